From an optimization exercise on the open Yosys and OpenROAD flow, aimed at small area and a short achievable clock period; shortcuts taken in it are not production practice. Where RTL was checked, it was by simulation tests only, not by an equivalence proof against the original. Order is by start time. A run may have started before the one above it ended, and the first run may already hold edits. The series may have gaps, and a smaller design here may also do less where the tests do not look. Only the layout flow was run in run 7; the RTL was not checked for function there. Power is estimated from default activity; no workload was simulated.

$ cat design/flow/design.v
module mul8_top (
    input  logic        clk,
    input  logic [ 7:0] i_A,
    input  logic [ 7:0] i_B,
    output logic [15:0] o_result
);
    logic [ 7:0] a_q;
    logic [ 7:0] b_q;
    logic [15:0] product;
    r4mbe_dadda_multiplier_8bit mult_i (
        .i_A     (a_q),
        .i_B     (b_q),
        .o_result(product)
    );
    always_ff @(posedge clk) begin
        a_q      <= i_A;
        b_q      <= i_B;
        o_result <= product;
    end
endmodule

module HA (
    input  logic a,
    input  logic b,
    output logic s,
    output logic cout
);
    assign s = a ^ b;
    assign cout = a & b;
endmodule
module FA (
    input  logic a,
    input  logic b,
    input  logic cin,
    output logic s,
    output logic cout
);
    assign s = a ^ b ^ cin;
    assign cout = (a & b) | (a & cin) | (b & cin);
endmodule
module booth_encoder #(
    parameter int DATAW = 7
) (
    input logic [DATAW-1:0] i_multiplicand,
    input logic [2:0] i_window,
    output logic [DATAW:0] o_encoded,
    output logic o_sign
);
    always_comb begin
        case (i_window)
            3'b000:  o_encoded = '0;
            3'b001:  o_encoded = {1'b0, i_multiplicand[DATAW-1:0]};
            3'b010:  o_encoded = {1'b0, i_multiplicand[DATAW-1:0]};
            3'b011:  o_encoded = {i_multiplicand[DATAW-1:0], 1'b0};
            3'b100:  o_encoded = ~{i_multiplicand[DATAW-1:0], 1'b0};
            3'b101:  o_encoded = ~{1'b0, i_multiplicand[DATAW-1:0]};
            3'b110:  o_encoded = ~{1'b0, i_multiplicand[DATAW-1:0]};
            default: o_encoded = '1;
        endcase
    end
    assign o_sign = i_window[2];
endmodule
module dadda_tree(
    input  logic [8:0] i_rows_0,
    input  logic [8:0] i_rows_1,
    input  logic [8:0] i_rows_2,
    input  logic [8:0] i_rows_3,
    input  logic [8:0] i_rows_4,
    input  logic i_signs_0,
    input  logic i_signs_1,
    input  logic i_signs_2,
    input  logic i_signs_3,
    input  logic i_signs_4,
    output logic [16:0] o_sums,
    output logic [16:0] o_carries
);
    logic [1:0] layer_03_col_00;
    logic [0:0] layer_03_col_01;
    logic [2:0] layer_03_col_02;
    logic [1:0] layer_03_col_03;
    logic [3:0] layer_03_col_04;
    logic [2:0] layer_03_col_05;
    logic [4:0] layer_03_col_06;
    logic [3:0] layer_03_col_07;
    logic [4:0] layer_03_col_08;
    logic [4:0] layer_03_col_09;
    logic [4:0] layer_03_col_10;
    logic [4:0] layer_03_col_11;
    logic [3:0] layer_03_col_12;
    logic [2:0] layer_03_col_13;
    logic [2:0] layer_03_col_14;
    logic [1:0] layer_03_col_15;
    logic [1:0] layer_02_col_00;
    logic [0:0] layer_02_col_01;
    logic [2:0] layer_02_col_02;
    logic [1:0] layer_02_col_03;
    logic [3:0] layer_02_col_04;
    logic [2:0] layer_02_col_05;
    logic [3:0] layer_02_col_06;
    logic [3:0] layer_02_col_07;
    logic [3:0] layer_02_col_08;
    logic [3:0] layer_02_col_09;
    logic [3:0] layer_02_col_10;
    logic [3:0] layer_02_col_11;
    logic [3:0] layer_02_col_12;
    logic [3:0] layer_02_col_13;
    logic [2:0] layer_02_col_14;
    logic [1:0] layer_02_col_15;
    logic [1:0] layer_01_col_00;
    logic [0:0] layer_01_col_01;
    logic [2:0] layer_01_col_02;
    logic [1:0] layer_01_col_03;
    logic [2:0] layer_01_col_04;
    logic [2:0] layer_01_col_05;
    logic [2:0] layer_01_col_06;
    logic [2:0] layer_01_col_07;
    logic [2:0] layer_01_col_08;
    logic [2:0] layer_01_col_09;
    logic [2:0] layer_01_col_10;
    logic [2:0] layer_01_col_11;
    logic [2:0] layer_01_col_12;
    logic [2:0] layer_01_col_13;
    logic [2:0] layer_01_col_14;
    logic [2:0] layer_01_col_15;
    logic [1:0] layer_00_col_00;
    logic [0:0] layer_00_col_01;
    logic [1:0] layer_00_col_02;
    logic [1:0] layer_00_col_03;
    logic [1:0] layer_00_col_04;
    logic [1:0] layer_00_col_05;
    logic [1:0] layer_00_col_06;
    logic [1:0] layer_00_col_07;
    logic [1:0] layer_00_col_08;
    logic [1:0] layer_00_col_09;
    logic [1:0] layer_00_col_10;
    logic [1:0] layer_00_col_11;
    logic [1:0] layer_00_col_12;
    logic [1:0] layer_00_col_13;
    logic [1:0] layer_00_col_14;
    logic [1:0] layer_00_col_15;
    logic [0:0] layer_00_col_16;
    assign layer_03_col_00 = {i_rows_0[0], i_signs_0};
    assign layer_03_col_01 = {i_rows_0[1]};
    assign layer_03_col_02 = {i_rows_0[2], i_rows_1[0], i_signs_1};
    assign layer_03_col_03 = {i_rows_0[3], i_rows_1[1]};
    assign layer_03_col_04 = {i_rows_0[4], i_rows_1[2], i_rows_2[0], i_signs_2};
    assign layer_03_col_05 = {i_rows_0[5], i_rows_1[3], i_rows_2[1]};
    assign layer_03_col_06 = {i_rows_0[6], i_rows_1[4], i_rows_2[2], i_rows_3[0], i_signs_3};
    assign layer_03_col_07 = {i_rows_0[7], i_rows_1[5], i_rows_2[3], i_rows_3[1]};
    assign layer_03_col_08 = {i_rows_0[8], i_rows_1[6], i_rows_2[4], i_rows_3[2], i_rows_4[0]};
    assign layer_03_col_09 = {i_signs_0, i_rows_1[7], i_rows_2[5], i_rows_3[3], i_rows_4[1]};
    assign layer_03_col_10 = {i_signs_0, i_rows_1[8], i_rows_2[6], i_rows_3[4], i_rows_4[2]};
    assign layer_03_col_11 = {~i_signs_0, ~i_signs_1, i_rows_2[7], i_rows_3[5], i_rows_4[3]};
    assign layer_03_col_12 = {1'b1, i_rows_2[8], i_rows_3[6], i_rows_4[4]};
    assign layer_03_col_13 = {~i_signs_2, i_rows_3[7], i_rows_4[5]};
    assign layer_03_col_14 = {1'b1, i_rows_3[8], i_rows_4[6]};
    assign layer_03_col_15 = {~i_signs_3, i_rows_4[7]};
    HA HA_2_0_i (.a(layer_03_col_06[0]), .b(layer_03_col_06[1]), .s(layer_02_col_06[0]), .cout(layer_02_col_07[0]));
    HA HA_2_1_i (.a(layer_03_col_07[0]), .b(layer_03_col_07[1]), .s(layer_02_col_07[1]), .cout(layer_02_col_08[0]));
    HA HA_2_2_i (.a(layer_03_col_12[0]), .b(layer_03_col_12[1]), .s(layer_02_col_12[0]), .cout(layer_02_col_13[0]));
    FA FA_2_0_i (.a(layer_03_col_08[0]), .b(layer_03_col_08[1]), .cin(layer_03_col_08[2]), .s(layer_02_col_08[1]), .cout(layer_02_col_09[0]));
    FA FA_2_1_i (.a(layer_03_col_09[0]), .b(layer_03_col_09[1]), .cin(layer_03_col_09[2]), .s(layer_02_col_09[1]), .cout(layer_02_col_10[0]));
    FA FA_2_2_i (.a(layer_03_col_10[0]), .b(layer_03_col_10[1]), .cin(layer_03_col_10[2]), .s(layer_02_col_10[1]), .cout(layer_02_col_11[0]));
    FA FA_2_3_i (.a(layer_03_col_11[0]), .b(layer_03_col_11[1]), .cin(layer_03_col_11[2]), .s(layer_02_col_11[1]), .cout(layer_02_col_12[1]));
    assign layer_02_col_00[0] = layer_03_col_00[0];
    assign layer_02_col_00[1] = layer_03_col_00[1];
    assign layer_02_col_01[0] = layer_03_col_01[0];
    assign layer_02_col_02[0] = layer_03_col_02[0];
    assign layer_02_col_02[1] = layer_03_col_02[1];
    assign layer_02_col_02[2] = layer_03_col_02[2];
    assign layer_02_col_03[0] = layer_03_col_03[0];
    assign layer_02_col_03[1] = layer_03_col_03[1];
    assign layer_02_col_04[0] = layer_03_col_04[0];
    assign layer_02_col_04[1] = layer_03_col_04[1];
    assign layer_02_col_04[2] = layer_03_col_04[2];
    assign layer_02_col_04[3] = layer_03_col_04[3];
    assign layer_02_col_05[0] = layer_03_col_05[0];
    assign layer_02_col_05[1] = layer_03_col_05[1];
    assign layer_02_col_05[2] = layer_03_col_05[2];
    assign layer_02_col_06[1] = layer_03_col_06[2];
    assign layer_02_col_06[2] = layer_03_col_06[3];
    assign layer_02_col_06[3] = layer_03_col_06[4];
    assign layer_02_col_07[2] = layer_03_col_07[2];
    assign layer_02_col_07[3] = layer_03_col_07[3];
    assign layer_02_col_08[2] = layer_03_col_08[3];
    assign layer_02_col_08[3] = layer_03_col_08[4];
    assign layer_02_col_09[2] = layer_03_col_09[3];
    assign layer_02_col_09[3] = layer_03_col_09[4];
    assign layer_02_col_10[2] = layer_03_col_10[3];
    assign layer_02_col_10[3] = layer_03_col_10[4];
    assign layer_02_col_11[2] = layer_03_col_11[3];
    assign layer_02_col_11[3] = layer_03_col_11[4];
    assign layer_02_col_12[2] = layer_03_col_12[2];
    assign layer_02_col_12[3] = layer_03_col_12[3];
    assign layer_02_col_13[1] = layer_03_col_13[0];
    assign layer_02_col_13[2] = layer_03_col_13[1];
    assign layer_02_col_13[3] = layer_03_col_13[2];
    assign layer_02_col_14[0] = layer_03_col_14[0];
    assign layer_02_col_14[1] = layer_03_col_14[1];
    assign layer_02_col_14[2] = layer_03_col_14[2];
    assign layer_02_col_15[0] = layer_03_col_15[0];
    assign layer_02_col_15[1] = layer_03_col_15[1];
    HA HA_1_0_i (.a(layer_02_col_04[0]), .b(layer_02_col_04[1]), .s(layer_01_col_04[0]), .cout(layer_01_col_05[0]));
    HA HA_1_1_i (.a(layer_02_col_05[0]), .b(layer_02_col_05[1]), .s(layer_01_col_05[1]), .cout(layer_01_col_06[0]));
    HA HA_1_2_i (.a(layer_02_col_14[0]), .b(layer_02_col_14[1]), .s(layer_01_col_14[0]), .cout(layer_01_col_15[0]));
    FA FA_1_0_i (.a(layer_02_col_06[0]), .b(layer_02_col_06[1]), .cin(layer_02_col_06[2]), .s(layer_01_col_06[1]), .cout(layer_01_col_07[0]));
    FA FA_1_1_i (.a(layer_02_col_07[0]), .b(layer_02_col_07[1]), .cin(layer_02_col_07[2]), .s(layer_01_col_07[1]), .cout(layer_01_col_08[0]));
    FA FA_1_2_i (.a(layer_02_col_08[0]), .b(layer_02_col_08[1]), .cin(layer_02_col_08[2]), .s(layer_01_col_08[1]), .cout(layer_01_col_09[0]));
    FA FA_1_3_i (.a(layer_02_col_09[0]), .b(layer_02_col_09[1]), .cin(layer_02_col_09[2]), .s(layer_01_col_09[1]), .cout(layer_01_col_10[0]));
    FA FA_1_4_i (.a(layer_02_col_10[0]), .b(layer_02_col_10[1]), .cin(layer_02_col_10[2]), .s(layer_01_col_10[1]), .cout(layer_01_col_11[0]));
    FA FA_1_5_i (.a(layer_02_col_11[0]), .b(layer_02_col_11[1]), .cin(layer_02_col_11[2]), .s(layer_01_col_11[1]), .cout(layer_01_col_12[0]));
    FA FA_1_6_i (.a(layer_02_col_12[0]), .b(layer_02_col_12[1]), .cin(layer_02_col_12[2]), .s(layer_01_col_12[1]), .cout(layer_01_col_13[0]));
    FA FA_1_7_i (.a(layer_02_col_13[0]), .b(layer_02_col_13[1]), .cin(layer_02_col_13[2]), .s(layer_01_col_13[1]), .cout(layer_01_col_14[1]));
    assign layer_01_col_00[0] = layer_02_col_00[0];
    assign layer_01_col_00[1] = layer_02_col_00[1];
    assign layer_01_col_01[0] = layer_02_col_01[0];
    assign layer_01_col_02[0] = layer_02_col_02[0];
    assign layer_01_col_02[1] = layer_02_col_02[1];
    assign layer_01_col_02[2] = layer_02_col_02[2];
    assign layer_01_col_03[0] = layer_02_col_03[0];
    assign layer_01_col_03[1] = layer_02_col_03[1];
    assign layer_01_col_04[1] = layer_02_col_04[2];
    assign layer_01_col_04[2] = layer_02_col_04[3];
    assign layer_01_col_05[2] = layer_02_col_05[2];
    assign layer_01_col_06[2] = layer_02_col_06[3];
    assign layer_01_col_07[2] = layer_02_col_07[3];
    assign layer_01_col_08[2] = layer_02_col_08[3];
    assign layer_01_col_09[2] = layer_02_col_09[3];
    assign layer_01_col_10[2] = layer_02_col_10[3];
    assign layer_01_col_11[2] = layer_02_col_11[3];
    assign layer_01_col_12[2] = layer_02_col_12[3];
    assign layer_01_col_13[2] = layer_02_col_13[3];
    assign layer_01_col_14[2] = layer_02_col_14[2];
    assign layer_01_col_15[1] = layer_02_col_15[0];
    assign layer_01_col_15[2] = layer_02_col_15[1];
    HA HA_0_0_i (.a(layer_01_col_02[0]), .b(layer_01_col_02[1]), .s(layer_00_col_02[0]), .cout(layer_00_col_03[0]));
    HA HA_0_1_i (.a(layer_01_col_03[0]), .b(layer_01_col_03[1]), .s(layer_00_col_03[1]), .cout(layer_00_col_04[0]));
    FA FA_0_0_i (.a(layer_01_col_04[0]), .b(layer_01_col_04[1]), .cin(layer_01_col_04[2]), .s(layer_00_col_04[1]), .cout(layer_00_col_05[0]));
    FA FA_0_1_i (.a(layer_01_col_05[0]), .b(layer_01_col_05[1]), .cin(layer_01_col_05[2]), .s(layer_00_col_05[1]), .cout(layer_00_col_06[0]));
    FA FA_0_2_i (.a(layer_01_col_06[0]), .b(layer_01_col_06[1]), .cin(layer_01_col_06[2]), .s(layer_00_col_06[1]), .cout(layer_00_col_07[0]));
    FA FA_0_3_i (.a(layer_01_col_07[0]), .b(layer_01_col_07[1]), .cin(layer_01_col_07[2]), .s(layer_00_col_07[1]), .cout(layer_00_col_08[0]));
    FA FA_0_4_i (.a(layer_01_col_08[0]), .b(layer_01_col_08[1]), .cin(layer_01_col_08[2]), .s(layer_00_col_08[1]), .cout(layer_00_col_09[0]));
    FA FA_0_5_i (.a(layer_01_col_09[0]), .b(layer_01_col_09[1]), .cin(layer_01_col_09[2]), .s(layer_00_col_09[1]), .cout(layer_00_col_10[0]));
    FA FA_0_6_i (.a(layer_01_col_10[0]), .b(layer_01_col_10[1]), .cin(layer_01_col_10[2]), .s(layer_00_col_10[1]), .cout(layer_00_col_11[0]));
    FA FA_0_7_i (.a(layer_01_col_11[0]), .b(layer_01_col_11[1]), .cin(layer_01_col_11[2]), .s(layer_00_col_11[1]), .cout(layer_00_col_12[0]));
    FA FA_0_8_i (.a(layer_01_col_12[0]), .b(layer_01_col_12[1]), .cin(layer_01_col_12[2]), .s(layer_00_col_12[1]), .cout(layer_00_col_13[0]));
    FA FA_0_9_i (.a(layer_01_col_13[0]), .b(layer_01_col_13[1]), .cin(layer_01_col_13[2]), .s(layer_00_col_13[1]), .cout(layer_00_col_14[0]));
    FA FA_0_10_i (.a(layer_01_col_14[0]), .b(layer_01_col_14[1]), .cin(layer_01_col_14[2]), .s(layer_00_col_14[1]), .cout(layer_00_col_15[0]));
    FA FA_0_11_i (.a(layer_01_col_15[0]), .b(layer_01_col_15[1]), .cin(layer_01_col_15[2]), .s(layer_00_col_15[1]), .cout(layer_00_col_16[0]));
    assign layer_00_col_00[0] = layer_01_col_00[0];
    assign layer_00_col_00[1] = layer_01_col_00[1];
    assign layer_00_col_01[0] = layer_01_col_01[0];
    assign layer_00_col_02[1] = layer_01_col_02[2];
    assign o_carries[0] = layer_00_col_00[0];
    assign o_sums[0] = layer_00_col_00[1];
    assign o_carries[1] = layer_00_col_01[0];
    assign o_sums[1] = 0;
    assign o_carries[2] = layer_00_col_02[0];
    assign o_sums[2] = layer_00_col_02[1];
    assign o_carries[3] = layer_00_col_03[0];
    assign o_sums[3] = layer_00_col_03[1];
    assign o_carries[4] = layer_00_col_04[0];
    assign o_sums[4] = layer_00_col_04[1];
    assign o_carries[5] = layer_00_col_05[0];
    assign o_sums[5] = layer_00_col_05[1];
    assign o_carries[6] = layer_00_col_06[0];
    assign o_sums[6] = layer_00_col_06[1];
    assign o_carries[7] = layer_00_col_07[0];
    assign o_sums[7] = layer_00_col_07[1];
    assign o_carries[8] = layer_00_col_08[0];
    assign o_sums[8] = layer_00_col_08[1];
    assign o_carries[9] = layer_00_col_09[0];
    assign o_sums[9] = layer_00_col_09[1];
    assign o_carries[10] = layer_00_col_10[0];
    assign o_sums[10] = layer_00_col_10[1];
    assign o_carries[11] = layer_00_col_11[0];
    assign o_sums[11] = layer_00_col_11[1];
    assign o_carries[12] = layer_00_col_12[0];
    assign o_sums[12] = layer_00_col_12[1];
    assign o_carries[13] = layer_00_col_13[0];
    assign o_sums[13] = layer_00_col_13[1];
    assign o_carries[14] = layer_00_col_14[0];
    assign o_sums[14] = layer_00_col_14[1];
    assign o_carries[15] = layer_00_col_15[0];
    assign o_sums[15] = layer_00_col_15[1];
    assign o_carries[16] = layer_00_col_16[0];
    assign o_sums[16] = 0;
endmodule
module r4mbe_dadda_multiplier_8bit (
    input  logic [ 7:0] i_A,
    input  logic [ 7:0] i_B,
    output logic [15:0] o_result
);
    logic [ 8:0] rows_0     ;
    logic        rows_sign_0;
    logic [ 8:0] rows_1     ;
    logic        rows_sign_1;
    logic [ 8:0] rows_2     ;
    logic        rows_sign_2;
    logic [ 8:0] rows_3     ;
    logic        rows_sign_3;
    logic [ 8:0] rows_4     ;
    logic        rows_sign_4;
    logic [10:0] padded_B;
    logic [16:0] dadda_out1;
    logic [16:0] dadda_out2;
    logic [17:0] full_result;
    assign padded_B = {1'b0, 1'b0, i_B, 1'b0};
    booth_encoder #(
        .DATAW(8)
    ) encoder_0 (
        .i_multiplicand(i_A),
        .i_window      (padded_B[2:0]),
        .o_encoded     (rows_0),
        .o_sign        (rows_sign_0)
    );
    booth_encoder #(
        .DATAW(8)
    ) encoder_1 (
        .i_multiplicand(i_A),
        .i_window      (padded_B[4:2]),
        .o_encoded     (rows_1),
        .o_sign        (rows_sign_1)
    );
    booth_encoder #(
        .DATAW(8)
    ) encoder_2 (
        .i_multiplicand(i_A),
        .i_window      (padded_B[6:4]),
        .o_encoded     (rows_2),
        .o_sign        (rows_sign_2)
    );
    booth_encoder #(
        .DATAW(8)
    ) encoder_3 (
        .i_multiplicand(i_A),
        .i_window      (padded_B[8:6]),
        .o_encoded     (rows_3),
        .o_sign        (rows_sign_3)
    );
    booth_encoder #(
        .DATAW(8)
    ) encoder_4 (
        .i_multiplicand(i_A),
        .i_window      (padded_B[10:8]),
        .o_encoded     (rows_4),
        .o_sign        (rows_sign_4)
    );
    dadda_tree dadda_tree_i (
        .i_rows_0(rows_0),
        .i_rows_1(rows_1),
        .i_rows_2(rows_2),
        .i_rows_3(rows_3),
        .i_rows_4(rows_4),
        .i_signs_0(rows_sign_0),
        .i_signs_1(rows_sign_1),
        .i_signs_2(rows_sign_2),
        .i_signs_3(rows_sign_3),
        .i_signs_4(rows_sign_4),
        .o_sums(dadda_out1),
        .o_carries(dadda_out2)
    );
    assign full_result = dadda_out1 + dadda_out2;
    assign o_result = full_result[15:0];
endmodule
$ cat design/flow/run.sh
#!/bin/bash
# synth_recipe.tcl (not shown) runs the flow's synth.tcl, then flattens the netlist and writes it again
# the make line also repeats each setting of config.mk as NAME=value (left out here)
make -C /OpenROAD-flow-scripts/flow DESIGN_CONFIG=/design/flow/config.mk WORK_HOME=/design/flow/orfs CLKGATE_MAP_FILE= SYNTH_SCRIPT=/design/flow/synth_recipe.tcl finish
$ cat design/flow/config.mk
export PLATFORM = sky130hd
export DESIGN_NAME = mul8_top
export DESIGN_NICKNAME = mul8_top
export VERILOG_FILES = /design/flow/design.v
export SDC_FILE = /design/flow/constraint.sdc
export NUM_CORES = 4
export LEC_CHECK = 0
export CAP_MARGIN = 20
export CORE_MARGIN = 2
export CORE_UTILIZATION = 40
export SLEW_MARGIN = 20
$ cat design/flow/constraint.sdc
create_clock -name core_clock -period 5.0 [get_ports {clk}]
set_input_delay 1.0000 -clock core_clock [delete_from_list [all_inputs] [get_ports {clk}]]
set_output_delay 1.0000 -clock core_clock [all_outputs]
set_load 0.01 [all_outputs]
==> impl_metrics.py, run 1 <==
metrics = {
    "sta": {
        "slew_viol_final": 0,
        "worst_slew_pin_slew_ns": 0.8061,
        "rsz0062_at_grt": "false",
        "slew_headroom_pct": 46.06,
        "final.setup.tns_ns": 0,
        "hold_viol_final": 0,
        "fin_skew_ns": 0.005271,
        "clock.fmax_ghz": 0.2154,
        "post-route-period-util_pct": 92.85,
        "setup_viol": 0,
        "finalCriticalPeriod_ns": 4.643,
    },
    "hold_path": {
        "hp-class": "flip-flop to flip-flop",
        "worstHoldPathCells": 3,
        "min_to": "o_result[0]",
        "worstHoldStart": "a_q[0]",
    },
    "finish": {
        "fin_area_um2": 3585,
        "drive_gt1_share_pct": 7.125,
        "mostFrequentLayoutCell": "nand2_1",
        "mostFrequentLayoutCells": "nand2_1, a21oi_1, inv_1",
        "final_nets": 469,
        "fillers": 762,
        "antenna_cells": 0,
        "area_growth_pct": 14.92,
        "instances_no_fill": 509,
    },
    "synthesis": {
        "syn_inst": 391,
        "syn_area_um2": 3119,
        "yosys_warnings": 2,
        "yosysUniqueCellTypes": 43,
        "ys_ff_latch": 32,
        "syn_nets": 454,
        "seq_area_frac_synth_pct": 20.54,
        "synth_flop_cell": "dfxtp_1",
        "async_flop_share_pct": 0,
        "synth.avg_cell_area_um2": 7.978,
        "synth_edf_count": 0,
    },
    "drt": {
        "routedWlPerCell_um": 14.08,
        "routed_wl_mm": 7.169,
        "final_antenna_net_count": 0,
        "drc_errors": 0,
        "dr.pass1.iters": 4,
        "vias_per_cell": 5.350,
        "drtIter0Drc": 147,
        "num_vias": 2723,
    },
    "global_route": {
        "grt_max_degree": 20,
        "grt_pass1_wl_mm": 11.96,
        "antenna_found_initial": 0,
        "grt_pass1_vias": 2616,
        "gr-total-overflow": 0,
        "grtUsageTotal_pct": 17.80,
    },
    "clock_network": {
        "cts_inserted_buffers": 5,
        "cts_tree": "yes",
        "cts_buffer_depth": 2,
        "htree_levels": 2,
        "clkSlewWorstSetupHoldPaths_ns": 0.07,
        "root_buffer": "clkbuf_8",
        "clock_sinks": 32,
        "insertion_delay_ns": 0.29,
    },
    "floorplan": {
        "io_pins": 33,
        "start_util_pct": 40.79,
        "rows": 32,
        "die_h_um": 92.31,
        "dieWidth_um": 92.31,
        "coreArea_um2": 7647,
        "dieArea_um2": 8520,
    },
    "setup_path": {
        "r2r_slack_ns": 0.36,
        "cp-end-kind": "flip-flop",
        "reg2reg_depth": 15,
        "rr_endpoint": "o_result[14]",
        "cp_max_fo": 12,
        "start_kind": "flip-flop",
        "critPathArrivalTime_ns": 4.82,
        "slowest_delay_ns": 0.59,
        "worstSetupPathType": "flip-flop to flip-flop",
        "rr_startpoint": "b_q[5]",
        "path_cells": "xor2_1, and2_1, a221oi_1, fa_1, inv_1, fa_1, fa_1, inv_1, ha_1, a21oi_1, o22ai_1, o21a_1, nor3_1, o22a_1, o21ai_0",
        "path_common_cell": "fa_1",
        "crit_path_top_delay_cell": "dfxtp_1",
        "required_ns": 5.18,
    },
    "place": {
        "dp_cells": 501,
        "port_buffers": 32,
        "hpwl_mm": 5.452,
        "gp_congestion": 0.8766,
        "place_area_um2": 3493,
    },
    "power": {
        "power.net_switching_uw": 735.9,
        "p_total_uw": 1713,
        "clkPwrFrac_pct": 12.5,
        "swShare_pct": 42.97,
        "p_int_uw": 976.7,
        "power_leakage_uw": 0.001572,
        "combPwrFrac_pct": 66.2,
        "ir_drop_uv": 203.7,
        "power_density_nw_per_um2": 477.8,
        "p_seq_share_pct": 21.3,
    },
    "job": {
        "drv_cap": 0,
    },
    "run_status": {
        "outcome": "timing/DRC/antenna clean",
    },
}
cells in the mapped netlist (2+ instances only):
master | count | area [um^2]
buf_1 | 2 | 7.510
o21a_1 | 4 | 30.03
fa_1 | 21 | 420.4
xor2_1 | 8 | 70.07
a211oi_1 | 2 | 15.01
o21ai_0 | 18 | 90.09
a21oi_1 | 38 | 190.2
buf_2 | 2 | 10.01
clkbuf_1 | 28 | 105.1
a31oi_1 | 5 | 31.28
ha_1 | 25 | 312.8
nand2b_1 | 2 | 12.51
dfxtp_1 | 32 | 640.6
nand3_1 | 4 | 20.02
a221oi_2 | 2 | 30.03
mux2i_1 | 7 | 70.07
a22o_2 | 5 | 50.05
buf_6 | 3 | 33.78
a21o_1 | 3 | 22.52
nand4_1 | 2 | 12.51
and2_1 | 8 | 50.05
nand2_1 | 42 | 157.7
inv_1 | 35 | 131.4
and2_0 | 2 | 12.51
a221oi_1 | 14 | 122.6
nor2_1 | 32 | 120.1
xnor2_1 | 12 | 105.1
nor3_1 | 3 | 15.01
o22ai_1 | 8 | 50.05
a22oi_1 | 9 | 67.56
area by class of cell:
class                   count  area, um^2  share of cell area (%)
clock buffers               8       90.09                   2.513
inverters                  35       131.4                   3.665
well taps                 102       127.6                   3.560
flip-flops and latches     32       641.9                   17.91
repair buffers             43       402.9                   11.24
multi-input cells         289        2191                   61.12
critical path: cells and delay by family (launching register included):
family | cells | cell delay (ns)
adder cells (fa/ha/maj) | 4 | 1.82
AO/OA/AOI/OAI | 6 | 1.17
AND/OR/NAND/NOR | 2 | 0.64
flip-flops | 1 | 0.59
XOR/XNOR | 1 | 0.16
buffers and inverters | 2 | 0.13
state kept, by name, indices dropped and copies added, names as in the netlist:
| name | cells |
|---|---|
| o_result | 16 |
| a_q | 8 |
| b_q | 8 |
how the worst max path moves through the flow:
| stage | start | end | cells after the start |
|---|---|---|---|
| 6_report | b_q[5] | o_result[14] | 15 |
| 5_1_grt | b_q[5] | o_result[14] | 15 |
| 4_1_cts | b_q[6] | o_result[14] | 15 |
| 3_5_place_dp | b_q[6] | o_result[14] | 15 |
| 3_3_place_gp | b_q[6] | o_result[14] | 15 |
| 2_1_floorplan | b_q[3] | o_result[14] | 20 |
metrics by stage:
step | util (%) | hold slack [ns] | setup WS (ns)
after CTS | 46.86 | 0.8576 | 0.2622
after global routing | 46.88 | 0.9229 | 0.07299
final | 46.88 | 0.8519 | 0.3574
after global placement | 45.68 | 0.8430 | 0.5077
after detailed placement | 45.68 | 0.8406 | 0.2486
after floorplan | - | 0.5643 | 0.6620
per-layer routing:
layer | share of wire (%) | wire (um) | vias to the layer above | track usage (%)
li1 | - | - | 1370 | -
met1 | 44 | 3140 | 1278 | 21.28
met3 | 3.7 | 263 | 12 | 2.848
met4 | 2.4 | 169 | 0 | 5.846
met5 | 0 | 0 | - | 0
met2 | 50 | 3595 | 63 | 32.36
power groups by stage:
stage	clock network [uW]	logic, uW	registers [uW]
after detailed placement	0	1140	370
after global placement	0	1120	370
after global routing	233	1300	372
after CTS	223	1140	364
final	214	1130	364
after floorplan	0	821	391
what timing repair did:
action,CTS,global route
resized for setup,0,1
hold buffers,0,0
setup buffers,0,0
setup endpoints to repair,0,1
logic make-up (layout without fill, tap and decap cells):
| logic type | count (synthesis) | after routing | share of synthesized area (%) |
|---|---|---|---|
| AOI/OAI and AO/OA | 116 | 116 | 24.71 |
| muxes | 7 | 7 | 2.246 |
| DFF | 32 | 32 | 20.54 |
| and+or+nand+nor | 100 | 100 | 14.16 |
| xor gates and xnor gates | 20 | 20 | 5.616 |
| adders and majority gates | 46 | 46 | 23.51 |
| buffers and inverters | 70 | 86 | 9.226 |
==> inputs of run 2 (changes only) <==
==> design/flow/design.v (replaced) <==
module mul8_top (
    input  logic        clk,
    input  logic [ 7:0] i_A,
    input  logic [ 7:0] i_B,
    output logic [15:0] o_result
);
    logic [ 7:0] a_q;
    logic [ 7:0] b_q;
    logic [15:0] product;
    r4mbe_dadda_multiplier_8bit mult_i (
        .i_A     (a_q),
        .i_B     (b_q),
        .o_result(product)
    );
    always_ff @(posedge clk) begin
        a_q      <= i_A;
        b_q      <= i_B;
        o_result <= product;
    end
endmodule

module r4mbe_dadda_multiplier_8bit (
    input  logic [ 7:0] i_A,
    input  logic [ 7:0] i_B,
    output logic [15:0] o_result
);
    wire pp_0_0 = i_A[0] & i_B[0];
    wire pp_0_1 = i_A[0] & i_B[1];
    wire pp_0_2 = i_A[0] & i_B[2];
    wire pp_0_3 = i_A[0] & i_B[3];
    wire pp_0_4 = i_A[0] & i_B[4];
    wire pp_0_5 = i_A[0] & i_B[5];
    wire pp_0_6 = i_A[0] & i_B[6];
    wire pp_0_7 = i_A[0] & i_B[7];
    wire pp_1_0 = i_A[1] & i_B[0];
    wire pp_1_1 = i_A[1] & i_B[1];
    wire pp_1_2 = i_A[1] & i_B[2];
    wire pp_1_3 = i_A[1] & i_B[3];
    wire pp_1_4 = i_A[1] & i_B[4];
    wire pp_1_5 = i_A[1] & i_B[5];
    wire pp_1_6 = i_A[1] & i_B[6];
    wire pp_1_7 = i_A[1] & i_B[7];
    wire pp_2_0 = i_A[2] & i_B[0];
    wire pp_2_1 = i_A[2] & i_B[1];
    wire pp_2_2 = i_A[2] & i_B[2];
    wire pp_2_3 = i_A[2] & i_B[3];
    wire pp_2_4 = i_A[2] & i_B[4];
    wire pp_2_5 = i_A[2] & i_B[5];
    wire pp_2_6 = i_A[2] & i_B[6];
    wire pp_2_7 = i_A[2] & i_B[7];
    wire pp_3_0 = i_A[3] & i_B[0];
    wire pp_3_1 = i_A[3] & i_B[1];
    wire pp_3_2 = i_A[3] & i_B[2];
    wire pp_3_3 = i_A[3] & i_B[3];
    wire pp_3_4 = i_A[3] & i_B[4];
    wire pp_3_5 = i_A[3] & i_B[5];
    wire pp_3_6 = i_A[3] & i_B[6];
    wire pp_3_7 = i_A[3] & i_B[7];
    wire pp_4_0 = i_A[4] & i_B[0];
    wire pp_4_1 = i_A[4] & i_B[1];
    wire pp_4_2 = i_A[4] & i_B[2];
    wire pp_4_3 = i_A[4] & i_B[3];
    wire pp_4_4 = i_A[4] & i_B[4];
    wire pp_4_5 = i_A[4] & i_B[5];
    wire pp_4_6 = i_A[4] & i_B[6];
    wire pp_4_7 = i_A[4] & i_B[7];
    wire pp_5_0 = i_A[5] & i_B[0];
    wire pp_5_1 = i_A[5] & i_B[1];
    wire pp_5_2 = i_A[5] & i_B[2];
    wire pp_5_3 = i_A[5] & i_B[3];
    wire pp_5_4 = i_A[5] & i_B[4];
    wire pp_5_5 = i_A[5] & i_B[5];
    wire pp_5_6 = i_A[5] & i_B[6];
    wire pp_5_7 = i_A[5] & i_B[7];
    wire pp_6_0 = i_A[6] & i_B[0];
    wire pp_6_1 = i_A[6] & i_B[1];
    wire pp_6_2 = i_A[6] & i_B[2];
    wire pp_6_3 = i_A[6] & i_B[3];
    wire pp_6_4 = i_A[6] & i_B[4];
    wire pp_6_5 = i_A[6] & i_B[5];
    wire pp_6_6 = i_A[6] & i_B[6];
    wire pp_6_7 = i_A[6] & i_B[7];
    wire pp_7_0 = i_A[7] & i_B[0];
    wire pp_7_1 = i_A[7] & i_B[1];
    wire pp_7_2 = i_A[7] & i_B[2];
    wire pp_7_3 = i_A[7] & i_B[3];
    wire pp_7_4 = i_A[7] & i_B[4];
    wire pp_7_5 = i_A[7] & i_B[5];
    wire pp_7_6 = i_A[7] & i_B[6];
    wire pp_7_7 = i_A[7] & i_B[7];
    wire s0 = pp_0_6 ^ pp_1_5;
    wire c1 = pp_0_6 & pp_1_5;
    wire s2 = pp_0_7 ^ pp_1_6 ^ pp_2_5;
    wire c3 = (pp_0_7 & pp_1_6) | (pp_0_7 & pp_2_5) | (pp_1_6 & pp_2_5);
    wire s4 = pp_3_4 ^ pp_4_3;
    wire c5 = pp_3_4 & pp_4_3;
    wire s6 = pp_1_7 ^ pp_2_6 ^ pp_3_5;
    wire c7 = (pp_1_7 & pp_2_6) | (pp_1_7 & pp_3_5) | (pp_2_6 & pp_3_5);
    wire s8 = pp_4_4 ^ pp_5_3;
    wire c9 = pp_4_4 & pp_5_3;
    wire s10 = pp_2_7 ^ pp_3_6 ^ pp_4_5;
    wire c11 = (pp_2_7 & pp_3_6) | (pp_2_7 & pp_4_5) | (pp_3_6 & pp_4_5);
    wire s12 = pp_0_4 ^ pp_1_3;
    wire c13 = pp_0_4 & pp_1_3;
    wire s14 = pp_0_5 ^ pp_1_4 ^ pp_2_3;
    wire c15 = (pp_0_5 & pp_1_4) | (pp_0_5 & pp_2_3) | (pp_1_4 & pp_2_3);
    wire s16 = pp_3_2 ^ pp_4_1;
    wire c17 = pp_3_2 & pp_4_1;
    wire s18 = pp_2_4 ^ pp_3_3 ^ pp_4_2;
    wire c19 = (pp_2_4 & pp_3_3) | (pp_2_4 & pp_4_2) | (pp_3_3 & pp_4_2);
    wire s20 = pp_5_1 ^ pp_6_0 ^ s0;
    wire c21 = (pp_5_1 & pp_6_0) | (pp_5_1 & s0) | (pp_6_0 & s0);
    wire s22 = pp_5_2 ^ pp_6_1 ^ pp_7_0;
    wire c23 = (pp_5_2 & pp_6_1) | (pp_5_2 & pp_7_0) | (pp_6_1 & pp_7_0);
    wire s24 = c1 ^ s4 ^ s2;
    wire c25 = (c1 & s4) | (c1 & s2) | (s4 & s2);
    wire s26 = pp_6_2 ^ pp_7_1 ^ c5;
    wire c27 = (pp_6_2 & pp_7_1) | (pp_6_2 & c5) | (pp_7_1 & c5);
    wire s28 = s8 ^ c3 ^ s6;
    wire c29 = (s8 & c3) | (s8 & s6) | (c3 & s6);
    wire s30 = pp_5_4 ^ pp_6_3 ^ pp_7_2;
    wire c31 = (pp_5_4 & pp_6_3) | (pp_5_4 & pp_7_2) | (pp_6_3 & pp_7_2);
    wire s32 = c9 ^ c7 ^ s10;
    wire c33 = (c9 & c7) | (c9 & s10) | (c7 & s10);
    wire s34 = pp_3_7 ^ pp_4_6 ^ pp_5_5;
    wire c35 = (pp_3_7 & pp_4_6) | (pp_3_7 & pp_5_5) | (pp_4_6 & pp_5_5);
    wire s36 = pp_6_4 ^ pp_7_3 ^ c11;
    wire c37 = (pp_6_4 & pp_7_3) | (pp_6_4 & c11) | (pp_7_3 & c11);
    wire s38 = pp_4_7 ^ pp_5_6 ^ pp_6_5;
    wire c39 = (pp_4_7 & pp_5_6) | (pp_4_7 & pp_6_5) | (pp_5_6 & pp_6_5);
    wire s40 = pp_0_3 ^ pp_1_2;
    wire c41 = pp_0_3 & pp_1_2;
    wire s42 = pp_2_2 ^ pp_3_1 ^ pp_4_0;
    wire c43 = (pp_2_2 & pp_3_1) | (pp_2_2 & pp_4_0) | (pp_3_1 & pp_4_0);
    wire s44 = pp_5_0 ^ c13 ^ s16;
    wire c45 = (pp_5_0 & c13) | (pp_5_0 & s16) | (c13 & s16);
    wire s46 = c17 ^ c15 ^ s18;
    wire c47 = (c17 & c15) | (c17 & s18) | (c15 & s18);
    wire s48 = c19 ^ s22 ^ c21;
    wire c49 = (c19 & s22) | (c19 & c21) | (s22 & c21);
    wire s50 = c23 ^ s26 ^ c25;
    wire c51 = (c23 & s26) | (c23 & c25) | (s26 & c25);
    wire s52 = s30 ^ c27 ^ c29;
    wire c53 = (s30 & c27) | (s30 & c29) | (c27 & c29);
    wire s54 = c31 ^ s34 ^ s36;
    wire c55 = (c31 & s34) | (c31 & s36) | (s34 & s36);
    wire s56 = pp_7_4 ^ c35 ^ s38;
    wire c57 = (pp_7_4 & c35) | (pp_7_4 & s38) | (c35 & s38);
    wire s58 = pp_5_7 ^ pp_6_6 ^ pp_7_5;
    wire c59 = (pp_5_7 & pp_6_6) | (pp_5_7 & pp_7_5) | (pp_6_6 & pp_7_5);
    wire s60 = pp_0_2 ^ pp_1_1;
    wire c61 = pp_0_2 & pp_1_1;
    wire s62 = pp_2_1 ^ pp_3_0 ^ s40;
    wire c63 = (pp_2_1 & pp_3_0) | (pp_2_1 & s40) | (pp_3_0 & s40);
    wire s64 = c41 ^ s12 ^ s42;
    wire c65 = (c41 & s12) | (c41 & s42) | (s12 & s42);
    wire s66 = c43 ^ s14 ^ s44;
    wire c67 = (c43 & s14) | (c43 & s44) | (s14 & s44);
    wire s68 = c45 ^ s20 ^ s46;
    wire c69 = (c45 & s20) | (c45 & s46) | (s20 & s46);
    wire s70 = c47 ^ s24 ^ s48;
    wire c71 = (c47 & s24) | (c47 & s48) | (s24 & s48);
    wire s72 = c49 ^ s28 ^ s50;
    wire c73 = (c49 & s28) | (c49 & s50) | (s28 & s50);
    wire s74 = s32 ^ c51 ^ s52;
    wire c75 = (s32 & c51) | (s32 & s52) | (c51 & s52);
    wire s76 = c33 ^ c53 ^ s54;
    wire c77 = (c33 & c53) | (c33 & s54) | (c53 & s54);
    wire s78 = c37 ^ s56 ^ c55;
    wire c79 = (c37 & s56) | (c37 & c55) | (s56 & c55);
    wire s80 = c39 ^ s58 ^ c57;
    wire c81 = (c39 & s58) | (c39 & c57) | (s58 & c57);
    wire s82 = pp_6_7 ^ pp_7_6 ^ c59;
    wire c83 = (pp_6_7 & pp_7_6) | (pp_6_7 & c59) | (pp_7_6 & c59);
    wire g84 = pp_0_0 & 1'b0;
    wire p85 = pp_0_0 ^ 1'b0;
    wire g86 = pp_0_1 & pp_1_0;
    wire p87 = pp_0_1 ^ pp_1_0;
    wire g88 = pp_2_0 & s60;
    wire p89 = pp_2_0 ^ s60;
    wire g90 = c61 & s62;
    wire p91 = c61 ^ s62;
    wire g92 = c63 & s64;
    wire p93 = c63 ^ s64;
    wire g94 = c65 & s66;
    wire p95 = c65 ^ s66;
    wire g96 = c67 & s68;
    wire p97 = c67 ^ s68;
    wire g98 = c69 & s70;
    wire p99 = c69 ^ s70;
    wire g100 = c71 & s72;
    wire p101 = c71 ^ s72;
    wire g102 = c73 & s74;
    wire p103 = c73 ^ s74;
    wire g104 = c75 & s76;
    wire p105 = c75 ^ s76;
    wire g106 = s78 & c77;
    wire p107 = s78 ^ c77;
    wire g108 = s80 & c79;
    wire p109 = s80 ^ c79;
    wire g110 = s82 & c81;
    wire p111 = s82 ^ c81;
    wire g112 = pp_7_7 & c83;
    wire p113 = pp_7_7 ^ c83;
    wire g114 = 1'b0 & 1'b0;
    wire p115 = 1'b0 ^ 1'b0;
    wire g116 = g86 | (p87 & g84);
    wire g117 = g90 | (p91 & g88);
    wire p118 = p91 & p89;
    wire g119 = g94 | (p95 & g92);
    wire p120 = p95 & p93;
    wire g121 = g98 | (p99 & g96);
    wire p122 = p99 & p97;
    wire g123 = g102 | (p103 & g100);
    wire p124 = p103 & p101;
    wire g125 = g106 | (p107 & g104);
    wire p126 = p107 & p105;
    wire g127 = g110 | (p111 & g108);
    wire p128 = p111 & p109;
    wire g129 = g88 | (p89 & g116);
    wire g130 = g117 | (p118 & g116);
    wire g131 = g96 | (p97 & g119);
    wire p132 = p97 & p120;
    wire g133 = g121 | (p122 & g119);
    wire p134 = p122 & p120;
    wire g135 = g104 | (p105 & g123);
    wire p136 = p105 & p124;
    wire g137 = g125 | (p126 & g123);
    wire p138 = p126 & p124;
    wire g139 = g112 | (p113 & g127);
    wire p140 = p113 & p128;
    wire g141 = g92 | (p93 & g130);
    wire g142 = g119 | (p120 & g130);
    wire g143 = g131 | (p132 & g130);
    wire g144 = g133 | (p134 & g130);
    wire g145 = g108 | (p109 & g137);
    wire p146 = p109 & p138;
    wire g147 = g127 | (p128 & g137);
    wire p148 = p128 & p138;
    wire g149 = g139 | (p140 & g137);
    wire p150 = p140 & p138;
    wire g151 = g100 | (p101 & g144);
    wire g152 = g123 | (p124 & g144);
    wire g153 = g135 | (p136 & g144);
    wire g154 = g137 | (p138 & g144);
    wire g155 = g145 | (p146 & g144);
    wire g156 = g147 | (p148 & g144);
    wire g157 = g149 | (p150 & g144);
    wire o158 = p87 ^ g84;
    wire o159 = p89 ^ g116;
    wire o160 = p91 ^ g129;
    wire o161 = p93 ^ g130;
    wire o162 = p95 ^ g141;
    wire o163 = p97 ^ g142;
    wire o164 = p99 ^ g143;
    wire o165 = p101 ^ g144;
    wire o166 = p103 ^ g151;
    wire o167 = p105 ^ g152;
    wire o168 = p107 ^ g153;
    wire o169 = p109 ^ g154;
    wire o170 = p111 ^ g155;
    wire o171 = p113 ^ g156;
    wire o172 = p115 ^ g157;
    assign o_result = {o172, o171, o170, o169, o168, o167, o166, o165, o164, o163, o162, o161, o160, o159, o158, p85};
endmodule
==> run 2 against run 1 <==
  * Still clean on timing, DRC and antenna
  * Power is 26% lower
  * Sequential power shrank 5%
  * Synthesized cell count decreased by 40%
  * First-iteration DRC count down 64%
  * Die area fell by 18%
  * Sequential share of layout area increased by 3.1 points
  * Register-to-register slack improved by 0.65 ns
  * Clock power increased by 23%
  * Critical path depth fell by 2
  * Clock skew increased by 0.0056 ns
  * Highest routed layer unchanged
==> impl_metrics.py, run 2 <==
metrics = {
    "clock_network": {
        "ctsResizeCount": 0,
        "cts_tree": "yes",
        "cts_inserted_buffers": 5,
        "htree_levels": 2,
        "clock_sinks": 32,
        "root_buffer": "clkbuf_8",
        "clkSlewWorstSetupHoldPaths_ns": 0.08,
        "cts_buffer_depth": 2,
        "insertion_delay_ns": 0.30,
        "hold_buffers": 0,
        "postCtsSetupBuffers": 0,
    },
    "run_status": {
        "outcome": "timing/DRC/antenna clean",
    },
    "drt": {
        "routedLengthMet1_mm": 2.124,
        "final_antenna_net_count": 0,
        "met2_length_mm": 2.228,
        "routed_wl_mm": 4.551,
        "drc_errors": 0,
        "wl_met3_um": 132,
        "routedWlPerCell_um": 13.04,
        "drtIter0Drc": 53,
        "vias_per_cell": 4.759,
        "num_vias": 1661,
        "highest_layer": "met4",
        "dr.pass1.iters": 4,
    },
    "setup_path": {
        "path_common_cell": "fa_1",
        "worstSetupPathType": "flip-flop to flip-flop",
        "cp_max_fo": 8,
        "reg2reg_depth": 13,
        "critPathArrivalTime_ns": 4.18,
        "cp-end-kind": "flip-flop",
        "rr_endpoint": "o_result[14]",
        "r2r_slack_ns": 1.01,
        "slowest_delay_ns": 0.54,
        "rr_startpoint": "b_q[7]",
        "crit_path_top_delay_cell": "fa_1",
        "required_ns": 5.19,
        "start_kind": "flip-flop",
        "path_cells": "and2_1, fa_1, inv_1, fa_1, inv_1, fa_1, fa_1, ha_1, and3_4, a221oi_4, nor2b_2, nor4_1, nor3b_2",
    },
    "synthesis": {
        "yosys_warnings": 1,
        "syn_area_um2": 2527,
        "synth.avg_cell_area_um2": 10.80,
        "syn_nets": 310,
        "synthTopCellsByArea": "fa_1, dfxtp_1, and2_1, ha_1, inv_1",
        "yosys.area.top_type": "fa_1",
        "synth_common_cells": "and2_1, fa_1, dfxtp_1",
        "seq_area_frac_synth_pct": 25.35,
        "async_flop_share_pct": 0,
        "post-synth-top-count-cell": "and2_1",
        "synth_edf_count": 0,
        "yosys.area.top_type_share_pct": 30.10,
        "syn_inst": 234,
        "ys_ff_latch": 32,
        "synth_flop_cell": "dfxtp_1",
        "yosysUniqueCellTypes": 31,
    },
    "finish": {
        "area_growth_pct": 20.94,
        "mostFrequentLayoutCell": "and2_1",
        "regArea_um2": 640.6,
        "final_nets": 349,
        "largest_register_ffs": 16,
        "fillers": 571,
        "antenna_cells": 0,
        "regMostFlops": "o_result",
        "multi_input_area_um2": 1778,
        "fin_area_um2": 3057,
        "drive_gt1_share_pct": 5.839,
        "top_regs": "o_result (16), a_q (8), b_q (8)",
        "instances_no_fill": 349,
        "mostFrequentLayoutCells": "and2_1, fa_1, dfxtp_1, clkdlybuf4s50_1, inv_1",
    },
    "sta": {
        "slew_headroom_pct": 78.30,
        "worst_slew_pin_slew_ns": 0.3225,
        "final.setup.tns_ns": 0,
        "clock.fmax_ghz": 0.2505,
        "post-route-period-util_pct": 79.82,
        "slew_viol_final": 0,
        "hold_viol_final": 0,
        "setup_viol": 0,
        "fin_skew_ns": 0.01083,
        "rsz0062_at_grt": "false",
        "finalCriticalPeriod_ns": 3.991,
    },
    "floorplan": {
        "start_util_pct": 41.94,
        "io_pins": 33,
        "dieArea_um2": 6971,
        "coreArea_um2": 6026,
        "die_h_um": 83.49,
        "dieWidth_um": 83.49,
        "rows": 28,
    },
    "place": {
        "hpwl_mm": 3.645,
        "place_area_um2": 2942,
        "gp_congestion": 0.7743,
        "port_buffers": 32,
        "dp_cells": 341,
    },
    "hold_path": {
        "worstHoldPathCells": 1,
        "min_to": "o_result[0]",
        "worstHoldStart": "b_q[0]",
        "hp-class": "flip-flop to flip-flop",
    },
    "job": {
        "drv_cap": 0,
    },
    "global_route": {
        "grtUsageTotal_pct": 14.96,
        "grt_pass1_wl_mm": 8.190,
        "grt_max_degree": 13,
        "antenna_found_initial": 0,
        "gr-total-overflow": 0,
        "grt_pass1_vias": 1780,
    },
    "power": {
        "ir_drop_uv": 248.6,
        "p_total_uw": 1265,
        "power_leakage_uw": 0.001450,
        "power_density_nw_per_um2": 413.9,
    },
}
==> run 2: cell families after synthesis <==
| logic type | count (synthesis) | share of synthesized area [%] |
|---|---|---|
| AOI/OAI and AO/OA | 22 | 7.080 |
| xor gates and xnor gates | 8 | 2.772 |
| adders and majority gates | 59 | 40.49 |
| buffers and inverters | 29 | 4.307 |
| DFF | 32 | 25.35 |
| muxes | 1 | 0.4455 |
| and+or+nand+nor | 83 | 19.56 |
==> run 2: layout make-up <==
| type | count | share of cell area, % |
|---|---|---|
| Timing Repair Buffer | 32 | 10.48 |
| Sequential cell | 32 | 20.96 |
| Multi-Input combinational cell | 173 | 58.17 |
| Inverter | 29 | 3.561 |
| Clock inverter | 3 | 1.515 |
| Clock buffer | 5 | 2.251 |
| Tap cell | 75 | 3.070 |
==> run 2: through the flow <==
stage | hold WS [ns] | util, % | worst slack [ns]
floorplan | 0.5083 | - | 1.280
global placement | 0.5705 | 48.82 | 1.071
detailed placement | 0.5800 | 48.82 | 1.000
CTS | 0.5902 | 50.73 | 0.9724
global route | 0.6179 | 50.73 | 0.7625
finish | 0.5891 | 50.73 | 1.009
==> run 2: critical path: cells and delay by family, from the launching register on <==
kind,cells,cell delay [ns]
compound gates,1,0.33
fa+ha+maj,5,2.16
buf+inv,2,0.15
flops,1,0.38
simple gates,5,0.87
==> run 2: how the worst max path moves through the flow <==
| stage | startpoint | cells after the start | end |
|---|---|---|---|
| after global placement | a_q[0] | 13 | o_result[14] |
| after CTS | b_q[7] | 13 | o_result[14] |
| final | b_q[7] | 13 | o_result[14] |
| after global routing | a_q[0] | 13 | o_result[14] |
| after floorplan | b_q[7] | 13 | o_result[14] |
| after detailed placement | b_q[7] | 13 | o_result[14] |
==> run 2: routing by layer <==
| metal | track usage [%] | vias up |
|---|---|---|
| met4 | 4.839 | 0 |
| met2 | 25.88 | 25 |
| met5 | 0 | - |
| met1 | 18.62 | 811 |
| li1 | - | 819 |
| met3 | 3.264 | 6 |
==> run 2: power by group <==
group | internal, uW | switching (uW) | total, uW | leakage [uW]
Clock | 150 | 113 | 263 | 0.0000548
Combinational | 335 | 321 | 656 | 0.00113
Sequential | 321 | 25.3 | 346 | 0.000269
Total | 806 | 459 | 1270 | 0.00145
==> inputs of run 3 (changes only) <==
==> design/flow/flow/run.sh (new file) <==
#!/bin/bash
# The standard layout (standard.sh), with two changes:
#  - ports are buffered with the smallest buffer, sky130_fd_sc_hd__buf_1;
#  - the clock tree is built without dummy loads.
# The make output goes to flow.log in the work folder; each ORFS step keeps its own
# log under orfs/logs/.
set -euo pipefail
export BUFFER_PORTS_ARGS="-buffer_cell sky130_fd_sc_hd__buf_1"
export CTS_ARGS="-sink_clustering_enable -repair_clock_nets -dont_use_dummy_load"
bash standard.sh > flow.log 2>&1
==> design/flow/standard.sh (new file) <==
#!/bin/bash
# synth_recipe.tcl (not shown) runs the flow's synth.tcl, then flattens the netlist and writes it again
# the make line also repeats each setting of config.mk as NAME=value (left out here)
make -C /OpenROAD-flow-scripts/flow DESIGN_CONFIG=/design/flow/config.mk WORK_HOME=/design/flow/orfs CLKGATE_MAP_FILE= SYNTH_SCRIPT=/design/flow/synth_recipe.tcl "${@:-finish}"
removed: design/flow/run.sh
==> run 3 against run 2 <==
  * Combinational power decreased by 11%
  * Sequential share of layout area increased by 1.8 points
  * Fmax increased by 0.48%
  * Largest power group unchanged
  * Critical path type unchanged
  * Final area decreased by 8.1%
  * Critical endpoint unchanged
  * Power decreased by 12%
  * Largest cell class unchanged
==> impl_metrics.py, run 3 <==
metrics = {
    "clock_network": {
        "htree_levels": 2,
        "cts_inserted_buffers": 5,
        "insertion_delay_ns": 0.29,
        "cts_tree": "yes",
        "clock_sinks": 32,
        "hold_buffers": 0,
        "root_buffer": "clkbuf_8",
        "cts_buffer_depth": 2,
        "postCtsSetupBuffers": 0,
        "ctsResizeCount": 0,
        "clkSlewWorstSetupHoldPaths_ns": 0.08,
    },
    "global_route": {
        "gr-total-overflow": 0,
        "antenna_found_initial": 0,
        "grt_pass1_wl_mm": 8.445,
        "grtUsageTotal_pct": 15.21,
        "grt_pass1_vias": 1810,
        "grt_max_degree": 13,
    },
    "synthesis": {
        "synth_edf_count": 0,
        "post-synth-top-count-cell": "and2_1",
        "seq_area_frac_synth_pct": 25.35,
        "synth_common_cells": "and2_1, fa_1, dfxtp_1",
        "syn_area_um2": 2527,
        "ys_ff_latch": 32,
        "yosys_warnings": 1,
        "yosys.area.top_type_share_pct": 30.10,
        "async_flop_share_pct": 0,
        "yosys.area.top_type": "fa_1",
        "syn_inst": 234,
        "synth_flop_cell": "dfxtp_1",
        "synth.avg_cell_area_um2": 10.80,
        "yosysUniqueCellTypes": 31,
        "synthTopCellsByArea": "fa_1, dfxtp_1, and2_1, ha_1, inv_1",
        "syn_nets": 310,
    },
    "setup_path": {
        "required_ns": 5.17,
        "cp-end-kind": "flip-flop",
        "critPathArrivalTime_ns": 4.14,
        "worstSetupPathType": "flip-flop to flip-flop",
        "cp_max_fo": 8,
        "start_kind": "flip-flop",
    },
    "sta": {
        "worst_slew_pin_slew_ns": 0.3117,
        "setup_viol": 0,
        "clock.fmax_ghz": 0.2518,
        "slew_headroom_pct": 79.03,
        "setup_slack_ns": 1.028,
        "fin_skew_ns": 0.01205,
        "hold_viol_final": 0,
        "holdWs_ns": 0.5861,
        "finalCriticalPeriod_ns": 3.972,
        "final.setup.tns_ns": 0,
        "slew_viol_final": 0,
        "rsz0062_at_grt": "false",
        "post-route-period-util_pct": 79.44,
    },
    "floorplan": {
        "coreArea_um2": 6026,
        "rows": 28,
        "dieWidth_um": 83.49,
        "start_util_pct": 41.94,
        "die_h_um": 83.49,
        "dieArea_um2": 6971,
        "io_pins": 33,
    },
    "drt": {
        "drtIter0Drc": 73,
        "dr.pass1.iters": 4,
        "highest_layer": "met4",
        "wl_met3_um": 186,
        "vias_per_cell": 4.850,
        "final_antenna_net_count": 0,
        "routedLengthMet1_mm": 2.089,
        "routedWlPerCell_um": 13.05,
        "num_vias": 1678,
        "routed_wl_mm": 4.517,
        "met2_length_mm": 2.180,
        "drc_errors": 0,
    },
    "finish": {
        "top_regs": "o_result (16), a_q (8), b_q (8)",
        "regMostFlops": "o_result",
        "mostFrequentLayoutCells": "and2_1, fa_1, dfxtp_1, buf_1, inv_1",
        "final_nets": 349,
        "drive_gt1_share_pct": 4.797,
        "fillers": 610,
        "area_growth_pct": 11.19,
        "largest_register_ffs": 16,
        "mostFrequentLayoutCell": "and2_1",
        "instances_no_fill": 346,
        "fin_area_um2": 2810,
        "antenna_cells": 0,
    },
    "power": {
        "ir_drop_uv": 217.3,
        "power_density_nw_per_um2": 396.4,
        "power_leakage_uw": 0.001345,
    },
    "hold_path": {
        "hp-class": "flip-flop to flip-flop",
    },
    "place": {
        "gp_congestion": 0.8031,
        "place_area_um2": 2741,
        "dp_cells": 341,
        "port_buffers": 32,
        "pre_cts_slack_ns": 1.031,
        "hpwl_mm": 3.617,
    },
    "job": {
        "drv_cap": 0,
    },
    "run_status": {
        "outcome": "timing/DRC/antenna clean",
    },
}
-- run 3: metrics by stage --
step / utilization (%) / power, uW
2_1_floorplan: - / 810.4
3_3_place_gp: 45.49 / 937.0
3_5_place_dp: 45.49 / 942.1
4_1_cts: 46.64 / 1130
5_1_grt: 46.64 / 1230
6_report: 46.64 / 1114
-- run 3: worst max-delay path: stages (launching register included) --
cell and delay, ns:
dfxtp_1 0.38, and2_1 0.20, fa_1 0.53, inv_1 0.05, fa_1 0.36, inv_1 0.09
fa_1 0.42, fa_1 0.50, ha_1 0.34, and3_4 0.18, a221oi_4 0.32, nor2b_2 0.10
nor4_1 0.30, nor3b_2 0.07
-- run 3: final cells by class --
type	count	area [um^2]	area share [%]
Clock buffer	5	68.82	2.449
Inverter	29	108.9	3.874
Tap cell	75	93.84	3.339
Multi-Input combinational cell	173	1778	63.27
Sequential cell	32	640.6	22.80
Timing Repair Buffer	32	120.1	4.274
-- run 3: power breakdown --
| group | internal, uW | switching [uW] | total, uW |
|---|---|---|---|
| logic | 263 | 319 | 583 |
| registers | 321 | 23.9 | 345 |
| clock network | 89.8 | 96.7 | 186 |
-- run 3: final timing paths --
check | start | end | slack, ns | cells past startpoint
worst min register to register | b_q[0] | o_result[0] | 0.59 | 1
worst max-delay path | b_q[7] | o_result[14] | 1.03 | 13
worst max register to register | b_q[7] | o_result[14] | 1.03 | 13
worst min-delay path | b_q[0] | o_result[0] | 0.59 | 1
-- run 3: layer usage --
layer	vias to the layer above	track usage (%)
met3	7	2.572
li1	821	-
met2	27	25.37
met5	-	0
met1	823	19.56
met4	0	6.452
-- run 3: kinds of logic after synthesis --
| logic type | count (synthesis) | synth area share [%] |
|---|---|---|
| AOI/OAI and AO/OA | 22 | 7.080 |
| xor gates and xnor gates | 8 | 2.772 |
| adders and majority gates | 59 | 40.49 |
| buffers and inverters | 29 | 4.307 |
| DFF | 32 | 25.35 |
| muxes | 1 | 0.4455 |
| and+or+nand+nor | 83 | 19.56 |
==> inputs of run 4 (changes only) <==
--- a/design/flow/flow/run.sh
+++ b/design/flow/flow/run.sh
@@ -6,5 +6,5 @@
 # log under orfs/logs/.
 set -euo pipefail
 export BUFFER_PORTS_ARGS="-buffer_cell sky130_fd_sc_hd__buf_1"
-export CTS_ARGS="-sink_clustering_enable -repair_clock_nets -dont_use_dummy_load"
+export CTS_ARGS="-sink_clustering_enable -sink_clustering_size 32 -sink_clustering_max_diameter 400 -repair_clock_nets -dont_use_dummy_load -root_buf sky130_fd_sc_hd__clkbuf_8 -buf_list sky130_fd_sc_hd__clkbuf_8"
 bash standard.sh > flow.log 2>&1
==> run 4 against run 3 <==
  * Fmax unchanged
  * Largest cell class unchanged
  * Sequential share of layout area unchanged
  * Critical endpoint unchanged
  * Sequential cell count unchanged
==> impl_metrics.py, run 4 <==
metrics = {
    "setup_path": {
        "cp-end-kind": "flip-flop",
        "path_cells": "and2_1, fa_1, inv_1, fa_1, inv_1, fa_1, fa_1, ha_1, and3_4, a221oi_4, nor2b_2, nor4_1, nor3b_2",
        "critPathArrivalTime_ns": 4.14,
        "critPathBufInv": 2,
        "start_kind": "flip-flop",
        "required_ns": 5.17,
        "cp_max_fo": 8,
        "slowest_delay_ns": 0.53,
        "path_common_cell": "fa_1",
        "worstSetupPathType": "flip-flop to flip-flop",
        "crit_path_top_delay_cell": "fa_1",
        "crit_family": "adder cells",
    },
    "synthesis": {
        "syn_nets": 310,
        "syn_area_um2": 2527,
        "synthTopCellsByArea": "fa_1, dfxtp_1, and2_1, ha_1, inv_1",
        "yosys.area.top_type_share_pct": 30.10,
        "yosysUniqueCellTypes": 31,
        "synth.avg_cell_area_um2": 10.80,
        "async_flop_share_pct": 0,
        "ys_ff_latch": 32,
        "synth_common_cells": "and2_1, fa_1, dfxtp_1",
        "post-synth-top-count-cell": "and2_1",
        "yosys.area.top_type": "fa_1",
        "yosys_warnings": 1,
        "synth_edf_count": 0,
        "syn_inst": 234,
        "seq_area_frac_synth_pct": 25.35,
        "synth_flop_cell": "dfxtp_1",
    },
    "sta": {
        "rsz0062_at_grt": "false",
        "slew_headroom_pct": 79.03,
        "fin_skew_ns": 0.01205,
        "clock.fmax_ghz": 0.2518,
        "post-route-period-util_pct": 79.44,
        "slew_viol_final": 0,
        "setup_viol": 0,
        "final.setup.tns_ns": 0,
        "worst_slew_pin_slew_ns": 0.3117,
        "finalCriticalPeriod_ns": 3.972,
        "hold_viol_final": 0,
    },
    "clock_network": {
        "clkSlewWorstSetupHoldPaths_ns": 0.08,
        "ctsResizeCount": 0,
        "cts_inserted_buffers": 5,
        "insertion_delay_ns": 0.29,
        "clock_sinks": 32,
        "hold_buffers": 0,
        "cts_buffer_depth": 2,
        "root_buffer": "clkbuf_8",
        "postCtsSetupBuffers": 0,
        "htree_levels": 2,
        "cts_tree": "yes",
    },
    "drt": {
        "final_antenna_net_count": 0,
        "routedWlPerCell_um": 13.05,
        "num_vias": 1678,
        "dr.pass1.iters": 4,
        "drtIter0Drc": 73,
        "routed_wl_mm": 4.517,
        "vias_per_cell": 4.850,
        "drc_errors": 0,
    },
    "global_route": {
        "gr-total-overflow": 0,
        "grt-busiest-layer": "met2",
        "grt_pass1_wl_mm": 8.445,
        "grt_util_met1_pct": 19.56,
        "grt_max_degree": 13,
        "grt_use_met3_pct": 2.572,
        "grt_pass1_vias": 1810,
        "antenna_found_initial": 0,
        "grtUsageTotal_pct": 15.21,
        "grtUsageMet2_pct": 25.37,
    },
    "finish": {
        "area_growth_pct": 11.19,
        "regMostFlops": "o_result",
        "mostFrequentLayoutCells": "and2_1, fa_1, dfxtp_1, buf_1, inv_1",
        "top_regs": "o_result (16), a_q (8), b_q (8)",
        "final_nets": 349,
        "fin_area_um2": 2810,
        "antenna_cells": 0,
        "fin_util_pct": 46.64,
        "fillers": 610,
        "mostFrequentLayoutCell": "and2_1",
        "regArea_um2": 640.6,
        "largest_register_ffs": 16,
        "drive_gt1_share_pct": 4.797,
        "multi_input_area_um2": 1778,
    },
    "place": {
        "port_buffers": 32,
        "gp_congestion": 0.8031,
        "place_area_um2": 2741,
        "hpwl_mm": 3.617,
    },
    "power": {
        "power_density_nw_per_um2": 396.4,
        "power_leakage_uw": 0.001345,
        "ir_drop_uv": 217.3,
    },
    "floorplan": {
        "dieArea_um2": 6971,
        "io_pins": 33,
        "start_util_pct": 41.94,
        "dieWidth_um": 83.49,
        "rows": 28,
        "coreArea_um2": 6026,
        "die_h_um": 83.49,
    },
    "run_status": {
        "outcome": "timing/DRC/antenna clean",
    },
    "hold_path": {
        "hp-class": "flip-flop to flip-flop",
    },
    "job": {
        "drv_cap": 0,
    },
}
run 4: cell counts after synthesis:
No cell type changed its count.
run 4: area by class of cell:
| cell class | count | area share (%) |
|---|---|---|
| Multi-Input combinational cell | 173 | 63.27 |
| Timing Repair Buffer | 32 | 4.274 |
| Clock buffer | 5 | 2.449 |
| Tap cell | 75 | 3.339 |
| Sequential cell | 32 | 22.80 |
| Inverter | 29 | 3.874 |
run 4: power by group:
group	switching, uW	leakage (uW)	total [uW]	internal, uW
clock	96.7	0.0000359	186	89.8
sequential	23.9	0.000269	345	321
combinational	319	0.00104	583	263
run 4: metal layers:
layer / wire, um / up-vias / part of all wire (%)
li1: - / 821 / -
met1: 2089 / 823 / 46
met2: 2180 / 27 / 48
met3: 186 / 7 / 4.1
met4: 61 / 0 / 1.4
met5: 0 / - / 0
run 4: cells by family (layout without fill, tap and decap cells):
| family | after synthesis | count (layout) | synth area share (%) |
|---|---|---|---|
| adders and majority gates | 59 | 59 | 40.49 |
| AOI/OAI and AO/OA | 22 | 22 | 7.080 |
| buffers and inverters | 29 | 66 | 4.307 |
| DFF | 32 | 32 | 25.35 |
| and+or+nand+nor | 83 | 83 | 19.56 |
| xor gates and xnor gates | 8 | 8 | 2.772 |
| muxes | 1 | 1 | 0.4455 |
run 4: per-stage QoR:
| stage | setup WS, ns | total power (uW) | std cells | hold slack, ns |
|---|---|---|---|---|
| final | 1.028 | 1114 | 346 | 0.5861 |
| after global routing | 0.8084 | 1230 | 346 | 0.6414 |
| after CTS | 1.002 | 1130 | 346 | 0.5808 |
| after detailed placement | 1.031 | 942.1 | 341 | 0.5799 |
| after global placement | 1.064 | 937.0 | 341 | 0.5811 |
| after floorplan | 1.280 | 810.4 | 234 | 0.5083 |
run 4: worst paths after layout:
check / from / end / slack, ns / depth (start not counted)
max: b_q[7] / o_result[14] / 1.03 / 13
min: b_q[0] / o_result[0] / 0.59 / 1
max reg2reg: b_q[7] / o_result[14] / 1.03 / 13
min reg2reg: b_q[0] / o_result[0] / 0.59 / 1
==> inputs of run 5 (changes only) <==
==> design/flow/flow/run.sh (replaced) <==
#!/bin/bash
# The standard layout (standard.sh), with two changes:
#  - ports are buffered with the smallest buffer, sky130_fd_sc_hd__buf_1;
#  - the clock tree is built without dummy loads.
# The make output goes to flow.log in the work folder; each ORFS step keeps its own
# log under orfs/logs/.
set -euo pipefail
export BUFFER_PORTS_ARGS="-buffer_cell sky130_fd_sc_hd__buf_1"
export CTS_ARGS="-repair_clock_nets -dont_use_dummy_load -root_buf sky130_fd_sc_hd__clkbuf_16 -buf_list sky130_fd_sc_hd__clkbuf_16"
bash standard.sh > flow.log 2>&1
==> run 5 against run 4 <==
  * Critical path type unchanged
  * Worst hold slack got worse by 0.0053 ns
  * Critical endpoint unchanged
  * Sequential cell count did not move
  * Utilization rose by 0.93 points
  * Highest routed layer unchanged
==> impl_metrics.py, run 5 <==
metrics = {
    "synthesis": {
        "synth_edf_count": 0,
        "syn_nets": 310,
        "synth_top_family_by_area": "adder cells",
        "synthMuxAreaShare_pct": 0.4455,
        "syn_inst": 234,
        "syn_area_um2": 2527,
        "yosysUniqueCellTypes": 31,
        "post-synth-top-count-cell": "and2_1",
        "yosys_warnings": 1,
        "synth_common_cells": "and2_1, fa_1, dfxtp_1",
        "synth-xor-area-share_pct": 2.772,
        "ys_ff_latch": 32,
        "synth.avg_cell_area_um2": 10.80,
        "synthTopCellsByArea": "fa_1, dfxtp_1, and2_1, ha_1, inv_1",
        "synth_fa_ha_area_share_pct": 40.50,
        "synth_compound_area_share_pct": 7.079,
        "synth_flop_cell": "dfxtp_1",
        "yosys.area.top_type_share_pct": 30.10,
        "yosys.area.top_type": "fa_1",
        "async_flop_share_pct": 0,
        "synth-simple-area-share_pct": 19.55,
        "seq_area_frac_synth_pct": 25.35,
    },
    "drt": {
        "vias_per_cell": 4.838,
        "wl_met3_um": 192,
        "dr.pass1.iters": 4,
        "drc_errors": 0,
        "routedLengthMet1_mm": 2.094,
        "routedWlPerCell_um": 13.03,
        "highest_layer": "met4",
        "met2_length_mm": 2.153,
        "num_vias": 1674,
        "drtIter0Drc": 49,
        "final_antenna_net_count": 0,
        "routed_wl_mm": 4.510,
    },
    "sta": {
        "clock.fmax_ghz": 0.2521,
        "slew_viol_final": 0,
        "fin_skew_ns": 0.009948,
        "worst_slew_pin_slew_ns": 0.3122,
        "final.setup.tns_ns": 0,
        "setup_viol": 0,
        "slew_headroom_pct": 78.99,
        "hold_viol_final": 0,
        "post-route-period-util_pct": 79.34,
        "rsz0062_at_grt": "false",
        "finalCriticalPeriod_ns": 3.967,
    },
    "power": {
        "p_int_uw": 760.5,
        "swShare_pct": 37.13,
        "clkPwrFrac_pct": 23.3,
        "p_seq_share_pct": 28.5,
        "p_total_uw": 1210,
        "power.net_switching_uw": 449.2,
        "ir_drop_uv": 260.3,
        "combPwrFrac_pct": 48.2,
        "power_density_nw_per_um2": 422.0,
        "power_leakage_uw": 0.001371,
    },
    "finish": {
        "regMostFlops": "o_result",
        "mostFrequentLayoutCells": "and2_1, fa_1, dfxtp_1, buf_1, inv_1",
        "area_growth_pct": 13.42,
        "mostFrequentLayoutCell": "and2_1",
        "final_nets": 349,
        "regArea_um2": 640.6,
        "fillers": 603,
        "largest_register_ffs": 16,
        "fin_area_um2": 2867,
        "multi_input_area_um2": 1778,
        "top_regs": "o_result (16), a_q (8), b_q (8)",
        "fin_util_pct": 47.57,
        "antenna_cells": 0,
        "drive_gt1_share_pct": 4.797,
    },
    "setup_path": {
        "cp-end-kind": "flip-flop",
        "cp_max_fo": 8,
        "r2r_slack_ns": 1.03,
        "critPathArrivalTime_ns": 4.12,
        "reg2reg_depth": 13,
        "rr_endpoint": "o_result[14]",
        "start_kind": "flip-flop",
        "rr_startpoint": "b_q[7]",
        "worstSetupPathType": "flip-flop to flip-flop",
        "required_ns": 5.15,
    },
    "floorplan": {
        "dieWidth_um": 83.49,
        "dieArea_um2": 6971,
        "die_h_um": 83.49,
        "rows": 28,
        "coreArea_um2": 6026,
        "start_util_pct": 41.94,
        "io_pins": 33,
    },
    "clock_network": {
        "cts_buffer_depth": 2,
        "ctsResizeCount": 0,
        "htree_levels": 2,
        "postCtsSetupBuffers": 0,
        "clkSlewWorstSetupHoldPaths_ns": 0.06,
        "insertion_delay_ns": 0.28,
        "cts_inserted_buffers": 5,
        "clock_sinks": 32,
        "cts_tree": "yes",
        "root_buffer": "clkbuf_16",
        "hold_buffers": 0,
    },
    "hold_path": {
        "hp-class": "flip-flop to flip-flop",
        "min_to": "o_result[0]",
        "worstHoldPathCells": 1,
        "worstHoldStart": "b_q[0]",
    },
    "run_status": {
        "outcome": "timing/DRC/antenna clean",
    },
    "global_route": {
        "gr-total-overflow": 0,
        "grt_pass1_vias": 1803,
        "grt_pass1_wl_mm": 8.459,
        "antenna_found_initial": 0,
        "grt_max_degree": 13,
        "grtUsageTotal_pct": 15.28,
    },
    "job": {
        "drv_cap": 0,
    },
    "place": {
        "port_buffers": 32,
        "gp_congestion": 0.8031,
        "hpwl_mm": 3.617,
        "place_area_um2": 2741,
    },
}
[run 5: cell count changes in the layout (fill, tap and decap cells not counted)]
cell	delta
clkbuf_8	-5
clkbuf_16	+5
[run 5: cell type report]
cell class / instances / area share [%]
timing repair buffer: 32 / 4.190
sequential: 32 / 22.35
inverter: 29 / 3.797
clock buffer: 5 / 4.365
tap: 75 / 3.274
multi-input combinational: 173 / 62.03
[run 5: cell families after synthesis]
family,after synthesis
and+or+nand+nor,83
adders and majority gates,59
DFF,32
buffers and inverters,29
AOI/OAI and AO/OA,22
xor gates and xnor gates,8
muxes,1
[run 5: worst max path at each step]
stage          cells after the start           end    from  slack, ns
2_1_floorplan                     13  o_result[14]  b_q[7]       1.28
3_3_place_gp                      13  o_result[14]  b_q[7]       1.06
3_5_place_dp                      13  o_result[14]  b_q[7]       1.03
4_1_cts                           13  o_result[14]  b_q[7]       1.01
5_1_grt                           13  o_result[14]  b_q[7]       0.82
6_report                          13  o_result[14]  b_q[7]       1.03
[run 5: per-layer routing]
metal	track usage [%]	up-vias
met3	3.165	7
li1	-	823
met4	6.012	0
met1	19.56	814
met2	25.37	30
met5	0	-
[run 5: power by group through the flow]
stage	combinational, uW	clock (uW)	sequential (uW)
after floorplan	435	0	375
after global placement	585	0	352
after detailed placement	590	0	352
after CTS	593	288	346
after global routing	672	302	353
final	583	281	345
[run 5: worst max-delay path, cell delays in order (launching register included)]
cell	delay [ns]
dfxtp_1	0.37
and2_1	0.20
fa_1	0.53
inv_1	0.05
fa_1	0.36
inv_1	0.09
fa_1	0.42
fa_1	0.50
ha_1	0.34
and3_4	0.18
a221oi_4	0.32
nor2b_2	0.10
nor4_1	0.30
nor3b_2	0.07
[run 5: through the flow]
step	cells	setup slack [ns]	hold slack, ns
after detailed placement	341	1.031	0.5799
after floorplan	234	1.280	0.5083
after global routing	346	0.8170	0.6310
final	346	1.033	0.5807
after global placement	341	1.064	0.5811
after CTS	346	1.010	0.5808
==> inputs of run 6 (changes only) <==
==> design/flow/design.v (replaced) <==
module mul8_top (
    input  logic        clk,
    input  logic [ 7:0] i_A,
    input  logic [ 7:0] i_B,
    output logic [15:0] o_result
);
    logic [ 7:0] a_q;
    logic [ 7:0] b_q;
    logic [15:0] product;
    r4mbe_dadda_multiplier_8bit mult_i (
        .i_A     (a_q),
        .i_B     (b_q),
        .o_result(product)
    );
    always_ff @(posedge clk) begin
        a_q      <= i_A;
        b_q      <= i_B;
        o_result <= product;
    end
endmodule

module HA (
    input  logic a,
    input  logic b,
    output logic s,
    output logic cout
);
    assign s = a ^ b;
    assign cout = a & b;
endmodule
module HAN (
    input  logic a,
    input  logic b,
    output logic s,
    output logic cout
);
    assign s = ~(a ^ b);
    assign cout = a | b;
endmodule
module FA (
    input  logic a,
    input  logic b,
    input  logic cin,
    output logic s,
    output logic cout
);
    assign s = a ^ b ^ cin;
    assign cout = (a & b) | (a & cin) | (b & cin);
endmodule
module r4mbe_dadda_multiplier_8bit (
    input  logic [ 7:0] i_A,
    input  logic [ 7:0] i_B,
    output logic [15:0] o_result
);
    wire pp0_0 = i_A[0] & i_B[0];
    wire pp0_1 = i_A[0] & i_B[1];
    wire pp0_2 = i_A[0] & i_B[2];
    wire pp0_3 = i_A[0] & i_B[3];
    wire pp0_4 = i_A[0] & i_B[4];
    wire pp0_5 = i_A[0] & i_B[5];
    wire pp0_6 = i_A[0] & i_B[6];
    wire pp0_7 = i_A[0] & i_B[7];
    wire pp1_0 = i_A[1] & i_B[0];
    wire pp1_1 = i_A[1] & i_B[1];
    wire pp1_2 = i_A[1] & i_B[2];
    wire pp1_3 = i_A[1] & i_B[3];
    wire pp1_4 = i_A[1] & i_B[4];
    wire pp1_5 = i_A[1] & i_B[5];
    wire pp1_6 = i_A[1] & i_B[6];
    wire pp1_7 = i_A[1] & i_B[7];
    wire pp2_0 = i_A[2] & i_B[0];
    wire pp2_1 = i_A[2] & i_B[1];
    wire pp2_2 = i_A[2] & i_B[2];
    wire pp2_3 = i_A[2] & i_B[3];
    wire pp2_4 = i_A[2] & i_B[4];
    wire pp2_5 = i_A[2] & i_B[5];
    wire pp2_6 = i_A[2] & i_B[6];
    wire pp2_7 = i_A[2] & i_B[7];
    wire pp3_0 = i_A[3] & i_B[0];
    wire pp3_1 = i_A[3] & i_B[1];
    wire pp3_2 = i_A[3] & i_B[2];
    wire pp3_3 = i_A[3] & i_B[3];
    wire pp3_4 = i_A[3] & i_B[4];
    wire pp3_5 = i_A[3] & i_B[5];
    wire pp3_6 = i_A[3] & i_B[6];
    wire pp3_7 = i_A[3] & i_B[7];
    wire pp4_0 = i_A[4] & i_B[0];
    wire pp4_1 = i_A[4] & i_B[1];
    wire pp4_2 = i_A[4] & i_B[2];
    wire pp4_3 = i_A[4] & i_B[3];
    wire pp4_4 = i_A[4] & i_B[4];
    wire pp4_5 = i_A[4] & i_B[5];
    wire pp4_6 = i_A[4] & i_B[6];
    wire pp4_7 = i_A[4] & i_B[7];
    wire pp5_0 = i_A[5] & i_B[0];
    wire pp5_1 = i_A[5] & i_B[1];
    wire pp5_2 = i_A[5] & i_B[2];
    wire pp5_3 = i_A[5] & i_B[3];
    wire pp5_4 = i_A[5] & i_B[4];
    wire pp5_5 = i_A[5] & i_B[5];
    wire pp5_6 = i_A[5] & i_B[6];
    wire pp5_7 = i_A[5] & i_B[7];
    wire pp6_0 = i_A[6] & i_B[0];
    wire pp6_1 = i_A[6] & i_B[1];
    wire pp6_2 = i_A[6] & i_B[2];
    wire pp6_3 = i_A[6] & i_B[3];
    wire pp6_4 = i_A[6] & i_B[4];
    wire pp6_5 = i_A[6] & i_B[5];
    wire pp6_6 = i_A[6] & i_B[6];
    wire pp6_7 = i_A[6] & i_B[7];
    wire pp7_0 = i_A[7] & i_B[0];
    wire pp7_1 = i_A[7] & i_B[1];
    wire pp7_2 = i_A[7] & i_B[2];
    wire pp7_3 = i_A[7] & i_B[3];
    wire pp7_4 = i_A[7] & i_B[4];
    wire pp7_5 = i_A[7] & i_B[5];
    wire pp7_6 = i_A[7] & i_B[6];
    wire pp7_7 = i_A[7] & i_B[7];
    wire s0, c1;
    HA u_s0 (.a(pp0_6), .b(pp1_5), .s(s0), .cout(c1));
    wire s2, c3;
    FA u_s2 (.a(pp0_7), .b(pp1_6), .cin(pp2_5), .s(s2), .cout(c3));
    wire s4, c5;
    HA u_s4 (.a(pp3_4), .b(pp4_3), .s(s4), .cout(c5));
    wire s6, c7;
    FA u_s6 (.a(pp1_7), .b(pp2_6), .cin(pp3_5), .s(s6), .cout(c7));
    wire s8, c9;
    HA u_s8 (.a(pp4_4), .b(pp5_3), .s(s8), .cout(c9));
    wire s10, c11;
    FA u_s10 (.a(pp2_7), .b(pp3_6), .cin(pp4_5), .s(s10), .cout(c11));
    wire s12, c13;
    HA u_s12 (.a(pp0_4), .b(pp1_3), .s(s12), .cout(c13));
    wire s14, c15;
    FA u_s14 (.a(pp0_5), .b(pp1_4), .cin(pp2_3), .s(s14), .cout(c15));
    wire s16, c17;
    HA u_s16 (.a(pp3_2), .b(pp4_1), .s(s16), .cout(c17));
    wire s18, c19;
    FA u_s18 (.a(pp2_4), .b(pp3_3), .cin(pp4_2), .s(s18), .cout(c19));
    wire s20, c21;
    FA u_s20 (.a(pp5_1), .b(pp6_0), .cin(s0), .s(s20), .cout(c21));
    wire s22, c23;
    FA u_s22 (.a(pp5_2), .b(pp6_1), .cin(pp7_0), .s(s22), .cout(c23));
    wire s24, c25;
    FA u_s24 (.a(c1), .b(s4), .cin(s2), .s(s24), .cout(c25));
    wire s26, c27;
    FA u_s26 (.a(pp6_2), .b(pp7_1), .cin(c5), .s(s26), .cout(c27));
    wire s28, c29;
    FA u_s28 (.a(s8), .b(c3), .cin(s6), .s(s28), .cout(c29));
    wire s30, c31;
    FA u_s30 (.a(pp5_4), .b(pp6_3), .cin(pp7_2), .s(s30), .cout(c31));
    wire s32, c33;
    FA u_s32 (.a(c9), .b(c7), .cin(s10), .s(s32), .cout(c33));
    wire s34, c35;
    FA u_s34 (.a(pp3_7), .b(pp4_6), .cin(pp5_5), .s(s34), .cout(c35));
    wire s36, c37;
    FA u_s36 (.a(pp6_4), .b(pp7_3), .cin(c11), .s(s36), .cout(c37));
    wire s38, c39;
    FA u_s38 (.a(pp4_7), .b(pp5_6), .cin(pp6_5), .s(s38), .cout(c39));
    wire s40, c41;
    HA u_s40 (.a(pp0_3), .b(pp1_2), .s(s40), .cout(c41));
    wire s42, c43;
    FA u_s42 (.a(pp2_2), .b(pp3_1), .cin(pp4_0), .s(s42), .cout(c43));
    wire s44, c45;
    FA u_s44 (.a(pp5_0), .b(c13), .cin(s16), .s(s44), .cout(c45));
    wire s46, c47;
    FA u_s46 (.a(c17), .b(c15), .cin(s18), .s(s46), .cout(c47));
    wire s48, c49;
    FA u_s48 (.a(c19), .b(s22), .cin(c21), .s(s48), .cout(c49));
    wire s50, c51;
    FA u_s50 (.a(c23), .b(s26), .cin(c25), .s(s50), .cout(c51));
    wire s52, c53;
    FA u_s52 (.a(s30), .b(c27), .cin(c29), .s(s52), .cout(c53));
    wire s54, c55;
    FA u_s54 (.a(c31), .b(s34), .cin(c33), .s(s54), .cout(c55));
    wire s56, c57;
    FA u_s56 (.a(pp7_4), .b(c35), .cin(s38), .s(s56), .cout(c57));
    wire s58, c59;
    FA u_s58 (.a(pp5_7), .b(pp6_6), .cin(pp7_5), .s(s58), .cout(c59));
    wire s60, c61;
    HA u_s60 (.a(pp0_2), .b(pp1_1), .s(s60), .cout(c61));
    wire s62, c63;
    FA u_s62 (.a(pp2_1), .b(pp3_0), .cin(s40), .s(s62), .cout(c63));
    wire s64, c65;
    FA u_s64 (.a(c41), .b(s12), .cin(s42), .s(s64), .cout(c65));
    wire s66, c67;
    FA u_s66 (.a(c43), .b(s14), .cin(s44), .s(s66), .cout(c67));
    wire s68, c69;
    FA u_s68 (.a(c45), .b(s20), .cin(s46), .s(s68), .cout(c69));
    wire s70, c71;
    FA u_s70 (.a(c47), .b(s24), .cin(s48), .s(s70), .cout(c71));
    wire s72, c73;
    FA u_s72 (.a(s28), .b(c49), .cin(s50), .s(s72), .cout(c73));
    wire s74, c75;
    FA u_s74 (.a(s32), .b(c51), .cin(s52), .s(s74), .cout(c75));
    wire s76, c77;
    FA u_s76 (.a(s36), .b(c53), .cin(s54), .s(s76), .cout(c77));
    wire s78, c79;
    FA u_s78 (.a(c37), .b(s56), .cin(c55), .s(s78), .cout(c79));
    wire s80, c81;
    FA u_s80 (.a(c39), .b(s58), .cin(c57), .s(s80), .cout(c81));
    wire s82, c83;
    FA u_s82 (.a(pp6_7), .b(pp7_6), .cin(c59), .s(s82), .cout(c83));
    wire [15:0] ra = {1'b0, pp7_7, s82, s80, s78, c75, c73, c71, c69, c67, c65, c63, c61, pp2_0, pp0_1, pp0_0};
    wire [15:0] rb = {1'b0, c83, c81, c79, c77, s76, s74, s72, s70, s68, s66, s64, s62, s60, pp1_0, 1'b0};
    assign o_result = ra + rb;
endmodule
--- a/design/flow/flow/run.sh
+++ b/design/flow/flow/run.sh
@@ -6,5 +6,5 @@
 # log under orfs/logs/.
 set -euo pipefail
 export BUFFER_PORTS_ARGS="-buffer_cell sky130_fd_sc_hd__buf_1"
-export CTS_ARGS="-repair_clock_nets -dont_use_dummy_load -root_buf sky130_fd_sc_hd__clkbuf_16 -buf_list sky130_fd_sc_hd__clkbuf_16"
+export CTS_ARGS="-sink_clustering_enable -repair_clock_nets -dont_use_dummy_load"
 bash standard.sh > flow.log 2>&1
--- a/design/flow/config.mk
+++ b/design/flow/config.mk
@@ -9,3 +9,5 @@
 export CORE_MARGIN = 2
 export CORE_UTILIZATION = 40
 export SLEW_MARGIN = 20
+export SYNTH_HIERARCHICAL = 1
+export SYNTH_MINIMUM_KEEP_SIZE = 0
==> run 6 against run 5 <==
  * Clock skew grew 0.0031 ns
  * Global-route usage decreased by 0.36 points
  * Still clean
  * Utilization down 1.4 points
  * Sequential power about the same
  * Critical endpoint is now o_result[13]
  * Worst hold slack lost 0.0046 ns
  * Final area decreased by 4.6%
==> impl_metrics.py, run 6 <==
metrics = {
    "clock_network": {
        "hold_buffers": 0,
        "ctsResizeCount": 0,
        "cts_tree": "yes",
        "clkSlewWorstSetupHoldPaths_ns": 0.07,
        "postCtsSetupBuffers": 0,
        "cts_buffer_depth": 2,
        "clock_sinks": 32,
        "insertion_delay_ns": 0.28,
        "root_buffer": "clkbuf_8",
        "cts_inserted_buffers": 5,
        "htree_levels": 2,
    },
    "synthesis": {
        "syn_nets": 294,
        "synth.avg_cell_area_um2": 11.18,
        "yosys.area.top_type_share_pct": 29.31,
        "syn_area_um2": 2459,
        "ys_ff_latch": 32,
        "yosys.area.top_type": "fa_1",
        "yosys_warnings": 7,
        "post-synth-top-count-cell": "and2_1",
        "yosysUniqueCellTypes": 27,
        "async_flop_share_pct": 0,
        "synth_common_cells": "and2_1, fa_1, dfxtp_1",
        "seq_area_frac_synth_pct": 26.06,
        "syn_inst": 220,
        "synth_flop_cell": "dfxtp_1",
        "synthTopCellsByArea": "fa_1, dfxtp_1, and2_1, ha_1, xnor2_1",
        "synth_edf_count": 0,
    },
    "power": {
        "swShare_pct": 38.89,
        "combPwrFrac_pct": 53.2,
        "p_total_uw": 1114,
        "p_seq_share_pct": 30.9,
        "power_leakage_uw": 0.001256,
        "p_int_uw": 680.6,
        "clkPwrFrac_pct": 15.9,
        "power_density_nw_per_um2": 407.4,
        "ir_drop_uv": 193.4,
        "power.net_switching_uw": 433.2,
    },
    "place": {
        "port_buffers": 32,
        "place_area_um2": 2665,
        "hpwl_mm": 3.675,
        "gp_congestion": 0.8034,
    },
    "job": {
        "drv_cap": 0,
    },
    "run_status": {
        "outcome": "timing/DRC/antenna clean",
    },
    "floorplan": {
        "dieWidth_um": 82.40,
        "coreArea_um2": 5921,
        "rows": 28,
        "io_pins": 33,
        "start_util_pct": 41.53,
        "die_h_um": 82.40,
        "dieArea_um2": 6790,
    },
    "finish": {
        "top_regs": "o_result (16), a_q (8), b_q (8)",
        "drive_gt1_share_pct": 3.516,
        "mostFrequentLayoutCell": "and2_1",
        "fin_area_um2": 2734,
        "antenna_cells": 0,
        "regMostFlops": "o_result",
        "area_growth_pct": 11.20,
        "mostFrequentLayoutCells": "and2_1, fa_1, dfxtp_1, buf_1, ha_1",
        "final_nets": 332,
        "largest_register_ffs": 16,
    },
    "drt": {
        "routed_wl_mm": 4.441,
        "drtIter0Drc": 77,
        "dr.pass1.iters": 4,
        "final_antenna_net_count": 0,
        "vias_per_cell": 4.958,
        "num_vias": 1641,
        "drc_errors": 0,
        "routedWlPerCell_um": 13.42,
    },
    "sta": {
        "hold_viol_final": 0,
        "fin_skew_ns": 0.01301,
        "slew_viol_final": 0,
        "slew_headroom_pct": 70.36,
        "post-route-period-util_pct": 75.91,
        "worst_slew_pin_slew_ns": 0.4399,
        "clock.fmax_ghz": 0.2635,
        "finalCriticalPeriod_ns": 3.795,
        "setup_viol": 0,
        "final.setup.tns_ns": 0,
        "rsz0062_at_grt": "false",
    },
    "global_route": {
        "grt_pass1_wl_mm": 7.555,
        "grt_pass1_vias": 1617,
        "grt_max_degree": 12,
        "antenna_found_initial": 0,
        "grtUsageTotal_pct": 14.92,
        "gr-total-overflow": 0,
    },
    "setup_path": {
        "cp_max_fo": 8,
        "start_kind": "flip-flop",
        "required_ns": 5.17,
        "critPathArrivalTime_ns": 3.96,
        "worstSetupPathType": "flip-flop to flip-flop",
        "cp-end-kind": "flip-flop",
    },
    "hold_path": {
        "hp-class": "flip-flop to flip-flop",
    },
}
==> run 6: cell types whose count changed in the layout (fill, tap and decap cells not counted), sizes merged, moves of 2 or more <==
| cell | delta |
|---|---|
| inv | -29 |
| and2 | +8 |
| nand2 | -8 |
| nor2 | +8 |
| o21ai | +4 |
| and3 | +3 |
| xnor2 | +3 |
| fa | -2 |
| nand3 | +2 |
| nand4 | -2 |
| nor3 | +2 |
| o2111ai | -2 |
==> run 6: modules after synthesis, one instance, submodules excluded <==
module,cells inside,cell area [um^2]
r4mbe_dadda_multiplier_8bit,146,1030
HA,1,12.51
mul8_top,32,640.6
FA,1,20.02
==> run 6: critical path, stage by stage (launching register included) <==
cell and delay [ns]:
dfxtp_1 0.46, and2_1 0.19, fa_1 0.42, fa_1 0.40, fa_1 0.53, fa_1 0.42, ha_1 0.37, a21oi_1 0.19
o21ai_0 0.15, o41a_1 0.40, xor2_1 0.15
==> run 6: power groups by stage <==
stage / clock network [uW] / registers [uW] / logic, uW
after global routing: 195 / 352 / 676
final: 178 / 344 / 592
after CTS: 186 / 345 / 600
after detailed placement: 0 / 351 / 598
after floorplan: 0 / 374 / 438
after global placement: 0 / 352 / 593
==> run 6: layer usage <==
metal	GRT usage, %	wire, um
met1	20.14	1992
met5	0	0
met3	3.370	221
met2	23.87	2174
met4	4.500	52
==> run 6: cell families after synthesis <==
family,after synthesis,share of synthesized area [%]
XOR/XNOR,10,3.562
AO/OA/AOI/OAI,26,7.583
buffers and inverters,1,0.3055
AND/OR/NAND/NOR,93,22.09
adder cells (fa/ha/maj),57,40.00
multiplexers,1,0.4071
flip-flops,32,26.06
==> run 6: layout make-up <==
type / count / area, um^2
clock buffer: 5 / 68.82
fill: 580 / 3187
multi-input combinational: 187 / 1810
sequential: 32 / 640.6
tap: 75 / 93.84
timing repair buffer: 32 / 120.1
==> run 6: metrics by stage <==
step | instances | hold slack, ns | utilization, % | setup WS (ns)
final | 331 | 0.5762 | 46.18 | 1.205
after global routing | 331 | 0.5990 | 46.18 | 1.028
after CTS | 331 | 0.5884 | 46.18 | 1.176
after detailed placement | 326 | 0.5797 | 45.01 | 1.200
after global placement | 326 | 0.5474 | 45.01 | 1.259
after floorplan | 220 | 0.5993 | - | 1.471
==> run 6: worst paths after layout <==
check	from	endpoint	slack, ns	cells after the start
min	b_q[0]	o_result[0]	0.58	1
min reg2reg	b_q[0]	o_result[0]	0.58	1
max reg2reg	a_q[2]	o_result[13]	1.20	10
max	a_q[2]	o_result[13]	1.20	10
==> inputs of run 7 (changes only) <==
==> design/flow/design.v (replaced) <==
module mul8_top (
    input  logic        clk,
    input  logic [ 7:0] i_A,
    input  logic [ 7:0] i_B,
    output logic [15:0] o_result
);
    logic [ 7:0] a_q;
    logic [ 7:0] b_q;
    logic [15:0] product;
    r4mbe_dadda_multiplier_8bit mult_i (
        .i_A     (a_q),
        .i_B     (b_q),
        .o_result(product)
    );
    always_ff @(posedge clk) begin
        a_q      <= i_A;
        b_q      <= i_B;
        o_result <= product;
    end
endmodule

module HA (
    input  logic a,
    input  logic b,
    output logic s,
    output logic cout
);
    assign s = a ^ b;
    assign cout = a & b;
endmodule
module HAN (
    input  logic a,
    input  logic b,
    output logic s,
    output logic cout
);
    assign s = ~(a ^ b);
    assign cout = a | b;
endmodule
module FA (
    input  logic a,
    input  logic b,
    input  logic cin,
    output logic s,
    output logic cout
);
    assign s = a ^ b ^ cin;
    assign cout = (a & b) | (a & cin) | (b & cin);
endmodule
module r4mbe_dadda_multiplier_8bit (
    input  logic [ 7:0] i_A,
    input  logic [ 7:0] i_B,
    output logic [15:0] o_result
);
    wire pp0_0 = ~(i_A[0] & i_B[0]);
    wire pp0_1 = ~(i_A[0] & i_B[1]);
    wire pp0_2 = ~(i_A[0] & i_B[2]);
    wire pp0_3 = ~(i_A[0] & i_B[3]);
    wire pp0_4 = ~(i_A[0] & i_B[4]);
    wire pp0_5 = ~(i_A[0] & i_B[5]);
    wire pp0_6 = ~(i_A[0] & i_B[6]);
    wire pp0_7 = ~(i_A[0] & i_B[7]);
    wire pp1_0 = ~(i_A[1] & i_B[0]);
    wire pp1_1 = ~(i_A[1] & i_B[1]);
    wire pp1_2 = ~(i_A[1] & i_B[2]);
    wire pp1_3 = ~(i_A[1] & i_B[3]);
    wire pp1_4 = ~(i_A[1] & i_B[4]);
    wire pp1_5 = ~(i_A[1] & i_B[5]);
    wire pp1_6 = ~(i_A[1] & i_B[6]);
    wire pp1_7 = ~(i_A[1] & i_B[7]);
    wire pp2_0 = ~(i_A[2] & i_B[0]);
    wire pp2_1 = ~(i_A[2] & i_B[1]);
    wire pp2_2 = ~(i_A[2] & i_B[2]);
    wire pp2_3 = ~(i_A[2] & i_B[3]);
    wire pp2_4 = ~(i_A[2] & i_B[4]);
    wire pp2_5 = ~(i_A[2] & i_B[5]);
    wire pp2_6 = ~(i_A[2] & i_B[6]);
    wire pp2_7 = ~(i_A[2] & i_B[7]);
    wire pp3_0 = ~(i_A[3] & i_B[0]);
    wire pp3_1 = ~(i_A[3] & i_B[1]);
    wire pp3_2 = ~(i_A[3] & i_B[2]);
    wire pp3_3 = ~(i_A[3] & i_B[3]);
    wire pp3_4 = ~(i_A[3] & i_B[4]);
    wire pp3_5 = ~(i_A[3] & i_B[5]);
    wire pp3_6 = ~(i_A[3] & i_B[6]);
    wire pp3_7 = ~(i_A[3] & i_B[7]);
    wire pp4_0 = ~(i_A[4] & i_B[0]);
    wire pp4_1 = ~(i_A[4] & i_B[1]);
    wire pp4_2 = ~(i_A[4] & i_B[2]);
    wire pp4_3 = ~(i_A[4] & i_B[3]);
    wire pp4_4 = ~(i_A[4] & i_B[4]);
    wire pp4_5 = ~(i_A[4] & i_B[5]);
    wire pp4_6 = ~(i_A[4] & i_B[6]);
    wire pp4_7 = ~(i_A[4] & i_B[7]);
    wire pp5_0 = ~(i_A[5] & i_B[0]);
    wire pp5_1 = ~(i_A[5] & i_B[1]);
    wire pp5_2 = ~(i_A[5] & i_B[2]);
    wire pp5_3 = ~(i_A[5] & i_B[3]);
    wire pp5_4 = ~(i_A[5] & i_B[4]);
    wire pp5_5 = ~(i_A[5] & i_B[5]);
    wire pp5_6 = ~(i_A[5] & i_B[6]);
    wire pp5_7 = ~(i_A[5] & i_B[7]);
    wire pp6_0 = ~(i_A[6] & i_B[0]);
    wire pp6_1 = ~(i_A[6] & i_B[1]);
    wire pp6_2 = ~(i_A[6] & i_B[2]);
    wire pp6_3 = ~(i_A[6] & i_B[3]);
    wire pp6_4 = ~(i_A[6] & i_B[4]);
    wire pp6_5 = ~(i_A[6] & i_B[5]);
    wire pp6_6 = ~(i_A[6] & i_B[6]);
    wire pp6_7 = ~(i_A[6] & i_B[7]);
    wire pp7_0 = ~(i_A[7] & i_B[0]);
    wire pp7_1 = ~(i_A[7] & i_B[1]);
    wire pp7_2 = ~(i_A[7] & i_B[2]);
    wire pp7_3 = ~(i_A[7] & i_B[3]);
    wire pp7_4 = ~(i_A[7] & i_B[4]);
    wire pp7_5 = ~(i_A[7] & i_B[5]);
    wire pp7_6 = ~(i_A[7] & i_B[6]);
    wire pp7_7 = ~(i_A[7] & i_B[7]);
    wire s0, c1;
    HAN u_s0 (.a(pp0_6), .b(pp1_5), .s(s0), .cout(c1));
    wire s2, c3;
    FA u_s2 (.a(pp0_7), .b(pp1_6), .cin(pp2_5), .s(s2), .cout(c3));
    wire s4, c5;
    HAN u_s4 (.a(pp3_4), .b(pp4_3), .s(s4), .cout(c5));
    wire s6, c7;
    FA u_s6 (.a(pp1_7), .b(pp2_6), .cin(pp3_5), .s(s6), .cout(c7));
    wire s8, c9;
    HAN u_s8 (.a(pp4_4), .b(pp5_3), .s(s8), .cout(c9));
    wire s10, c11;
    FA u_s10 (.a(pp2_7), .b(pp3_6), .cin(pp4_5), .s(s10), .cout(c11));
    wire s12, c13;
    HAN u_s12 (.a(pp0_4), .b(pp1_3), .s(s12), .cout(c13));
    wire s14, c15;
    FA u_s14 (.a(pp0_5), .b(pp1_4), .cin(pp2_3), .s(s14), .cout(c15));
    wire s16, c17;
    HAN u_s16 (.a(pp3_2), .b(pp4_1), .s(s16), .cout(c17));
    wire s18, c19;
    FA u_s18 (.a(pp2_4), .b(pp3_3), .cin(pp4_2), .s(s18), .cout(c19));
    wire s20, c21;
    FA u_s20 (.a(pp5_1), .b(pp6_0), .cin(s0), .s(s20), .cout(c21));
    wire s22, c23;
    FA u_s22 (.a(pp5_2), .b(pp6_1), .cin(pp7_0), .s(s22), .cout(c23));
    wire s24, c25;
    FA u_s24 (.a(c1), .b(s4), .cin(s2), .s(s24), .cout(c25));
    wire s26, c27;
    FA u_s26 (.a(pp6_2), .b(pp7_1), .cin(c5), .s(s26), .cout(c27));
    wire s28, c29;
    FA u_s28 (.a(s8), .b(c3), .cin(s6), .s(s28), .cout(c29));
    wire s30, c31;
    FA u_s30 (.a(pp5_4), .b(pp6_3), .cin(pp7_2), .s(s30), .cout(c31));
    wire s32, c33;
    FA u_s32 (.a(c9), .b(c7), .cin(s10), .s(s32), .cout(c33));
    wire s34, c35;
    FA u_s34 (.a(pp3_7), .b(pp4_6), .cin(pp5_5), .s(s34), .cout(c35));
    wire s36, c37;
    FA u_s36 (.a(pp6_4), .b(pp7_3), .cin(c11), .s(s36), .cout(c37));
    wire s38, c39;
    FA u_s38 (.a(pp4_7), .b(pp5_6), .cin(pp6_5), .s(s38), .cout(c39));
    wire s40, c41;
    HAN u_s40 (.a(pp0_3), .b(pp1_2), .s(s40), .cout(c41));
    wire s42, c43;
    FA u_s42 (.a(pp2_2), .b(pp3_1), .cin(pp4_0), .s(s42), .cout(c43));
    wire s44, c45;
    FA u_s44 (.a(pp5_0), .b(c13), .cin(s16), .s(s44), .cout(c45));
    wire s46, c47;
    FA u_s46 (.a(c17), .b(c15), .cin(s18), .s(s46), .cout(c47));
    wire s48, c49;
    FA u_s48 (.a(c19), .b(s22), .cin(c21), .s(s48), .cout(c49));
    wire s50, c51;
    FA u_s50 (.a(c23), .b(s26), .cin(c25), .s(s50), .cout(c51));
    wire s52, c53;
    FA u_s52 (.a(s30), .b(c27), .cin(c29), .s(s52), .cout(c53));
    wire s54, c55;
    FA u_s54 (.a(c31), .b(s34), .cin(c33), .s(s54), .cout(c55));
    wire s56, c57;
    FA u_s56 (.a(pp7_4), .b(c35), .cin(s38), .s(s56), .cout(c57));
    wire s58, c59;
    FA u_s58 (.a(pp5_7), .b(pp6_6), .cin(pp7_5), .s(s58), .cout(c59));
    wire s60, c61;
    HAN u_s60 (.a(pp0_2), .b(pp1_1), .s(s60), .cout(c61));
    wire s62, c63;
    FA u_s62 (.a(pp2_1), .b(pp3_0), .cin(s40), .s(s62), .cout(c63));
    wire s64, c65;
    FA u_s64 (.a(c41), .b(s12), .cin(s42), .s(s64), .cout(c65));
    wire s66, c67;
    FA u_s66 (.a(c43), .b(s14), .cin(s44), .s(s66), .cout(c67));
    wire s68, c69;
    FA u_s68 (.a(c45), .b(s20), .cin(s46), .s(s68), .cout(c69));
    wire s70, c71;
    FA u_s70 (.a(c47), .b(s24), .cin(s48), .s(s70), .cout(c71));
    wire s72, c73;
    FA u_s72 (.a(s28), .b(c49), .cin(s50), .s(s72), .cout(c73));
    wire s74, c75;
    FA u_s74 (.a(s32), .b(c51), .cin(s52), .s(s74), .cout(c75));
    wire s76, c77;
    FA u_s76 (.a(s36), .b(c53), .cin(s54), .s(s76), .cout(c77));
    wire s78, c79;
    FA u_s78 (.a(c37), .b(s56), .cin(c55), .s(s78), .cout(c79));
    wire s80, c81;
    FA u_s80 (.a(c39), .b(s58), .cin(c57), .s(s80), .cout(c81));
    wire s82, c83;
    FA u_s82 (.a(pp6_7), .b(pp7_6), .cin(c59), .s(s82), .cout(c83));
    wire [15:0] ra = {1'b1, pp7_7, s82, s80, s78, c75, c73, c71, c69, c67, c65, c63, c61, pp2_0, pp0_1, pp0_0};
    wire [15:0] rb = {1'b1, c83, c81, c79, c77, s76, s74, s72, s70, s68, s66, s64, s62, s60, pp1_0, 1'b1};
    assign o_result = ~(ra + rb + 16'd1);
endmodule
==> run 7 against run 6 <==
  * Sequential cell count stayed put
  * Still clean on timing, DRC and antenna
  * Sequential power is 2% higher
  * First-iteration DRC count is 14% higher
  * Worst hold slack better by 0.030 ns
  * Count of clock-buffer cells in the layout stayed put
  * Non-clock buffer count stayed put
  * Synthesized area is 2.3% higher
  * Global-route usage is 0.064 points lower
  * Largest power group unchanged
  * Fmax is 1.5% lower
==> impl_metrics.py, run 7 <==
metrics = {
    "sta": {
        "slew_headroom_pct": 75.23,
        "slew_viol_final": 0,
        "rsz0062_at_grt": "false",
        "fin_skew_ns": 0.01407,
        "setup_viol": 0,
        "finalCriticalPeriod_ns": 3.854,
        "worst_slew_pin_slew_ns": 0.3677,
        "holdWs_ns": 0.6061,
        "final.setup.tns_ns": 0,
        "post-route-period-util_pct": 77.08,
        "clock.fmax_ghz": 0.2595,
        "hold_viol_final": 0,
    },
    "finish": {
        "antenna_cells": 0,
        "instances_no_fill": 370,
        "fillers": 603,
        "final_nets": 371,
        "mostFrequentLayoutCells": "nand2_1, fa_1, dfxtp_1, buf_1, inv_1",
        "largest_register_ffs": 16,
        "drive_gt1_share_pct": 3.390,
        "fin_area_um2": 2749,
        "mostFrequentLayoutCell": "nand2_1",
        "area_growth_pct": 9.304,
        "top_regs": "o_result (16), a_q (8), b_q (8)",
        "regMostFlops": "o_result",
    },
    "clock_network": {
        "cts_inserted_buffers": 5,
        "clock_sinks": 32,
        "hold_buffers": 0,
        "postCtsSetupBuffers": 0,
        "cts_buffer_depth": 2,
        "ctsResizeCount": 0,
        "insertion_delay_ns": 0.28,
        "htree_levels": 2,
        "root_buffer": "clkbuf_8",
        "clkSlewWorstSetupHoldPaths_ns": 0.07,
        "cts_tree": "yes",
    },
    "global_route": {
        "grt_pass1_vias": 1923,
        "grt_pass1_wl_mm": 8.404,
        "grt_util_met1_pct": 19.15,
        "grt-busiest-layer": "met2",
        "grt_use_met3_pct": 3.082,
        "antenna_found_initial": 0,
        "grt_max_degree": 13,
        "grtUsageMet2_pct": 25.37,
        "gr-total-overflow": 0,
        "grtUsageTotal_pct": 14.86,
    },
    "floorplan": {
        "coreArea_um2": 5991,
        "die_h_um": 83.29,
        "rows": 28,
        "dieWidth_um": 83.29,
        "start_util_pct": 41.98,
        "io_pins": 33,
        "dieArea_um2": 6937,
    },
    "setup_path": {
        "slowest_delay_ns": 0.51,
        "crit_path_top_delay_cell": "fa_1",
        "critPathArrivalTime_ns": 4.02,
        "cp_max_fo": 8,
        "start_kind": "flip-flop",
        "path_cells": "nand2_1, fa_1, fa_1, fa_1, fa_1, ha_1, a21o_1, a2bb2oi_1, nor2b_1, and4b_1, nor3_1",
        "crit_start": "a_q[1]",
        "r2r_slack_ns": 1.15,
        "rr_startpoint": "a_q[1]",
        "cp-end-kind": "flip-flop",
        "required_ns": 5.16,
        "rr_endpoint": "o_result[12]",
        "reg2reg_depth": 11,
        "path_common_cell": "fa_1",
        "worstSetupPathType": "flip-flop to flip-flop",
    },
    "synthesis": {
        "syn_inst": 271,
        "yosysUniqueCellTypes": 33,
        "ys_ff_latch": 32,
        "synth_edf_count": 0,
        "yosys.area.top_type": "fa_1",
        "async_flop_share_pct": 0,
        "post-synth-top-count-cell": "nand2_1",
        "synth_common_cells": "nand2_1, fa_1, dfxtp_1",
        "syn_nets": 345,
        "yosys_warnings": 7,
        "synth_flop_cell": "dfxtp_1",
        "syn_area_um2": 2515,
        "seq_area_frac_synth_pct": 25.47,
        "yosys.area.top_type_share_pct": 28.66,
        "synth.avg_cell_area_um2": 9.280,
        "synthTopCellsByArea": "fa_1, dfxtp_1, ha_1, nand2_1, inv_1",
    },
    "place": {
        "dp_cells": 365,
        "place_area_um2": 2680,
        "gp_congestion": 0.8594,
        "hpwl_mm": 3.724,
        "port_buffers": 32,
    },
    "power": {
        "clkPwrFrac_pct": 13.8,
        "power_density_nw_per_um2": 466.1,
        "power_leakage_uw": 0.001189,
        "ir_drop_uv": 242.2,
        "p_total_uw": 1281,
        "swShare_pct": 41.84,
        "combPwrFrac_pct": 58.7,
        "p_seq_share_pct": 27.4,
        "p_int_uw": 745.1,
        "power.net_switching_uw": 536.1,
    },
    "drt": {
        "num_vias": 1829,
        "final_antenna_net_count": 0,
        "vias_per_cell": 4.943,
        "dr.pass1.iters": 4,
        "drc_errors": 0,
        "drtIter0Drc": 88,
        "routed_wl_mm": 4.550,
        "routedWlPerCell_um": 12.30,
    },
    "run_status": {
        "outcome": "timing/DRC/antenna clean",
    },
    "hold_path": {
        "worstHoldPathCells": 1,
        "worstHoldStart": "b_q[0]",
        "min_to": "o_result[0]",
        "hp-class": "flip-flop to flip-flop",
    },
    "job": {
        "drv_cap": 0,
    },
}
run 7: changes by cell type in the layout (fill, tap and decap cells not counted), sizes merged, moves of 5 or more:
cell,previous run,this run
nand2b,0,5
a21oi,8,14
nand2,4,70
and2,64,5
nor2,10,4
inv,0,30
run 7: layout make-up:
| type | count | area (um^2) | share of cell area [%] |
|---|---|---|---|
| timing repair buffer | 32 | 120.1 | 4.370 |
| inverter | 30 | 112.6 | 4.096 |
| clock buffer | 5 | 68.82 | 2.503 |
| sequential | 32 | 640.6 | 23.30 |
| multi-input combinational | 196 | 1713 | 62.31 |
| tap | 75 | 93.84 | 3.414 |
run 7: logic make-up (layout without fill, tap and decap cells):
kind of cell    after synthesis  after routing  share of synthesized area, %
simple gates                 97             97                         16.67
mux                           2              2                        0.8458
buf+inv                      43             67                         6.418
xor+xnor                      9              9                         3.134
fa+ha+maj                    57             57                         39.10
compound gates               31             31                         8.359
flops                        32             32                         25.47
run 7: how the worst max path moves through the flow:
stage               slack (ns)  cells after the start           end
global placement          1.20                     11  o_result[12]
global route              0.90                     11  o_result[14]
floorplan                 1.40                     12  o_result[12]
CTS                       1.11                     11  o_result[12]
finish                    1.15                     11  o_result[12]
detailed placement        1.14                     11  o_result[12]
run 7: stage by stage:
| step | setup WS, ns | utilization [%] |
|---|---|---|
| final | 1.146 | 45.89 |
| after floorplan | 1.398 | - |
| after detailed placement | 1.141 | 44.74 |
| after CTS | 1.107 | 45.89 |
| after global routing | 0.9018 | 45.89 |
| after global placement | 1.200 | 44.74 |
run 7: power by group through the flow:
| stage | sequential, uW | clock, uW | combinational [uW] |
|---|---|---|---|
| finish | 351 | 177 | 753 |
| global route | 359 | 202 | 867 |
| CTS | 352 | 188 | 761 |
| detailed placement | 357 | 0 | 756 |
| global placement | 359 | 0 | 750 |
| floorplan | 376 | 0 | 579 |
run 7: critical path, delay by kind of cell, from the launching register on:
family	cells	cell delay, ns
fa+ha+maj	5	2.23
flops	1	0.47
compound gates	2	0.45
simple gates	4	0.59
run 7: metal layers:
metal / up-vias / part of all wire (%)
li1: 896 / -
met1: 896 / 46
met2: 31 / 50
met3: 6 / 3.0
met4: 0 / 1.4
met5: - / 0
run 7: Yosys stat by module, one instance, submodules excluded:
module	times used	flip-flops and latches	cell area, um^2
mul8_top	1	32	640.6
HAN	7	0	27.53
r4mbe_dadda_multiplier_8bit	1	0	980.9
FA	35	0	20.02

==> static timing again, ports no longer ideal <==
The results above use ideal ports. As a check the final layouts listed here were re-extracted and re-timed, cells and wires unchanged.
Step 1 assumes that a clkbuf_16 drives the clock port and a buf_2 every other input.
Step 2 moves the port delays by t, midway between the first and last clock arrival at a register: inputs arrive t later, outputs are due t later. That takes back most of the time a late clock gives input paths.
a / b / c = ideal ports / drivers / drivers and shift; a / b = the first two.
| run | t, ns | setup WS [ns] | cell pins on the clock port's net |
|---|---|---|---|
| run 1 | 0.315 | 0.357 / 0.357 / 0.357 | 1 |
| run 2 | 0.323 | 1.009 / 1.009 / 1.009 | 1 |
| run 3 | 0.313 | 1.028 / 1.028 / 1.028 | 1 |
| run 4 | 0.313 | 1.028 / 1.028 / 1.028 | 1 |
| run 5 | 0.308 | 1.033 / 1.033 / 1.033 | 1 |
| run 6 | 0.302 | 1.205 / 1.205 / 1.205 | 1 |
| run 7 | 0.300 | 1.146 / 1.146 / 1.146 | 1 |
After both steps setup and hold are still met in every run listed.
